Source: an optimization exercise on an open RTL-to-GDS flow (aim: small area). Production flows keep margins and buffers that such runs may drop. At most, simulation tests tie the RTL to the original design; equivalence was not proved. Order is by start time. A run may have started before the one above it ended, and the first run may already hold edits. Not every run is shown, and edits may drop behaviour that the tests do not exercise. The RTL of runs 3 to 6 was laid out without a check of its function. The clock port is modelled as an ideal driver; clocking choices that lean on that would not hold on a real chip. No activity file was given, so power comes from the tool's default toggle rates.

<file path="flow/design.v">
module	top(
		o_seg_enb,
		o_seg_dp,
		o_seg,
		out_buzz,
		i_sw0,
		i_sw1,
		i_sw2,
		i_sw3,
		i_sw4,
		i_sw5,
		i_sw6,
		i_sw7,
		clk,
		rst_n);
output	[5:0]	o_seg_enb	;
output		o_seg_dp	;
output	[6:0]	o_seg		;
output		out_buzz	;
input		i_sw0		;
input		i_sw1		;
input		i_sw2		;
input		i_sw3		;
input		i_sw4		;
input		i_sw5		;
input		i_sw6		;
input		i_sw7		;
input		clk		;
input		rst_n		;
reg	[10:0]	tc		;
always @(posedge clk or negedge rst_n) begin
	if(rst_n == 1'b0)	tc <= 11'd0;
	else			tc <= tc + 1'b1;
end
wire		scan_tick	= (tc[3:0] == 4'd8);
wire		smp_tick	= (tc[4:0] == 5'd16);
wire		t17		= (tc[4:0] == 5'd17);
wire		blink_tick	= (tc[6:0] == 7'd64);
wire		beat_tick	= (tc[10:0] == 11'd1024);
wire	[7:0]	sw_in	= {i_sw7, i_sw6, i_sw5, i_sw4, i_sw3, i_sw2, i_sw1, i_sw0};
reg	[7:0]	p1, p2, rp	;
always @(posedge clk or negedge rst_n) begin
	if(rst_n == 1'b0) begin
		p1 <= 8'd0;
		p2 <= 8'd0;
		rp <= 8'd0;
	end else if(smp_tick) begin
		p1 <= ~sw_in;
		p2 <= p1;
		rp <= p1 & ~p2;
	end
end
wire	[7:0]	rise	= rp & {8{t17}};
wire		nsw2	= p1[2] & ~p2[2];
reg	[2:0]	mode		;
reg	[1:0]	pos		;
reg		alarm_en, ss_mode, sw_start, sw_reset, sw_12h;
always @(posedge clk or negedge rst_n) begin
	if(rst_n == 1'b0) begin
		mode	<= 3'd0;
		pos	<= 2'd0;
		alarm_en<= 1'b0;
		ss_mode	<= 1'b0;
		sw_start<= 1'b0;
		sw_reset<= 1'b0;
		sw_12h	<= 1'b0;
	end else begin
		if(rise[0]) mode <= (mode >= 3'd5) ? 3'd0 : mode + 1'b1;
		if(rise[1]) pos  <= (pos  >= 2'd2) ? 2'd0 : pos + 1'b1;
		alarm_en <= alarm_en ^ rise[3];
		ss_mode	 <= ss_mode  ^ rise[4];
		sw_start <= sw_start ^ rise[5];
		sw_reset <= sw_reset ^ rise[6];
		sw_12h	 <= sw_12h   ^ rise[7];
	end
end
wire		m_setup	= (mode == 3'd1);
wire		m_alarm	= (mode == 3'd2);
wire		m_set1	= (mode == 3'd5);
wire		ps0	= (pos == 2'd0);
wire		ps1	= (pos == 2'd1);
wire		ps2	= (pos == 2'd2);
reg	[5:0]	sec, min, asec, amin, swsec, swmin;
reg	[4:0]	hr, ahr, date;
reg	[3:0]	month		;
reg	[6:0]	csec, year	;
reg		mh_sec, mh_min, mh_hr, mh_csec, mh_swsec;
wire		mh_date	= (date == 5'd1);
wire		mh_month= (month == 4'd1);
wire	[11:0]	lvl;
assign	lvl[0]	= m_setup ? (ps0 & nsw2) : tc[7];
assign	lvl[1]	= m_setup ? (ps1 & nsw2) : mh_sec;
assign	lvl[2]	= m_setup ? (ps2 & nsw2) : mh_min;
assign	lvl[3]	= m_setup ? 1'b0 : m_set1 ? (ps0 & nsw2) : mh_hr;
assign	lvl[4]	= m_setup ? 1'b0 : m_set1 ? (ps1 & nsw2) : mh_date;
assign	lvl[5]	= m_setup ? 1'b0 : m_set1 ? (ps2 & nsw2) : mh_month;
assign	lvl[6]	= m_alarm & ps0 & nsw2;
assign	lvl[7]	= m_alarm & ps1 & nsw2;
assign	lvl[8]	= m_alarm & ps2 & nsw2;
assign	lvl[9]	= sw_start & tc[4];
assign	lvl[10]	= sw_start & mh_csec;
assign	lvl[11]	= sw_start & mh_swsec;
reg	[11:0]	lvl_qn		;	 
always @(posedge clk or negedge rst_n) begin
	if(rst_n == 1'b0)	lvl_qn <= 12'd0;
	else			lvl_qn <= ~lvl;
end
wire	[11:0]	up	= lvl & lvl_qn;
reg	[4:0]	max_date	;
always @(*) begin
	case(month)
		4'd2 :			max_date = 5'd28;
		4'd4, 4'd6, 4'd9, 4'd11:max_date = 5'd30;
		default :		max_date = 5'd31;
	endcase
end
always @(posedge clk or negedge rst_n) begin
	if(rst_n == 1'b0) begin
		sec <= 6'd0;	mh_sec <= 1'b0;
		min <= 6'd0;	mh_min <= 1'b0;
		hr  <= 5'd0;	mh_hr  <= 1'b0;
		date <= 5'd10;
		month <= 4'd12;
		year <= 7'd19;
		asec <= 6'd0;
		amin <= 6'd0;
		ahr  <= 5'd0;
	end else begin
		if(up[0]) begin
			if(sec >= 6'd59) begin sec <= 6'd0; mh_sec <= 1'b1; end
			else begin sec <= sec + 1'b1; mh_sec <= 1'b0; end
		end
		if(up[1]) begin
			if(min >= 6'd59) begin min <= 6'd0; mh_min <= 1'b1; end
			else begin min <= min + 1'b1; mh_min <= 1'b0; end
		end
		if(up[2]) begin
			if(hr >= 5'd23) begin hr <= 5'd0; mh_hr <= 1'b1; end
			else begin hr <= hr + 1'b1; mh_hr <= 1'b0; end
		end
		if(up[3]) begin
			if(date >= max_date) date <= 5'd1;
			else date <= date + 1'b1;
		end
		if(up[4]) begin
			if(month >= 4'd11) month <= 4'd1;
			else month <= month + 1'b1;
		end
		if(up[5]) begin
			if(year >= 7'd99) year <= 7'd0;
			else year <= year + 1'b1;
		end
		if(up[6]) asec <= (asec >= 6'd59) ? 6'd0 : asec + 1'b1;
		if(up[7]) amin <= (amin >= 6'd59) ? 6'd0 : amin + 1'b1;
		if(up[8]) ahr  <= (ahr  >= 5'd23) ? 5'd0 : ahr + 1'b1;
	end
end
always @(posedge clk or negedge rst_n) begin
	if(rst_n == 1'b0) begin
		csec  <= 7'd0;	mh_csec  <= 1'b0;
		swsec <= 6'd0;	mh_swsec <= 1'b0;
		swmin <= 6'd0;
	end else if(sw_reset) begin
		csec  <= 7'd0;	mh_csec  <= 1'b0;
		swsec <= 6'd0;	mh_swsec <= 1'b0;
		swmin <= 6'd0;
	end else begin
		if(up[9]) begin
			if(csec >= 7'd99) begin csec <= 7'd0; mh_csec <= 1'b1; end
			else begin csec <= csec + 1'b1; mh_csec <= 1'b0; end
		end
		if(up[10]) begin
			if(swsec >= 6'd59) begin swsec <= 6'd0; mh_swsec <= 1'b1; end
			else begin swsec <= swsec + 1'b1; mh_swsec <= 1'b0; end
		end
		if(up[11]) swmin <= (swmin >= 6'd59) ? 6'd0 : swmin + 1'b1;
	end
end
wire	[4:0]	hr_half	= (hr == 5'd0) ? 5'd12 : (hr > 5'd12) ? hr - 5'd12 : hr;
reg		alarm, bday	;
always @(posedge clk or negedge rst_n) begin
	if(rst_n == 1'b0) begin
		alarm <= 1'b0;
		bday  <= 1'b0;
	end else begin
		alarm <= alarm_en & (alarm | ((sec == asec) & (min == amin) & (hr == ahr)));
		bday  <= (date == 5'd12) & (month == 4'd12) & (hr < 5'd13);
	end
end
reg	[1:0]	blk		;
always @(posedge clk or negedge rst_n) begin
	if(rst_n == 1'b0)	blk <= 2'd0;
	else if(blink_tick) begin
		if(m_setup | m_alarm | m_set1)
			blk <= (blk == pos + 2'd1) ? 2'd0 : pos + 2'd1;
		else
			blk <= 2'd0;
	end
end
reg	[2:0]	node		;
always @(posedge clk or negedge rst_n) begin
	if(rst_n == 1'b0)	node <= 3'd0;
	else if(scan_tick)	node <= (node >= 3'd5) ? 3'd0 : node + 1'b1;
end
reg	[5:0]	o_seg_enb	;
always @(*) begin
	case(node)
		3'd0:	o_seg_enb = 6'b111110;
		3'd1:	o_seg_enb = 6'b111101;
		3'd2:	o_seg_enb = 6'b111011;
		3'd3:	o_seg_enb = 6'b110111;
		3'd4:	o_seg_enb = 6'b101111;
		3'd5:	o_seg_enb = 6'b011111;
		default:o_seg_enb = 6'b111111;
	endcase
end
assign	o_seg_dp = 1'b0;
wire		flip	= ss_mode & (mode == 3'd0);
wire	[1:0]	fld	= flip ? (2'd2 - node[2:1]) : node[2:1];
wire		tens	= node[0] ^ flip;
reg	[6:0]	val		;
always @(*) begin
	case(mode)
		3'd0:	val = (fld == 2'd0) ? {1'b0, sec} : (fld == 2'd1) ? {1'b0, min} : {2'b0, (sw_12h ? hr_half : hr)};
		3'd2:	val = (fld == 2'd0) ? {1'b0, asec} : (fld == 2'd1) ? {1'b0, amin} : {2'b0, ahr};
		3'd3:	val = (fld == 2'd0) ? csec : (fld == 2'd1) ? {1'b0, swsec} : {1'b0, swmin};
		3'd4,
		3'd5:	val = (fld == 2'd0) ? {2'b0, date} : (fld == 2'd1) ? {3'b0, month} : year;
		default:val = (fld == 2'd0) ? {1'b0, sec} : (fld == 2'd1) ? {1'b0, min} : {2'b0, hr};
	endcase
end
wire	[3:0]	dig	= tens ? (val / 7'd10) : (val % 7'd10);
wire		lit	= flip | (blk != {1'b0, fld} + 2'd1);
reg	[6:0]	o_seg		;
always @(*) begin
	if(!lit) o_seg = 7'b000_0000;
	else if(flip) begin
		case(dig)
			4'd0 : o_seg = 7'b111_1110;
			4'd1 : o_seg = 7'b000_0110;
			4'd2 : o_seg = 7'b110_1101;
			4'd3 : o_seg = 7'b100_1111;
			4'd4 : o_seg = 7'b001_0111;
			4'd5 : o_seg = 7'b101_1011;
			4'd6 : o_seg = 7'b111_1011;
			4'd7 : o_seg = 7'b001_1110;
			4'd8 : o_seg = 7'b111_1111;
			4'd9 : o_seg = 7'b001_1111;
			default : o_seg = 7'b000_0000;
		endcase
	end else begin
		case(dig)
			4'd0 : o_seg = 7'b111_1110;
			4'd1 : o_seg = 7'b011_0000;
			4'd2 : o_seg = 7'b110_1101;
			4'd3 : o_seg = 7'b111_1001;
			4'd4 : o_seg = 7'b011_0011;
			4'd5 : o_seg = 7'b101_1011;
			4'd6 : o_seg = 7'b101_1111;
			4'd7 : o_seg = 7'b111_0000;
			4'd8 : o_seg = 7'b111_1111;
			4'd9 : o_seg = 7'b111_0011;
			default : o_seg = 7'b000_0000;
		endcase
	end
end
localparam	C4 = 191113/2400, D4 = 170262/2400, E4 = 151686/2400, F4 = 143173/2400;
localparam	G4 = 127553/2400, A4 = 113636/2400, B4 = 101238/2400;
localparam	C5 = 95556/2400, D5 = 85131/2400, E5 = 75843/2400, F5 = 71586/2400;
localparam	F51 = 67569/2400, G5 = 63776/2400, A5 = 56818/2400, B5 = 50619/2400;
localparam	[4:0]	L_G4 = G4/2-1, L_A4 = A4/2-1, L_B4 = B4/2-1, L_E4 = E4/2-1;
localparam	[4:0]	L_C5 = C5/2-1, L_D5 = D5/2-1, L_E5 = E5/2-1, L_F5 = F5/2-1;
localparam	[4:0]	L_F51 = F51/2-1, L_G5 = G5/2-1, L_A5 = A5/2-1, L_B5 = B5/2-1;
reg	[5:0]	mel		;	 
reg	[4:0]	mel0		;	 
reg	[8:0]	hcnt		;	 
reg		htog		;
always @(posedge clk or negedge rst_n) begin
	if(rst_n == 1'b0) begin
		hcnt <= 9'd0;
		htog <= 1'b0;
	end else if(hcnt >= 9'd409) begin
		hcnt <= 9'd0;
		htog <= ~htog;
	end else begin
		hcnt <= hcnt + 1'b1;
	end
end
wire		hbd_tick = htog & (hcnt == 9'd0);
always @(posedge clk or negedge rst_n) begin
	if(rst_n == 1'b0) begin
		mel  <= 6'd0;
		mel0 <= 5'd0;
	end else begin
		if(beat_tick & alarm)
			mel <= (mel >= 6'd48) ? 6'd0 : mel + 1'b1;
		if(hbd_tick)
			mel0 <= (mel0 >= 5'd22) ? 5'd0 : mel0 + 1'b1;
	end
end
reg	[4:0]	lim		;
always @(*) begin
	case(mel)
		6'd00: lim = L_E4;
		6'd01: lim = L_A4;
		6'd02: lim = L_C5;
		6'd03: lim = L_E5;
		6'd04: lim = L_E5;
		6'd05: lim = L_E5;
		6'd06: lim = L_D5;
		6'd07: lim = L_C5;
		6'd08: lim = L_B4;
		6'd09: lim = L_C5;
		6'd10: lim = L_C5;
		6'd11: lim = L_C5;
		6'd12: lim = L_A4;
		6'd13: lim = L_C5;
		6'd14: lim = L_E5;
		6'd15: lim = L_A5;
		6'd16: lim = L_A5;
		6'd17: lim = L_A5;
		6'd18: lim = L_A5;
		6'd19: lim = L_G5;
		6'd20: lim = L_F5;
		6'd21: lim = L_G5;
		6'd22: lim = L_G5;
		6'd23: lim = L_G5;
		6'd24: lim = L_B4;
		6'd25: lim = L_E5;
		6'd26: lim = L_G5;
		6'd27: lim = L_B5;
		6'd28: lim = L_B5;
		6'd29: lim = L_A5;
		6'd30: lim = L_G5;
		6'd31: lim = L_F51;
		6'd32: lim = L_G5;
		6'd33: lim = L_A5;
		6'd34: lim = L_A5;
		6'd35: lim = L_G5;
		6'd36: lim = L_F51;
		6'd37: lim = L_F51;
		6'd38: lim = L_E5;
		6'd39: lim = L_D5;
		6'd40: lim = L_C5;
		6'd41: lim = L_D5;
		6'd42: lim = L_E5;
		6'd43: lim = L_D5;
		6'd44: lim = L_A4;
		default: lim = L_B4;
	endcase
end
reg	[4:0]	lim0		;
always @(*) begin
	case(mel0)
		5'd00: lim0 = L_G4;
		5'd01: lim0 = L_A4;
		5'd02: lim0 = L_G4;
		5'd03: lim0 = L_C5;
		5'd04: lim0 = L_B4;
		5'd05: lim0 = L_G4;
		5'd06: lim0 = L_A4;
		5'd07: lim0 = L_G4;
		5'd08: lim0 = L_D5;
		5'd09: lim0 = L_C5;
		5'd10: lim0 = L_G4;
		5'd11: lim0 = L_F5;
		5'd12: lim0 = L_E5;
		5'd13: lim0 = L_C5;
		5'd14: lim0 = L_B4;
		5'd15: lim0 = L_A4;
		5'd16: lim0 = L_A4;
		5'd17: lim0 = L_F5;
		5'd18: lim0 = L_E5;
		5'd19: lim0 = L_C5;
		5'd20: lim0 = L_D5;
		default: lim0 = L_C5;
	endcase
end
reg	[4:0]	bcnt, bcnt0	;
reg		btog, btog0	;
always @(posedge clk or negedge rst_n) begin
	if(rst_n == 1'b0) begin
		bcnt  <= 5'd0;	btog  <= 1'b0;
		bcnt0 <= 5'd0;	btog0 <= 1'b0;
	end else begin
		if(bcnt >= lim) begin bcnt <= 5'd0; btog <= ~btog; end
		else bcnt <= bcnt + 1'b1;
		if(bcnt0 >= lim0) begin bcnt0 <= 5'd0; btog0 <= ~btog0; end
		else bcnt0 <= bcnt0 + 1'b1;
	end
end
reg		out_buzz	;
always @(posedge clk or negedge rst_n) begin
	if(rst_n == 1'b0)	out_buzz <= 1'b0;
	else			out_buzz <= bday ? btog0 : (btog & alarm);
end
endmodule
</file>
<file path="flow/run.sh">
#!/bin/bash
# synth_recipe.tcl (not shown) runs the flow's synth.tcl, then flattens the netlist and writes it again
# the make line also repeats each setting of config.mk as NAME=value (left out here)
make -C /OpenROAD-flow-scripts/flow DESIGN_CONFIG=/design/flow/config.mk WORK_HOME=/design/flow/orfs CLKGATE_MAP_FILE= SYNTH_SCRIPT=/design/flow/synth_recipe.tcl finish
</file>
<file path="flow/config.mk">
export PLATFORM = sky130hd
export DESIGN_NAME = top
export DESIGN_NICKNAME = top
export VERILOG_FILES = /design/flow/design.v
export SDC_FILE = /design/flow/constraint.sdc
export NUM_CORES = 4
export LEC_CHECK = 0
export ABC_AREA = 1
export CAP_MARGIN = 20
export CORE_MARGIN = 2
export CORE_UTILIZATION = 40
export SLEW_MARGIN = 20
</file>
<file path="flow/constraint.sdc">
create_clock -name core_clock -period 20.0 [get_ports {clk}]
set_input_delay 4.0000 -clock core_clock [delete_from_list [all_inputs] [get_ports {clk}]]
set_output_delay 4.0000 -clock core_clock [all_outputs]
set_load 0.01 [all_outputs]
</file>
==> flow_summary.ini, run 1 <==
[status]
status = finished clean

[timing]
fmax_ghz = 0.0920
finalSetupViolCount = 0
fin_skew_ns = 0.0126
period_share_pct = 54.3
fin_tns_setup_ns = 0
slew-limit-headroom_pct = 39.1
period_needed_ns = 10.87
drv_slew = 0
worstMarginPinSlew_ns = 0.905
rsz0062_at_grt = false
hold_violations = 0

[cts]
clk_pin_slew_ns = 0.07
cts_root_buffer = clkbuf_16
cts_tree = done
cts_max_level = 4
numClockSinks = 171
ctsResizeCount = 0
numCtsBuffers = 17
post_cts_buffers = 0
cts_buffer_depth = 2
clock_insertion_delay_worst_skew_ns = 0.44
hold_buffers = 0

[setup_path]
cp_max_fo = 25
crit_slowest_cell = clkdlybuf4s50_1
worstSetupPathType = reg2out
setup.worst_path.start_class = register
critPathCaptureType = primary output
required_ns = 16.00
crit_top_cell = nand2_1
critPathMaxStageDelay_ns = 0.55
crit_arrival_ns = 6.87

[routing]
wl_um = 25200
via_per_inst = 5.16
antenna_left = 0
drt_first_pass_iters = 7
num_vias = 9110
drc = 0
drtIter0Drc = 554
wl_per_cell_um = 14.3

[floorplanning]
core_area_sq_mm = 0.0268
io_pins = 25
initial_core_util_pct = 40.5
die-area_sq_mm = 0.0285
rows = 60
die_w_um = 169
die_y_um = 169

[global_route]
grt_remaining_overflow = 0
grt_pass1_wl_um = 42600
grt_max_degree = 100
grt_usage_pct = 18.5
grt_pass1_vias = 8704
antenna_found_initial = 0

[synthesis]
synth_edf_count = 0
synth_most_common_cell = nand2_1
synthesis.area_sq_mm = 0.0109
synth_ff_type = dfrtp_1
postSynthCellCount = 1392
ys_ff_latch = 171
netlist_top_cells_area = dfrtp_1 38%, ha_1 9.2%, nand2_1 8.6%
avgSynthCellArea_sq_um = 7.80
yosysTopAreaCell = dfrtp_1
synth_top_area_share_pct = 37.8
yosysWarnings = 1
synthDistinctLibCells = 55
synth_commonest_cells = 250 x nand2_1, 185 x inv_1, 164 x dfrtp_1, 134 x nor2_1, 112 x nand3_1
yosysSeqAreaShare_pct = 39.5
synthArstFlopShare_pct = 100
syn_nets = 1482

[place]
port_buffers = 23
place_congestion = 0.852
hpwlAfterDp_um = 19100
dp.cells = 1735

[final_layout]
num-nets-final = 1503
n_fill_cell = 2652
area_growth_syn_to_layout_pct = 10.6
antennaDiodeCount = 0
instances_no_fill = 1767
drive_gt1_share_pct = 7.08

[run]
max_cap_viol_count = 0

[hold_path]
hp-class = reg2reg
## stage by stage
| step | hold WS, ns | area (sq um) | util [%] | worst slack (ns) |
|---|---|---|---|---|
| floorplan | 0.427 | 10900 | - | 10.91 |
| global route | 0.473 | 12000 | 44.8 | 8.50 |
| global placement | 0.441 | 11400 | 42.7 | 9.91 |
| CTS | 0.456 | 12000 | 44.8 | 9.16 |
| detailed placement | 0.446 | 11400 | 42.7 | 9.63 |
| finish | 0.456 | 12000 | 44.8 | 9.13 |
## final cells by class
cell class | instances | area (sq um) | share of cell area (%)
inverters | 203 | 766 | 6.38
flip-flops and latches | 171 | 4290 | 35.7
well taps | 341 | 427 | 3.55
clock buffers | 18 | 439 | 3.66
clock inverters | 14 | 130 | 1.08
multi-input cells | 993 | 5700 | 47.4
repair buffers | 27 | 262 | 2.18
## metal layers
metal	up-vias	track usage (%)	routed length (um)	share of wire (%)
met4	0	4.61	265	1.1
met2	133	30.1	11600	46
met1	4296	25.6	12400	49
li1	4663	-	-	-
met3	18	3.34	925	3.7
met5	-	0	0	0
## state kept, by name (all words and copies together), names as in the netlist, 5 cells and up
register / flops
lvl_qn: 12
tc: 11
hcnt: 9
p1: 8
p2: 8
csec: 7
rp: 7
year: 7
amin: 6
asec: 6
mel: 6
min: 6
sec: 6
swmin: 6
swsec: 6
ahr: 5
bcnt0: 5
bcnt: 5
date: 5
hr: 5
mel0: 5
## cells in the final DEF, fill, tap and decap left out, types with 4 or more instances in the layout
master           instances
nor3_1                  24
o21a_1                  11
nand4_1                 22
nand2_4                 12
nand3_1                112
buf_4                    4
nand3_2                  5
dfrtp_1                164
o22ai_1                 20
nand2_2                 13
nand2_1                250
a211oi_1                 5
ha_1                    80
xnor2_1                  9
o211ai_1                 8
dfstp_2                  7
nor3b_1                 17
o21ai_1                  7
nor4_1                   9
o21ai_0                103
inv_2                   11
clkdlybuf4s50_1         22
inv_1                  185
inv_6                    4
nand3b_1                 4
xor2_1                  31
o2111ai_1                4
nor2_1                 134
a21oi_1                 71
clkinv_1                 5
clkbuf_16               17
or2_2                    5
a31oi_1                  6
## critical path, delay by kind of cell, from the launching register on
kind,cells,cell delay [ns]
buffers and inverters,10,1.76
DFF,1,0.42
AOI/OAI and AO/OA,3,0.47
and+or+nand+nor,25,2.73
adders and majority gates,5,1.03
## kinds of logic after synthesis
group,count (synthesis),share of synthesized area (%)
xor gates and xnor gates,40,3.23
and+or+nand+nor,613,26.1
adders and majority gates,80,9.22
other,1,0.0345
AOI/OAI and AO/OA,259,13.8
buffers and inverters,228,8.07
DFF,171,39.5
## worst paths after layout
kind,cells after the start,endpoint,start,slack (ns)
min in group asynchronous,1,mel0[1]$_DFFE_PN0P_,rst_n,3.68
setup / recovery,43,o_seg[6],mode[1]$_DFFE_PN0P_,9.13
setup reg to reg,12,sec[5]$_DFFE_PN0P_,mode[1]$_DFFE_PN0P_,17.25
max in group asynchronous,2,csec[3]$_DFFE_PN0P_,rst_n,14.87
hold / removal,1,rp[0]$_DFFE_PN0N_,p2[0]$_DFFE_PN0N_,0.46
hold reg to reg,1,rp[0]$_DFFE_PN0N_,p2[0]$_DFFE_PN0N_,0.46
Power of run 1 is not shown: the default activity estimate is doubtful for this run.
==> run 2, diff against run 1 <==
--- a/flow/design.v
+++ b/flow/design.v
@@ -38,14 +38,14 @@
 wire		blink_tick	= (tc[6:0] == 7'd64);
 wire		beat_tick	= (tc[10:0] == 11'd1024);
 wire	[7:0]	sw_in	= {i_sw7, i_sw6, i_sw5, i_sw4, i_sw3, i_sw2, i_sw1, i_sw0};
-reg	[7:0]	p1, p2, rp	;
+reg	[7:0]	p1		;
 always @(posedge clk or negedge rst_n) begin
-	if(rst_n == 1'b0) begin
-		p1 <= 8'd0;
-		p2 <= 8'd0;
-		rp <= 8'd0;
-	end else if(smp_tick) begin
-		p1 <= ~sw_in;
+	if(rst_n == 1'b0)	p1 <= 8'd0;
+	else if(smp_tick)	p1 <= ~sw_in;
+end
+reg	[7:0]	p2, rp		;
+always @(posedge clk) begin
+	if(smp_tick) begin
 		p2 <= p1;
 		rp <= p1 & ~p2;
 	end
@@ -100,12 +100,12 @@
 assign	lvl[9]	= sw_start & tc[4];
 assign	lvl[10]	= sw_start & mh_csec;
 assign	lvl[11]	= sw_start & mh_swsec;
-reg	[11:0]	lvl_qn		;	 
-always @(posedge clk or negedge rst_n) begin
-	if(rst_n == 1'b0)	lvl_qn <= 12'd0;
-	else			lvl_qn <= ~lvl;
-end
-wire	[11:0]	up	= lvl & lvl_qn;
+reg	[11:0]	lvl_qn		;
+always @(posedge clk) lvl_qn <= ~lvl;
+wire	[11:0]	up;
+assign	up[8:0]	= lvl[8:0] & lvl_qn[8:0];
+assign	up[9]	= sw_start & ((tc[4:0] == 5'd16) | ((tc[4:0] == 5'd18) & rp[5]));
+assign	up[11:10] = lvl[11:10] & lvl_qn[11:10];
 reg	[4:0]	max_date	;
 always @(*) begin
 	case(month)
@@ -229,7 +229,11 @@
 		default:val = (fld == 2'd0) ? {1'b0, sec} : (fld == 2'd1) ? {1'b0, min} : {2'b0, hr};
 	endcase
 end
-wire	[3:0]	dig	= tens ? (val / 7'd10) : (val % 7'd10);
+wire	[3:0]	tq	= (val >= 7'd90) ? 4'd9 : (val >= 7'd80) ? 4'd8 : (val >= 7'd70) ? 4'd7 :
+			  (val >= 7'd60) ? 4'd6 : (val >= 7'd50) ? 4'd5 : (val >= 7'd40) ? 4'd4 :
+			  (val >= 7'd30) ? 4'd3 : (val >= 7'd20) ? 4'd2 : (val >= 7'd10) ? 4'd1 : 4'd0;
+wire	[6:0]	oq	= val - tq * 7'd10;
+wire	[3:0]	dig	= tens ? tq : oq[3:0];
 wire		lit	= flip | (blk != {1'b0, fld} + 2'd1);
 reg	[6:0]	o_seg		;
 always @(*) begin
@@ -273,20 +277,12 @@
 localparam	[4:0]	L_F51 = F51/2-1, L_G5 = G5/2-1, L_A5 = A5/2-1, L_B5 = B5/2-1;
 reg	[5:0]	mel		;	 
 reg	[4:0]	mel0		;	 
-reg	[8:0]	hcnt		;	 
-reg		htog		;
+reg	[7:0]	hcnt		;
 always @(posedge clk or negedge rst_n) begin
-	if(rst_n == 1'b0) begin
-		hcnt <= 9'd0;
-		htog <= 1'b0;
-	end else if(hcnt >= 9'd409) begin
-		hcnt <= 9'd0;
-		htog <= ~htog;
-	end else begin
-		hcnt <= hcnt + 1'b1;
-	end
+	if(rst_n == 1'b0)		hcnt <= 8'd0;
+	else if(tc[1:0] == 2'd3)	hcnt <= (hcnt == 8'd204) ? 8'd0 : hcnt + 1'b1;
 end
-wire		hbd_tick = htog & (hcnt == 9'd0);
+wire		hbd_tick = (tc[1:0] == 2'd2) & (hcnt == 8'd102);
 always @(posedge clk or negedge rst_n) begin
 	if(rst_n == 1'b0) begin
 		mel  <= 6'd0;
==> flow/flow/run.sh (new file) <==
#!/bin/bash
# Own layout flow: the standard synthesis, then the combinational logic is
# re-mapped for area with ABC (registers untouched), then the standard
# layout steps, with small port buffers and a clock tree without dummy loads.
set -euo pipefail
here=$(pwd)
R=$here/orfs/results/${FLOW_PLATFORM}/top/base
LIB=$FLOW_HOME/platforms/${FLOW_PLATFORM}/lib/sky130_fd_sc_hd__tt_025C_1v80.lib
YOSYS=${YOSYS_EXE:-$(command -v yosys || echo /OpenROAD-flow-scripts/tools/install/yosys/bin/yosys)}

# 1. standard synthesis, unchanged
bash standard.sh synth > std_synth.log 2>&1

# 2. area re-mapping of the combinational logic
cp $R/1_2_yosys.v $here/std_1_2_yosys.v
sed -e "s#LIBFILE#$LIB#g" -e "s#STD_NETLIST#$here/std_1_2_yosys.v#" -e "s#TOPNAME#$FLOW_TOP#" \
    -e "s#SCRIPTFILE#$here/flow/resynth.script#" -e "s#OUT_NETLIST#$here/resynth.v#" \
    flow/resynth.ys > resynth.ys
$YOSYS -s resynth.ys > resynth.log 2>&1
cp $here/resynth.v $R/1_2_yosys.v
touch $R/1_2_yosys.v

# 3. standard layout steps from the new netlist
export BUFFER_PORTS_ARGS="-buffer_cell sky130_fd_sc_hd__buf_1"
export CTS_ARGS="-sink_clustering_enable -repair_clock_nets -buf_list sky130_fd_sc_hd__clkbuf_8 -dont_use_dummy_load"
bash standard.sh finish > std_finish.log 2>&1
==> flow/flow/resynth.script (new file) <==
strash
dc2
&get -n
&deepsyn -T 60
&put
dch -f
amap
topo
==> flow/flow/resynth.ys (new file) <==
# Re-map the combinational logic of the standard synthesis for area.
# Registers (and tie cells) stay as they are: same instances, names and types.
read_liberty -ignore_miss_func LIBFILE
blackbox sky130_fd_sc_hd__df* sky130_fd_sc_hd__edf* sky130_fd_sc_hd__sdf* sky130_fd_sc_hd__dl* sky130_fd_sc_hd__conb_1
read_verilog STD_NETLIST
hierarchy -top TOPNAME
flatten
opt -purge
abc -script SCRIPTFILE -liberty LIBFILE -dont_use *lpflow* -dont_use *probe*
opt_clean -purge
hilomap -singleton -hicell sky130_fd_sc_hd__conb_1 HI -locell sky130_fd_sc_hd__conb_1 LO
opt_clean -purge
tee -o resynth_stat.txt stat -liberty LIBFILE
write_verilog -noattr -nohex -nodec OUT_NETLIST
==> flow/standard.sh (new file) <==
#!/bin/bash
# synth_recipe.tcl (not shown) runs the flow's synth.tcl, then flattens the netlist and writes it again
# the make line also repeats each setting of config.mk as NAME=value (left out here)
make -C /OpenROAD-flow-scripts/flow DESIGN_CONFIG=/design/flow/config.mk WORK_HOME=/design/flow/orfs CLKGATE_MAP_FILE= SYNTH_SCRIPT=/design/flow/synth_recipe.tcl "${@:-finish}"
--- a/flow/config.mk
+++ b/flow/config.mk
@@ -8,5 +8,5 @@
 export ABC_AREA = 1
 export CAP_MARGIN = 20
 export CORE_MARGIN = 2
-export CORE_UTILIZATION = 40
+export CORE_UTILIZATION = 70
 export SLEW_MARGIN = 20
removed: flow/run.sh
==> run 2 against run 1 <==
Clock-buffer cell count fell by 1. Maximum frequency fell by 17%. Cell count decreased by 33%. Sequential cell count is 3 lower. Register-to-register slack got worse by 0.76 ns. Via count decreased by 16%. Non-clock buffer count is 1 lower. Utilization grew 32 points. Area after synthesis shrank 23%. Global-route usage increased by 16 points.
==> flow_summary.ini, run 2 <==
[place]
place_area_sq_mm = 0.00863
hpwlAfterDp_um = 15400
port_buffers = 23
place_congestion = 1.01

[cts]
cts_tree = done
clock_insertion_delay_worst_skew_ns = 0.46
clk_pin_slew_ns = 0.07
hold_buffers = 0
post_cts_buffers = 0
cts_buffer_depth = 2
numCtsBuffers = 17
cts_root_buffer = clkbuf_8
cts_max_level = 4
numClockSinks = 168
ctsResizeCount = 0

[final_layout]
fin_area_sq_mm = 0.00887
biggestRegsByFlops = lvl_qn x11, tc x11
layout_commonest_cell = nor2_1
area_growth_syn_to_layout_pct = 6.36
drive_gt1_share_pct = 2.79
layout_common_cells = 209 x nor2_1, 148 x clkinv_1, 135 x dfrtp_1, 73 x nand2_1, 59 x o21ai_0
final_util_pct = 77.0
num-nets-final = 1052
antennaDiodeCount = 0

[synthesis]
yosysWarnings = 1
syn_nets = 1007
postSynthCellCount = 997
avgSynthCellArea_sq_um = 8.37
synthesis.area_sq_mm = 0.00834

[floorplanning]
die_y_um = 113
die-area_sq_mm = 0.0128
rows = 39
io_pins = 25
die_w_um = 113
core_area_sq_mm = 0.0115
initial_core_util_pct = 72.4

[routing]
via_per_inst = 6.46
drtIter0Drc = 1051
drt_first_pass_iters = 17
antenna_left = 0
drc = 0
num_vias = 7639
wl_per_cell_um = 17.6
wl_um = 20800

[global_route]
grt_max_degree = 81
antenna_found_initial = 0
grt_pass1_wl_um = 34600
grt_remaining_overflow = 0
grt_pass1_vias = 7181
grt_usage_pct = 34.3

[timing]
fin_skew_ns = 0.0346
fmax_ghz = 0.0767
hold_violations = 0
slew-limit-headroom_pct = 41.7
period_needed_ns = 13.04
period_share_pct = 65.2
worstMarginPinSlew_ns = 0.866
finalSetupViolCount = 0
rsz0062_at_grt = false
drv_slew = 0
fin_tns_setup_ns = 0

[setup_path]
worstSetupPathType = reg2out
critPathCaptureType = primary output
crit_slowest_cell = nor2_1
setup.worst_path.start_class = register
required_ns = 16.00
critPathMaxStageDelay_ns = 0.79
crit_top_cell = clkinv_1
cp_max_fo = 17
crit_arrival_ns = 9.04

[power_and_ir_drop]
p_leak_uw = 0.00343
power_density_mw_per_mm2 = 70.7
ir_drop_v = 0.0000745

[hold_path]
hp-class = reg2reg

[run]
max_cap_viol_count = 0

[status]
status = finished clean
## run 2: changes by cell type in the layout (fill, tap and decap cells not counted), sizes merged, moves of 22 or more
cell | before | now
o21ai | 113 | 59
nor2 | 136 | 209
nand3 | 119 | 21
ha | 80 | 0
clkdlybuf4s50 | 22 | 0
clkinv | 10 | 148
xor2 | 31 | 0
dfrtp | 164 | 135
nor3 | 24 | 52
nand2 | 275 | 73
inv | 204 | 0
a211oi | 5 | 31
## run 2: stage by stage
stage / hold WS (ns) / worst slack [ns] / cells / total power (uW)
CTS: 0.471 / 7.20 / 1183 / 625
floorplan: 0.411 / 9.10 / 997 / 423
global placement: 0.424 / 8.12 / 1166 / 451
global route: 0.490 / 5.96 / 1183 / 651
finish: 0.472 / 6.96 / 1183 / 627
detailed placement: 0.449 / 7.75 / 1166 / 452
## run 2: worst max-delay path, delay by kind of cell, from the launching register on
kind	cells	cell delay (ns)
AND/OR/NAND/NOR	13	3.12
flip-flops	1	0.49
AO/OA/AOI/OAI	11	2.81
buffers and inverters	9	2.18
## run 2: layout make-up
type	count	area, sq um
Fill cell	797	2650
Tap cell	143	179
Inverter	148	556
Clock buffer	17	234
Multi-Input combinational cell	681	3550
Sequential cell	168	4230
Timing Repair Buffer	26	116
## run 2: layer usage
layer	global-route usage [%]	routed length [um]
met4	9.67	536
met1	46.0	8480
met2	54.6	9680
met5	0	0
met3	10.8	2120
## run 2: worst paths after layout
path / startpoint / endpoint / slack (ns) / depth (start not counted)
max reg2reg: tc[0]$_DFF_PN0_ / tc[10]$_DFF_PN0_ / 16.49 / 20
min: bcnt0[0]$_DFF_PN0_ / bcnt0[0]$_DFF_PN0_ / 0.47 / 1
min reg2reg: bcnt0[0]$_DFF_PN0_ / bcnt0[0]$_DFF_PN0_ / 0.47 / 1
max in group asynchronous: rst_n / min[2]$_DFFE_PN0P_ / 15.06 / 2
min in group asynchronous: rst_n / mel0[2]$_DFFE_PN0P_ / 3.67 / 1
max: mode[1]$_DFFE_PN0P_ / o_seg[6] / 6.96 / 33
## run 2: report_power, final
group / internal (uW) / switching, uW / leakage [uW]
sequential: 349 / 7.10 / 0.00204
clock: 75.0 / 104 / 0.000122
combinational: 31.2 / 60.9 / 0.00126
==> run 3, diff against run 2 <==
--- a/flow/design.v
+++ b/flow/design.v
@@ -34,7 +34,6 @@
 end
 wire		scan_tick	= (tc[3:0] == 4'd8);
 wire		smp_tick	= (tc[4:0] == 5'd16);
-wire		t17		= (tc[4:0] == 5'd17);
 wire		blink_tick	= (tc[6:0] == 7'd64);
 wire		beat_tick	= (tc[10:0] == 11'd1024);
 wire	[7:0]	sw_in	= {i_sw7, i_sw6, i_sw5, i_sw4, i_sw3, i_sw2, i_sw1, i_sw0};
@@ -43,14 +42,15 @@
 	if(rst_n == 1'b0)	p1 <= 8'd0;
 	else if(smp_tick)	p1 <= ~sw_in;
 end
-reg	[7:0]	p2, rp		;
+reg	[7:0]	p2		;
 always @(posedge clk) begin
-	if(smp_tick) begin
-		p2 <= p1;
-		rp <= p1 & ~p2;
-	end
+	if(smp_tick) p2 <= p1;
+end
+reg	[7:0]	rise		;
+always @(posedge clk or negedge rst_n) begin
+	if(rst_n == 1'b0)	rise <= 8'd0;
+	else			rise <= {8{smp_tick}} & p1 & ~p2;
 end
-wire	[7:0]	rise	= rp & {8{t17}};
 wire		nsw2	= p1[2] & ~p2[2];
 reg	[2:0]	mode		;
 reg	[1:0]	pos		;
@@ -102,10 +102,7 @@
 assign	lvl[11]	= sw_start & mh_swsec;
 reg	[11:0]	lvl_qn		;
 always @(posedge clk) lvl_qn <= ~lvl;
-wire	[11:0]	up;
-assign	up[8:0]	= lvl[8:0] & lvl_qn[8:0];
-assign	up[9]	= sw_start & ((tc[4:0] == 5'd16) | ((tc[4:0] == 5'd18) & rp[5]));
-assign	up[11:10] = lvl[11:10] & lvl_qn[11:10];
+wire	[11:0]	up	= lvl & lvl_qn;
 reg	[4:0]	max_date	;
 always @(*) begin
 	case(month)
@@ -178,14 +175,9 @@
 end
 wire	[4:0]	hr_half	= (hr == 5'd0) ? 5'd12 : (hr > 5'd12) ? hr - 5'd12 : hr;
 reg		alarm, bday	;
-always @(posedge clk or negedge rst_n) begin
-	if(rst_n == 1'b0) begin
-		alarm <= 1'b0;
-		bday  <= 1'b0;
-	end else begin
-		alarm <= alarm_en & (alarm | ((sec == asec) & (min == amin) & (hr == ahr)));
-		bday  <= (date == 5'd12) & (month == 4'd12) & (hr < 5'd13);
-	end
+always @(posedge clk) begin
+	alarm <= alarm_en & (alarm | ((sec == asec) & (min == amin) & (hr == ahr)));
+	bday  <= (date == 5'd12) & (month == 4'd12) & (hr < 5'd13);
 end
 reg	[1:0]	blk		;
 always @(posedge clk or negedge rst_n) begin
@@ -229,11 +221,7 @@
 		default:val = (fld == 2'd0) ? {1'b0, sec} : (fld == 2'd1) ? {1'b0, min} : {2'b0, hr};
 	endcase
 end
-wire	[3:0]	tq	= (val >= 7'd90) ? 4'd9 : (val >= 7'd80) ? 4'd8 : (val >= 7'd70) ? 4'd7 :
-			  (val >= 7'd60) ? 4'd6 : (val >= 7'd50) ? 4'd5 : (val >= 7'd40) ? 4'd4 :
-			  (val >= 7'd30) ? 4'd3 : (val >= 7'd20) ? 4'd2 : (val >= 7'd10) ? 4'd1 : 4'd0;
-wire	[6:0]	oq	= val - tq * 7'd10;
-wire	[3:0]	dig	= tens ? tq : oq[3:0];
+wire	[3:0]	dig	= tens ? (val / 7'd10) : (val % 7'd10);
 wire		lit	= flip | (blk != {1'b0, fld} + 2'd1);
 reg	[6:0]	o_seg		;
 always @(*) begin
@@ -275,6 +263,8 @@
 localparam	[4:0]	L_G4 = G4/2-1, L_A4 = A4/2-1, L_B4 = B4/2-1, L_E4 = E4/2-1;
 localparam	[4:0]	L_C5 = C5/2-1, L_D5 = D5/2-1, L_E5 = E5/2-1, L_F5 = F5/2-1;
 localparam	[4:0]	L_F51 = F51/2-1, L_G5 = G5/2-1, L_A5 = A5/2-1, L_B5 = B5/2-1;
+localparam	[5:0]	MEL_K	= 6'd30;
+localparam	[4:0]	MEL0_K	= 5'd30;
 reg	[5:0]	mel		;	 
 reg	[4:0]	mel0		;	 
 reg	[7:0]	hcnt		;
@@ -285,91 +275,97 @@
 wire		hbd_tick = (tc[1:0] == 2'd2) & (hcnt == 8'd102);
 always @(posedge clk or negedge rst_n) begin
 	if(rst_n == 1'b0) begin
-		mel  <= 6'd0;
-		mel0 <= 5'd0;
+		mel  <= MEL_K;
+		mel0 <= MEL0_K;
 	end else begin
 		if(beat_tick & alarm)
-			mel <= (mel >= 6'd48) ? 6'd0 : mel + 1'b1;
+			mel <= (mel == MEL_K + 6'd48) ? MEL_K : mel + 1'b1;
 		if(hbd_tick)
-			mel0 <= (mel0 >= 5'd22) ? 5'd0 : mel0 + 1'b1;
+			mel0 <= (mel0 == MEL0_K - 5'd22) ? MEL0_K : mel0 - 1'b1;
 	end
 end
 reg	[4:0]	lim		;
 always @(*) begin
 	case(mel)
-		6'd00: lim = L_E4;
-		6'd01: lim = L_A4;
-		6'd02: lim = L_C5;
-		6'd03: lim = L_E5;
-		6'd04: lim = L_E5;
-		6'd05: lim = L_E5;
-		6'd06: lim = L_D5;
-		6'd07: lim = L_C5;
-		6'd08: lim = L_B4;
-		6'd09: lim = L_C5;
-		6'd10: lim = L_C5;
-		6'd11: lim = L_C5;
-		6'd12: lim = L_A4;
-		6'd13: lim = L_C5;
-		6'd14: lim = L_E5;
-		6'd15: lim = L_A5;
-		6'd16: lim = L_A5;
-		6'd17: lim = L_A5;
-		6'd18: lim = L_A5;
-		6'd19: lim = L_G5;
-		6'd20: lim = L_F5;
-		6'd21: lim = L_G5;
-		6'd22: lim = L_G5;
-		6'd23: lim = L_G5;
-		6'd24: lim = L_B4;
-		6'd25: lim = L_E5;
-		6'd26: lim = L_G5;
-		6'd27: lim = L_B5;
-		6'd28: lim = L_B5;
-		6'd29: lim = L_A5;
-		6'd30: lim = L_G5;
-		6'd31: lim = L_F51;
-		6'd32: lim = L_G5;
-		6'd33: lim = L_A5;
-		6'd34: lim = L_A5;
-		6'd35: lim = L_G5;
-		6'd36: lim = L_F51;
-		6'd37: lim = L_F51;
-		6'd38: lim = L_E5;
-		6'd39: lim = L_D5;
-		6'd40: lim = L_C5;
-		6'd41: lim = L_D5;
-		6'd42: lim = L_E5;
-		6'd43: lim = L_D5;
-		6'd44: lim = L_A4;
-		default: lim = L_B4;
+		MEL_K + 6'd0:	lim = L_E4;
+		MEL_K + 6'd1:	lim = L_A4;
+		MEL_K + 6'd2:	lim = L_C5;
+		MEL_K + 6'd3:	lim = L_E5;
+		MEL_K + 6'd4:	lim = L_E5;
+		MEL_K + 6'd5:	lim = L_E5;
+		MEL_K + 6'd6:	lim = L_D5;
+		MEL_K + 6'd7:	lim = L_C5;
+		MEL_K + 6'd8:	lim = L_B4;
+		MEL_K + 6'd9:	lim = L_C5;
+		MEL_K + 6'd10:	lim = L_C5;
+		MEL_K + 6'd11:	lim = L_C5;
+		MEL_K + 6'd12:	lim = L_A4;
+		MEL_K + 6'd13:	lim = L_C5;
+		MEL_K + 6'd14:	lim = L_E5;
+		MEL_K + 6'd15:	lim = L_A5;
+		MEL_K + 6'd16:	lim = L_A5;
+		MEL_K + 6'd17:	lim = L_A5;
+		MEL_K + 6'd18:	lim = L_A5;
+		MEL_K + 6'd19:	lim = L_G5;
+		MEL_K + 6'd20:	lim = L_F5;
+		MEL_K + 6'd21:	lim = L_G5;
+		MEL_K + 6'd22:	lim = L_G5;
+		MEL_K + 6'd23:	lim = L_G5;
+		MEL_K + 6'd24:	lim = L_B4;
+		MEL_K + 6'd25:	lim = L_E5;
+		MEL_K + 6'd26:	lim = L_G5;
+		MEL_K + 6'd27:	lim = L_B5;
+		MEL_K + 6'd28:	lim = L_B5;
+		MEL_K + 6'd29:	lim = L_A5;
+		MEL_K + 6'd30:	lim = L_G5;
+		MEL_K + 6'd31:	lim = L_F51;
+		MEL_K + 6'd32:	lim = L_G5;
+		MEL_K + 6'd33:	lim = L_A5;
+		MEL_K + 6'd34:	lim = L_A5;
+		MEL_K + 6'd35:	lim = L_G5;
+		MEL_K + 6'd36:	lim = L_F51;
+		MEL_K + 6'd37:	lim = L_F51;
+		MEL_K + 6'd38:	lim = L_E5;
+		MEL_K + 6'd39:	lim = L_D5;
+		MEL_K + 6'd40:	lim = L_C5;
+		MEL_K + 6'd41:	lim = L_D5;
+		MEL_K + 6'd42:	lim = L_E5;
+		MEL_K + 6'd43:	lim = L_D5;
+		MEL_K + 6'd44:	lim = L_A4;
+		MEL_K + 6'd45:	lim = L_B4;
+		MEL_K + 6'd46:	lim = L_B4;
+		MEL_K + 6'd47:	lim = L_B4;
+		MEL_K + 6'd48:	lim = L_B4;
+		default:	lim = 5'bx;
 	endcase
 end
 reg	[4:0]	lim0		;
 always @(*) begin
 	case(mel0)
-		5'd00: lim0 = L_G4;
-		5'd01: lim0 = L_A4;
-		5'd02: lim0 = L_G4;
-		5'd03: lim0 = L_C5;
-		5'd04: lim0 = L_B4;
-		5'd05: lim0 = L_G4;
-		5'd06: lim0 = L_A4;
-		5'd07: lim0 = L_G4;
-		5'd08: lim0 = L_D5;
-		5'd09: lim0 = L_C5;
-		5'd10: lim0 = L_G4;
-		5'd11: lim0 = L_F5;
-		5'd12: lim0 = L_E5;
-		5'd13: lim0 = L_C5;
-		5'd14: lim0 = L_B4;
-		5'd15: lim0 = L_A4;
-		5'd16: lim0 = L_A4;
-		5'd17: lim0 = L_F5;
-		5'd18: lim0 = L_E5;
-		5'd19: lim0 = L_C5;
-		5'd20: lim0 = L_D5;
-		default: lim0 = L_C5;
+		MEL0_K - 5'd0:	lim0 = L_G4;
+		MEL0_K - 5'd1:	lim0 = L_A4;
+		MEL0_K - 5'd2:	lim0 = L_G4;
+		MEL0_K - 5'd3:	lim0 = L_C5;
+		MEL0_K - 5'd4:	lim0 = L_B4;
+		MEL0_K - 5'd5:	lim0 = L_G4;
+		MEL0_K - 5'd6:	lim0 = L_A4;
+		MEL0_K - 5'd7:	lim0 = L_G4;
+		MEL0_K - 5'd8:	lim0 = L_D5;
+		MEL0_K - 5'd9:	lim0 = L_C5;
+		MEL0_K - 5'd10:	lim0 = L_G4;
+		MEL0_K - 5'd11:	lim0 = L_F5;
+		MEL0_K - 5'd12:	lim0 = L_E5;
+		MEL0_K - 5'd13:	lim0 = L_C5;
+		MEL0_K - 5'd14:	lim0 = L_B4;
+		MEL0_K - 5'd15:	lim0 = L_A4;
+		MEL0_K - 5'd16:	lim0 = L_A4;
+		MEL0_K - 5'd17:	lim0 = L_F5;
+		MEL0_K - 5'd18:	lim0 = L_E5;
+		MEL0_K - 5'd19:	lim0 = L_C5;
+		MEL0_K - 5'd20:	lim0 = L_D5;
+		MEL0_K - 5'd21:	lim0 = L_C5;
+		MEL0_K - 5'd22:	lim0 = L_C5;
+		default:	lim0 = 5'bx;
 	endcase
 end
 reg	[4:0]	bcnt, bcnt0	;
--- a/flow/flow/run.sh
+++ b/flow/flow/run.sh
@@ -1,12 +1,14 @@
 #!/bin/bash
 # Own layout flow: the standard synthesis, then the combinational logic is
 # re-mapped for area with ABC (registers untouched), then the standard
-# layout steps, with small port buffers and a clock tree without dummy loads.
+# layout steps, with small port buffers, a clock tree without dummy loads and
+# clock buffers downsized where the flip-flop clock slew allows.
 set -euo pipefail
 here=$(pwd)
 R=$here/orfs/results/${FLOW_PLATFORM}/top/base
 LIB=$FLOW_HOME/platforms/${FLOW_PLATFORM}/lib/sky130_fd_sc_hd__tt_025C_1v80.lib
 YOSYS=${YOSYS_EXE:-$(command -v yosys || echo /OpenROAD-flow-scripts/tools/install/yosys/bin/yosys)}
+OPENROAD=${OPENROAD_EXE:-$(command -v openroad || echo /OpenROAD-flow-scripts/tools/install/OpenROAD/bin/openroad)}
 
 # 1. standard synthesis, unchanged
 bash standard.sh synth > std_synth.log 2>&1
@@ -20,7 +22,15 @@
 cp $here/resynth.v $R/1_2_yosys.v
 touch $R/1_2_yosys.v
 
-# 3. standard layout steps from the new netlist
+# 3. standard layout steps up to the clock tree
 export BUFFER_PORTS_ARGS="-buffer_cell sky130_fd_sc_hd__buf_1"
 export CTS_ARGS="-sink_clustering_enable -repair_clock_nets -buf_list sky130_fd_sc_hd__clkbuf_8 -dont_use_dummy_load"
+bash standard.sh cts > std_cts.log 2>&1
+
+# 4. smaller clock buffers where the clock slew allows
+CTS_ODB=$R/4_cts.odb CTS_SDC=$R/4_cts.sdc CLK_SLEW_TARGET=0.110 \
+  $OPENROAD -no_init -exit flow/clkbuf_downsize.tcl > clkbuf_downsize.log 2>&1
+touch $R/4_cts.odb
+
+# 5. the rest of the standard layout
 bash standard.sh finish > std_finish.log 2>&1
==> flow/flow/clkbuf_downsize.tcl (new file) <==
# Downsize clock-tree buffers after CTS while every flip-flop clock pin keeps an
# estimated slew under the target (ns); reads and rewrites the CTS result.
set plat $::env(FLOW_HOME)/platforms/$::env(FLOW_PLATFORM)
read_lef $plat/lef/sky130_fd_sc_hd.tlef
read_lef $plat/lef/sky130_fd_sc_hd_merged.lef
read_liberty $plat/lib/sky130_fd_sc_hd__tt_025C_1v80.lib
read_db $::env(CTS_ODB)
read_sdc $::env(CTS_SDC)
source $plat/setRC.tcl
set_propagated_clock [all_clocks]
estimate_parasitics -placement

proc worst_clk_slew {} {
  set worst 0
  foreach pin [get_pins -hierarchical */CLK] {
    set s [get_property $pin slew_max]
    if {$s > $worst} {set worst $s}
  }
  return $worst
}
proc downsize_clock_buffers {target smaller} {
  set changed 0
  foreach inst [get_cells *] {
    set m [get_property $inst ref_name]
    if {![string match "sky130_fd_sc_hd__clkbuf_*" $m]} continue
    if {$m == $smaller} continue
    replace_cell $inst $smaller
    estimate_parasitics -placement
    if {[worst_clk_slew] > $target} {
      replace_cell $inst $m
      estimate_parasitics -placement
    } else {
      incr changed
    }
  }
  return $changed
}
puts "worst clock slew before: [worst_clk_slew]"
puts "downsized to clkbuf_4: [downsize_clock_buffers $::env(CLK_SLEW_TARGET) sky130_fd_sc_hd__clkbuf_4]"
puts "downsized to clkbuf_2: [downsize_clock_buffers $::env(CLK_SLEW_TARGET) sky130_fd_sc_hd__clkbuf_2]"
puts "worst clock slew after: [worst_clk_slew]"
detailed_placement
check_placement
write_db $::env(CTS_ODB)
--- a/flow/config.mk
+++ b/flow/config.mk
@@ -8,5 +8,6 @@
 export ABC_AREA = 1
 export CAP_MARGIN = 20
 export CORE_MARGIN = 2
-export CORE_UTILIZATION = 70
+export CORE_UTILIZATION = 85
+export GPL_TIMING_DRIVEN = 0
 export SLEW_MARGIN = 20
==> run 3 against run 2 <==
The run now fails in global placement without I/O. Synthesized cell count down 1.8%. Area after synthesis shrank 1.8%.
==> flow_summary.ini, run 3 <==
[synthesis]
syn_nets = 989
postSynthCellCount = 979
synthesis.area_sq_mm = 0.00819
avgSynthCellArea_sq_um = 8.36
yosysWarnings = 1

[status]
lastStage = global placement without I/O
status = stopped before the end
tool.error = [ERROR GPL-0301] Utilization 100.632 % exceeds 100%.

[floorplanning]
die_w_um = 102
initial_core_util_pct = 88.2
rows = 35
die_y_um = 102
==> run 4, diff against run 3 <==
--- a/flow/config.mk
+++ b/flow/config.mk
@@ -8,6 +8,5 @@
 export ABC_AREA = 1
 export CAP_MARGIN = 20
 export CORE_MARGIN = 2
-export CORE_UTILIZATION = 85
-export GPL_TIMING_DRIVEN = 0
+export CORE_UTILIZATION = 90
 export SLEW_MARGIN = 20
==> run 4 against run 3 <==
The run again fails in global placement without I/O. Area after synthesis unchanged. Synthesized cell count unchanged.
==> flow_summary.ini, run 4 <==
[status]
lastStage = global placement without I/O
status = stopped before the end
tool.error = [ERROR GPL-0301] Utilization 106.397 % exceeds 100%.

[synthesis]
syn_nets = 989
synthesis.area_sq_mm = 0.00819
yosysWarnings = 1
postSynthCellCount = 979
avgSynthCellArea_sq_um = 8.36

[floorplanning]
die_y_um = 99.4
rows = 34
initial_core_util_pct = 93.4
die_w_um = 99.4
==> run 5, diff against run 4 <==
--- a/flow/config.mk
+++ b/flow/config.mk
@@ -7,6 +7,9 @@
 export LEC_CHECK = 0
 export ABC_AREA = 1
 export CAP_MARGIN = 20
+export CELL_PAD_IN_SITES_DETAIL_PLACEMENT = 0
+export CELL_PAD_IN_SITES_GLOBAL_PLACEMENT = 0
 export CORE_MARGIN = 2
-export CORE_UTILIZATION = 90
+export CORE_UTILIZATION = 80
+export GPL_TIMING_DRIVEN = 0
 export SLEW_MARGIN = 20
==> run 5 against run 4 <==
Synthesized cell count is the same. Now clean on timing, DRC and antenna. Area after synthesis did not move.
==> flow_summary.ini, run 5 <==
[status]
status = finished clean

[final_layout]
num-nets-final = 1035
layout_common_cells = 199 x nor2_1, 148 x clkinv_1, 132 x dfrtp_1, 88 x nand2_1, 60 x o21ai_0
antennaDiodeCount = 0
n_fill_cell = 490
area_growth_syn_to_layout_pct = 6.31
layout_commonest_cell = nor2_1
top_register = lvl_qn
biggestRegsByFlops = lvl_qn x12, tc x11
drive_gt1_share_pct = 3.81
largest_register_ffs = 12
final_util_pct = 88.3

[floorplanning]
initial_core_util_pct = 83.0
core_area_sq_mm = 0.00986
io_pins = 25
die-area_sq_mm = 0.0111
rows = 36
die_w_um = 105
die_y_um = 105

[routing]
num_vias = 7816
drt_first_pass_iters = 11
wl_um = 21900
drtIter0Drc = 808
drc = 0
via_per_inst = 6.76
antenna_left = 0
wl_per_cell_um = 18.9

[cts]
cts_buffer_depth = 2
numCtsBuffers = 17
clock_insertion_delay_worst_skew_ns = 0.61
cts_root_buffer = clkbuf_8
post_cts_buffers = 0
cts_tree = done
ctsResizeCount = 0
clk_pin_slew_ns = 0.09
numClockSinks = 169
cts_max_level = 4
hold_buffers = 0

[place]
port_buffers = 23
hpwlAfterDp_um = 15400
place_congestion = 1.01

[setup_path]
worstSetupPathType = reg2out
cp_max_fo = 11
critPathCaptureType = primary output
required_ns = 16.00
reg2reg_slack_ns = 16.78
cp_top_family = compound AO/OA/AOI/OAI gates
setup.worst_path.start_class = register
critPathMaxStageDelay_ns = 0.57
crit_arrival_ns = 8.25
crit_slowest_cell = nor2_1
crit_buf_inv = 9

[timing]
fin_skew_ns = 0.0384
fmax_ghz = 0.0816
period_share_pct = 61.3
fin_tns_setup_ns = 0
worstMarginPinSlew_ns = 0.988
rsz0062_at_grt = false
whs_ns = 0.398
period_needed_ns = 12.25
drv_slew = 0
finalSetupViolCount = 0
slew-limit-headroom_pct = 34.1
hold_violations = 0

[synthesis]
synthesis.area_sq_mm = 0.00819
yosysWarnings = 1
avgSynthCellArea_sq_um = 8.36
syn_nets = 989
postSynthCellCount = 979

[global_route]
antenna_found_initial = 0
grt_pass1_vias = 7541
grt_remaining_overflow = 0
grt_pass1_wl_um = 35500
grt_usage_pct = 41.1
grt_max_degree = 34

[run]
max_cap_viol_count = 0

[power_and_ir_drop]
ir_drop_v = 0.0000709
power_density_mw_per_mm2 = 69.2
p_leak_uw = 0.00338

[hold_path]
hp-class = reg2reg
run 5: routing by layer:
layer,wire length (um),global-route usage [%],vias up
li1,-,-,3483
met1,8100,51.4,3622
met2,10400,66.8,582
met3,2190,9.79,129
met4,1170,22.1,0
met5,0,0,-
run 5: worst paths after layout:
path | cells after the start | startpoint | to
worst max-delay path | 34 | mode[0]$_DFFE_PN0P_ | o_seg[3]
worst min-delay path | 1 | p2[0]$_DFFE_PN_ | rise[0]$_DFF_PN0_
worst max register to register | 18 | tc[0]$_DFF_PN0_ | tc[10]$_DFF_PN0_
worst min register to register | 1 | p2[0]$_DFFE_PN_ | rise[0]$_DFF_PN0_
max in group asynchronous | 3 | rst_n | mel0[1]$_DFFE_PN1P_
min in group asynchronous | 1 | rst_n | bcnt[4]$_DFF_PN0_
run 5: power breakdown:
| part | switching, uW | internal, uW | total [uW] | leakage, uW |
|---|---|---|---|---|
| clock | 103 | 55.6 | 158 | 0.0000989 |
| combinational | 58.2 | 31.1 | 89.3 | 0.00123 |
| sequential | 5.70 | 349 | 355 | 0.00205 |
run 5: final cells by class:
class	count	area (sq um)	area share, %
Sequential cell	169	4220	48.4
Multi-Input combinational cell	662	3420	39.3
Inverter	148	556	6.38
Clock buffer	17	178	2.04
Timing Repair Buffer	27	168	1.93
Tap cell	133	166	1.91
run 5: through the flow:
step	std cells	worst slack (ns)	area, sq um	total power [uW]
5_1_grt	1156	7.09	8710	623
3_3_place_gp	1135	8.53	8440	443
6_report	1156	7.75	8710	603
4_1_cts	1156	8.26	8760	622
2_1_floorplan	979	10.43	8190	418
3_5_place_dp	1139	8.83	8530	448
==> run 6, diff against run 5 <==
--- a/flow/config.mk
+++ b/flow/config.mk
@@ -10,6 +10,7 @@
 export CELL_PAD_IN_SITES_DETAIL_PLACEMENT = 0
 export CELL_PAD_IN_SITES_GLOBAL_PLACEMENT = 0
 export CORE_MARGIN = 2
-export CORE_UTILIZATION = 80
+export CORE_UTILIZATION = 88
 export GPL_TIMING_DRIVEN = 0
+export PLACE_DENSITY = 0.95
 export SLEW_MARGIN = 20
==> run 6 against run 5 <==
The run now fails in global placement without I/O. Area after synthesis did not move. Synthesized cell count unchanged.
==> flow_summary.ini, run 6 <==
[status]
tool.error = [ERROR GPL-0301] Utilization 101.848 % exceeds 100%.
lastStage = global placement without I/O
status = stopped before the end

[floorplanning]
initial_core_util_pct = 89.5
die_y_um = 100
rows = 35
die_w_um = 100

[synthesis]
synthesis.area_sq_mm = 0.00819
syn_nets = 989
yosysWarnings = 1
avgSynthCellArea_sq_um = 8.36
postSynthCellCount = 979
==> run 7, diff against run 6 <==
--- a/flow/design.v
+++ b/flow/design.v
@@ -175,9 +175,14 @@
 end
 wire	[4:0]	hr_half	= (hr == 5'd0) ? 5'd12 : (hr > 5'd12) ? hr - 5'd12 : hr;
 reg		alarm, bday	;
-always @(posedge clk) begin
-	alarm <= alarm_en & (alarm | ((sec == asec) & (min == amin) & (hr == ahr)));
-	bday  <= (date == 5'd12) & (month == 4'd12) & (hr < 5'd13);
+always @(posedge clk or negedge rst_n) begin
+	if(rst_n == 1'b0) begin
+		alarm <= 1'b0;
+		bday  <= 1'b0;
+	end else begin
+		alarm <= alarm_en & (alarm | ((sec == asec) & (min == amin) & (hr == ahr)));
+		bday  <= (date == 5'd12) & (month == 4'd12) & (hr < 5'd13);
+	end
 end
 reg	[1:0]	blk		;
 always @(posedge clk or negedge rst_n) begin
--- a/flow/flow/run.sh
+++ b/flow/flow/run.sh
@@ -28,7 +28,7 @@
 bash standard.sh cts > std_cts.log 2>&1
 
 # 4. smaller clock buffers where the clock slew allows
-CTS_ODB=$R/4_cts.odb CTS_SDC=$R/4_cts.sdc CLK_SLEW_TARGET=0.110 \
+CTS_ODB=$R/4_cts.odb CTS_SDC=$R/4_cts.sdc CLK_SLEW_TARGET=0.100 \
   $OPENROAD -no_init -exit flow/clkbuf_downsize.tcl > clkbuf_downsize.log 2>&1
 touch $R/4_cts.odb
 
==> flow/config.mk (replaced) <==
export PLATFORM = sky130hd
export DESIGN_NAME = top
export DESIGN_NICKNAME = top
export VERILOG_FILES = /design/flow/design.v
export SDC_FILE = /design/flow/constraint.sdc
export NUM_CORES = 4
export LEC_CHECK = 0
export ABC_AREA = 1
export CAP_MARGIN = 20
export CORE_MARGIN = 2
export CORE_UTILIZATION = 70
export SLEW_MARGIN = 20
==> run 7 against run 6 <==
The run now finishes clean. Area after synthesis is essentially flat. Synthesized cell count shrank 1.2%.
==> flow_summary.ini, run 7 <==
[cts]
clk_pin_slew_ns = 0.08
cts_max_level = 4
clock_insertion_delay_worst_skew_ns = 0.62
numClockSinks = 169
cts_root_buffer = clkbuf_8
numCtsBuffers = 17
ctsResizeCount = 0
hold_buffers = 0
cts_tree = done
post_cts_buffers = 0
cts_buffer_depth = 2

[final_layout]
antennaDiodeCount = 0
biggestRegsByFlops = lvl_qn x12, tc x11
top_register = lvl_qn
drive_gt1_share_pct = 3.66
layout_commonest_cell = nor2_1
area_growth_syn_to_layout_pct = 6.11
final_util_pct = 76.2
layout_common_cells = 197 x nor2_1, 135 x clkinv_1, 134 x dfrtp_1, 86 x nand2_1, 57 x a21oi_1
largest_register_ffs = 12
fin_area_sq_mm = 0.00870
num-nets-final = 1022

[synthesis]
yosysWarnings = 1
synthesis.area_sq_mm = 0.00820
syn_nets = 977
avgSynthCellArea_sq_um = 8.48
postSynthCellCount = 967

[routing]
via_per_inst = 6.45
drtIter0Drc = 1052
num_vias = 7432
drt_first_pass_iters = 6
drc = 0
wl_per_cell_um = 17.9
antenna_left = 0
wl_um = 20700

[timing]
rsz0062_at_grt = false
hold_violations = 0
fin_tns_setup_ns = 0
fmax_ghz = 0.0884
period_needed_ns = 11.31
drv_slew = 0
worstMarginPinSlew_ns = 0.882
period_share_pct = 56.6
finalSetupViolCount = 0
whs_ns = 0.406
setup_slack_ns = 8.69
fin_skew_ns = 0.0376
slew-limit-headroom_pct = 41.0

[place]
hpwlAfterDp_um = 15500
port_buffers = 23
place_congestion = 0.976
dp_slack_ns = 9.64
place_area_sq_mm = 0.00849

[global_route]
antenna_found_initial = 0
grt_pass1_wl_um = 34600
grt_usage_pct = 34.8
grt_max_degree = 95
grt_remaining_overflow = 0
grt_pass1_vias = 7043

[setup_path]
required_ns = 16.00
cp_top_family = simple AND/OR/NAND/NOR gates
critPathCaptureType = primary output
crit_slowest_cell = o22ai_1
crit_top_cell = clkinv_1
critPathMaxStageDelay_ns = 0.55
cp_max_fo = 9
setup.worst_path.start_class = register
crit_buf_inv = 6
crit_arrival_ns = 7.31
worstSetupPathType = reg2out

[power_and_ir_drop]
ir_drop_v = 0.0000894
power_density_mw_per_mm2 = 70.4
p_leak_uw = 0.00338

[floorplanning]
rows = 39
die-area_sq_mm = 0.0126
die_y_um = 112
core_area_sq_mm = 0.0114
die_w_um = 112
initial_core_util_pct = 71.8
io_pins = 25

[run]
max_cap_viol_count = 0

[hold_path]
hp-class = reg2reg

[status]
status = finished clean
run 7: worst reg2reg max path, stage by stage, from the launching register on:
cell	delay [ns]
dfrtp_1	0.46
nand2_1	0.17
nor2_1	0.59
clkinv_1	0.44
or2_0	0.33
nand2b_1	0.19
nor2_1	0.17
nand2_1	0.13
nor2_1	0.16
clkinv_1	0.10
nor2_1	0.16
o21ai_0	0.14
o21a_1	0.13
run 7: routing by layer:
metal	share of wire [%]	wire length, um	GRT usage, %	up-vias
met5	0	0	0	-
met3	7.6	1580	7.94	65
met1	42	8730	48.1	3520
met4	3.3	680	12.0	0
met2	47	9670	55.3	367
li1	-	-	-	3480
run 7: cell type report:
cell class,instances,area [sq um]
fillers,803,2720
inverters,135,507
flip-flops and latches,169,4230
well taps,143,179
repair buffers,26,114
clock buffers,17,203
multi-input cells,663,3470
run 7: where the power goes:
part | internal [uW] | total (uW) | leakage (uW) | switching [uW]
combinational | 31.5 | 91.0 | 0.00121 | 59.6
clock | 63.9 | 167 | 0.000109 | 103
sequential | 349 | 355 | 0.00206 | 5.52
total | 445 | 612 | 0.00338 | 168
run 7: final timing paths:
check	startpoint	endpoint	slack [ns]	depth (start not counted)
max	mode[0]$_DFFE_PN0P_	o_seg[4]	8.69	25
min	p2[0]$_DFFE_PN_	rise[0]$_DFF_PN0_	0.41	1
max reg2reg	mode[1]$_DFFE_PN0P_	asec[4]$_DFFE_PN0P_	16.73	12
min reg2reg	p2[0]$_DFFE_PN_	rise[0]$_DFF_PN0_	0.41	1
max in group asynchronous	rst_n	blk[0]$_DFFE_PN0N_	15.20	3
min in group asynchronous	rst_n	bcnt[1]$_DFF_PN0_	3.53	2
run 7: metrics by stage:
stage          std cells  power [uW]
2_1_floorplan        967         420
3_3_place_gp        1136         445
3_5_place_dp        1136         450
4_1_cts             1153         624
5_1_grt             1153         636
6_report            1153         612
==> run 8, diff against run 7 <==
--- a/flow/flow/clkbuf_downsize.tcl
+++ b/flow/flow/clkbuf_downsize.tcl
@@ -24,6 +24,9 @@
     set m [get_property $inst ref_name]
     if {![string match "sky130_fd_sc_hd__clkbuf_*" $m]} continue
     if {$m == $smaller} continue
+    # only buffers of the clock tree
+    set onet [[[ord::get_db_block] findInst [get_property $inst full_name]] findITerm X]
+    if {[[$onet getNet] getSigType] != "CLOCK"} continue
     replace_cell $inst $smaller
     estimate_parasitics -placement
     if {[worst_clk_slew] > $target} {
--- a/flow/config.mk
+++ b/flow/config.mk
@@ -8,5 +8,5 @@
 export ABC_AREA = 1
 export CAP_MARGIN = 20
 export CORE_MARGIN = 2
-export CORE_UTILIZATION = 70
+export CORE_UTILIZATION = 76
 export SLEW_MARGIN = 20
==> run 8 against run 7 <==
Clock-buffer cell count stayed put. Die area is 7.2% lower. Register-to-register slack worse by 0.47 ns. Synthesized cell count is 2.0% higher.
==> flow_summary.ini, run 8 <==
[status]
status = finished clean

[floorplanning]
core_area_sq_mm = 0.0107
initial_core_util_pct = 77.0
die_w_um = 108
die_y_um = 108
die-area_sq_mm = 0.0117
rows = 38
io_pins = 25

[synthesis]
postSynthCellCount = 986
syn_nets = 996
yosysWarnings = 1
avgSynthCellArea_sq_um = 8.35
synthesis.area_sq_mm = 0.00823

[final_layout]
num-nets-final = 1043
area_growth_syn_to_layout_pct = 5.91
layout_commonest_cell = nor2_1
top_register = lvl_qn
drive_gt1_share_pct = 3.69
fin_area_sq_mm = 0.00872
antennaDiodeCount = 0
biggestRegsByFlops = lvl_qn x12, tc x11
n_fill_cell = 710
largest_register_ffs = 12
layout_common_cells = 198 x nor2_1, 149 x clkinv_1, 134 x dfrtp_1, 95 x nand2_1, 55 x o21ai_0

[place]
port_buffers = 23
place_congestion = 1.06
place_area_sq_mm = 0.00854
hpwlAfterDp_um = 15800

[cts]
clk_pin_slew_ns = 0.09
cts_root_buffer = clkbuf_8
clock_insertion_delay_worst_skew_ns = 0.59
post_cts_buffers = 0
numCtsBuffers = 17
cts_tree = done
cts_buffer_depth = 2
ctsResizeCount = 0
hold_buffers = 0
cts_max_level = 4
numClockSinks = 169

[timing]
finalSetupViolCount = 0
period_needed_ns = 10.89
drv_slew = 0
hold_violations = 0
fin_skew_ns = 0.0300
rsz0062_at_grt = false
period_share_pct = 54.5
worstMarginPinSlew_ns = 0.868
fmax_ghz = 0.0918
fin_tns_setup_ns = 0
slew-limit-headroom_pct = 41.9

[routing]
wl_per_cell_um = 18.1
num_vias = 7541
drtIter0Drc = 969
drc = 0
wl_um = 21200
antenna_left = 0
drt_first_pass_iters = 6
via_per_inst = 6.44

[power_and_ir_drop]
power_density_mw_per_mm2 = 70.8
ir_drop_v = 0.0000839
p_leak_uw = 0.00346

[setup_path]
required_ns = 16.00
crit_slowest_cell = o22ai_1
crit_chain = nor2_1 > nand3_1 > o22ai_1 > clkinv_1 > nor2_1 > clkinv_1 > a31oi_1 > nor3_1 > nor3_1 > nor2_1 > nor3_1 > a21oi_1 > or3_1 > a21oi_1 > clkinv_1 > o22a_1 > o21ai_0 > a21boi_0 > nand2b_1 > or2_0 > o22ai_1 > a21oi_1 > buf_1
setup.worst_path.start_class = register
crit_arrival_ns = 6.89
cp_max_fo = 8
critPathMaxStageDelay_ns = 0.52
worstSetupPathType = reg2out
critPathCaptureType = primary output

[run]
max_cap_viol_count = 0

[global_route]
grt_usage_pct = 38.6
grt_pass1_vias = 7229
grt_remaining_overflow = 0
grt_max_degree = 62
antenna_found_initial = 0
grt_pass1_wl_um = 34500

[hold_path]
hp-class = reg2reg
run 8: metrics by stage:
step                      utilization, %  power (uW)  setup WS [ns]  std cells  hold slack, ns
after floorplan                        -         426          11.05        986           0.377
after global placement              79.8         453          10.33       1154           0.382
after detailed placement            79.8         458           9.93       1154           0.392
after CTS                           82.0         635           9.43       1171           0.404
after global routing                81.5         643           8.61       1171           0.411
final                               81.5         618           9.11       1171           0.402
run 8: path summary, 6_finish.rpt:
check | cells past startpoint | slack [ns] | startpoint | to
worst max-delay path | 23 | 9.11 | mode[1]$_DFFE_PN0P_ | o_seg[4]
worst max register to register | 14 | 16.26 | mode[1]$_DFFE_PN0P_ | asec[5]$_DFFE_PN0P_
min in group asynchronous | 1 | 3.41 | rst_n | swsec[5]$_DFFE_PN0P_
worst min register to register | 1 | 0.40 | p2[1]$_DFFE_PN_ | rise[1]$_DFF_PN0_
worst min-delay path | 1 | 0.40 | p2[1]$_DFFE_PN_ | rise[1]$_DFF_PN0_
max in group asynchronous | 2 | 15.40 | rst_n | mode[2]$_DFFE_PN0P_
run 8: worst max-delay path, delay by kind of cell (launching register included):
kind | cells | cell delay [ns]
compound gates | 9 | 2.28
simple gates | 10 | 2.71
buf+inv | 4 | 0.88
flops | 1 | 0.44
run 8: power by group:
part	switching, uW	internal (uW)
registers	6.23	349
logic	64.8	34.9
clock network	105	57.7
total	176	442
run 8: cell type report:
type                    instances  area (sq um)  share of cell area [%]
well taps                     140           175                    2.01
multi-input cells             668          3450                    39.5
clock buffers                  17           184                    2.11
repair buffers                 28           128                    1.46
flip-flops and latches        169          4230                    48.5
inverters                     149           559                    6.41
run 8: per-layer routing:
layer	wire [um]	up-vias	part of all wire (%)	track usage (%)
li1	-	3533	-	-
met4	666	0	3.1	16.2
met2	9920	368	47	61.4
met1	8830	3572	42	50.9
met3	1740	68	8.2	10.0
met5	0	-	0	0

==> separate check: timing with driven ports <==
The flow's constraints put no driver on any port. The routed layouts listed below were extracted and timed again, unchanged, in two steps. Step 1 (the two cells are an assumption about what drives the block):
set clk [get_ports {clk}]
set_driving_cell -lib_cell sky130_fd_sc_hd__clkbuf_16 $clk
set_driving_cell -lib_cell sky130_fd_sc_hd__buf_2 [delete_from_list [all_inputs] $clk]
Step 2 adds t to the input delays and takes it off the output delays; t is the mean of the earliest and latest rising clock arrival at the registers after step 1. Input paths then give back, and output paths get back, about the clock's delay inside the block. Three values: ideal, step 1, step 2; two values: the first two.
run | t, ns | setup WS [ns] | worst register clock-pin slew, ns
run 1 | 0.479 | 9.134 / 9.086 / 9.565 | 0.07 / 0.07
run 2 | 0.478 | 6.960 / 6.926 / 7.404 | 0.09 / 0.09
run 5 | 0.628 | 7.748 / 7.712 / 8.340 | 0.11 / 0.11
run 7 | 0.639 | 8.688 / 8.649 / 9.288 | 0.10 / 0.10
run 8 | 0.613 | 9.108 / 9.071 / 9.684 | 0.10 / 0.10
After both steps every run listed still meets setup and hold.
